Context: an optimization exercise on an open-source flow, tuned for small area. The choices shown serve that exercise and are no tape-out recipe.
Only simulation tests tie the RTL to the original design; equivalence was not proved.
Order is by start time. A run may have started before the one above it ended, and the first run may already hold edits.
The series may have gaps, and a smaller design here may also do less where the tests do not look.
Power and IR drop assume default switching activity. No driver is modelled on the clock port, so clocking that relies on it looks cheaper here than on a real chip.

$ cat flow/run.sh
#!/bin/bash
# synth_recipe.tcl (not shown) runs the flow's synth.tcl, then flattens the netlist and writes it again
# the make line also repeats each setting of config.mk as NAME=value (left out here)
make -C /OpenROAD-flow-scripts/flow DESIGN_CONFIG=/design/flow/config.mk WORK_HOME=/design/flow/orfs CLKGATE_MAP_FILE= SYNTH_SCRIPT=/design/flow/synth_recipe.tcl finish
$ cat flow/config.mk
export PLATFORM = sky130hd
export DESIGN_NAME = event_monitor_top
export DESIGN_NICKNAME = event_monitor_top
export VERILOG_FILES = /design/flow/design.v
export SDC_FILE = /design/flow/constraint.sdc
export NUM_CORES = 4
export LEC_CHECK = 0
export CAP_MARGIN = 20
export CORE_MARGIN = 2
export CORE_UTILIZATION = 40
export SLEW_MARGIN = 20
$ cat flow/constraint.sdc
create_clock -name core_clock -period 10.0 [get_ports {clk}]
set_input_delay 2.0000 -clock core_clock [delete_from_list [all_inputs] [get_ports {clk}]]
set_output_delay 2.0000 -clock core_clock [all_outputs]
set_load 0.01 [all_outputs]
$ cat flow/design.v
module sync_fifo #(
  parameter int W = 72,
  parameter int DEPTH = 16
) (
  input  logic clk,
  input  logic rst_n,
  input  logic        push,
  input  logic [W-1:0] push_data,
  input  logic        pop,
  output logic [W-1:0] pop_data,
  output logic [W-1:0] peek_data,    
  output logic empty,
  output logic full,
  output logic [$clog2(DEPTH+1)-1:0] count,
  output logic overflow,
  output logic underflow
);
  localparam int AW = (DEPTH <= 2) ? 1 : $clog2(DEPTH);
  logic [W-1:0] mem [0:DEPTH-1];
  logic [AW-1:0] wptr;
  logic [AW-1:0] rptr;
  function automatic [AW-1:0] inc_ptr(input [AW-1:0] ptr);
    if (ptr == DEPTH-1) inc_ptr = '0;
    else inc_ptr = ptr + 1'b1;
  endfunction
  always_comb begin
    empty = (count == 0);
    full  = (count == DEPTH);
  end
  assign peek_data = empty ? '0 : mem[rptr];
  always_ff @(posedge clk or negedge rst_n) begin
    if (!rst_n) begin
      wptr      <= '0;
      rptr      <= '0;
      count     <= '0;
      pop_data  <= '0;
      overflow  <= 1'b0;
      underflow <= 1'b0;
    end else begin
      logic do_pop;
      logic do_push;
      overflow  <= 1'b0;
      underflow <= 1'b0;
      do_pop  = pop && !empty;
      do_push = push && (!full || do_pop);
      if (pop && empty) underflow <= 1'b1;
      if (push && full && !do_pop) overflow <= 1'b1;
      if (do_pop) begin
        pop_data <= mem[rptr];
        rptr <= inc_ptr(rptr);
      end
      if (do_push) begin
        mem[wptr] <= push_data;
        wptr <= inc_ptr(wptr);
      end
      unique case ({do_push, do_pop})
        2'b10: count <= count + 1'b1;
        2'b01: count <= count - 1'b1;
        default: count <= count;
      endcase
    end
  end
endmodule
module event_monitor_core #(
  parameter int PROBE_W = 32,
  parameter int ID_W = 8,
  parameter int TS_W = 32,
  parameter int FIFO_DEPTH = 16
)(
  input logic clk,
  input logic rst_n,
  input logic en,
  input logic arm,
  input logic clear_sticky, 
  input logic ts_load,
  input logic [TS_W-1:0] ts_load_value,
  output logic [TS_W-1:0] ts_value,
  input logic [1:0] trig_mode,
  input logic [PROBE_W-1:0] trig_value,
  input logic [PROBE_W-1:0] trig_mask,
  input logic [ID_W-1:0] probe_id,
  input logic [PROBE_W-1:0] probe_data,
  input logic evt_pop,
  output logic [TS_W + ID_W + PROBE_W - 1:0] evt_data,
  output logic evt_valid,
  output logic triggered_sticky,
  output logic fifo_overflow_sticky,
  output logic fifo_empty,
  output logic fifo_full,
  output logic [$clog2(FIFO_DEPTH + 1)-1:0] fifo_count
);
  localparam int EVT_W = TS_W + ID_W + PROBE_W;
  logic [TS_W-1:0] ts;
  logic [PROBE_W-1:0] masked_probe;
  logic [PROBE_W-1:0] masked_value;
  logic [PROBE_W-1:0] masked_probe_d;
  logic trig_hit_now;
  logic push_pending;
  logic [EVT_W-1:0] pending_event;
  logic [EVT_W-1:0] fifo_pop_data;
  logic [EVT_W-1:0] fifo_peek_data;
  logic [EVT_W-1:0] last_popped;
  logic last_popped_valid;
  logic fifo_overflow;
  logic fifo_underflow;
  assign masked_probe = probe_data & trig_mask;
  assign masked_value = trig_value & trig_mask;
  always_comb begin
    trig_hit_now = 1'b0;
    unique case (trig_mode)
      2'd0: trig_hit_now = (masked_probe == masked_value);
      2'd1: trig_hit_now = ((masked_probe_d == '0) && (masked_probe != '0));
      default: trig_hit_now = 1'b0;
    endcase
  end
  always_ff @(posedge clk or negedge rst_n) begin
    if (!rst_n) begin
      ts <= '0;
      masked_probe_d <= '0;
    end else begin
      if (ts_load) ts <= ts_load_value;
      else if (en) ts <= ts + 1'b1;
      masked_probe_d <= masked_probe;
    end
  end
  always_ff @(posedge clk or negedge rst_n) begin
    if (!rst_n) begin
      push_pending <= 1'b0;
      pending_event <= '0;
      triggered_sticky <= 1'b0;
      fifo_overflow_sticky <= 1'b0;
    end else begin
      push_pending <= 1'b0;
      if (en && arm && trig_hit_now) begin
        triggered_sticky <= 1'b1;
        pending_event <= {ts, probe_id, probe_data};
        push_pending <= 1'b1;
      end
      if (fifo_overflow) fifo_overflow_sticky <= 1'b1;
      if (clear_sticky) begin
         triggered_sticky <= 1'b0;
         fifo_overflow_sticky <= 1'b0;
      end
    end
  end
  sync_fifo #(.W(EVT_W), .DEPTH(FIFO_DEPTH)) u_fifo (
    .clk(clk),
    .rst_n(rst_n),
    .push(push_pending),
    .push_data(pending_event),
    .pop(evt_pop && !fifo_empty),
    .pop_data(fifo_pop_data),
    .peek_data(fifo_peek_data),
    .empty(fifo_empty),
    .full(fifo_full),
    .count(fifo_count),
    .overflow(fifo_overflow),
    .underflow(fifo_underflow)
  );
  always_ff @(posedge clk or negedge rst_n) begin
    if (!rst_n) begin
      last_popped <= '0;
      last_popped_valid <= 1'b0;
    end else begin
      last_popped_valid <= 1'b0;
      if (evt_pop && !fifo_empty) begin
        last_popped <= fifo_peek_data;
        last_popped_valid <= 1'b1;
      end
    end
  end
  assign evt_data = last_popped_valid ? last_popped : fifo_peek_data;
  assign evt_valid = !fifo_empty;
  assign ts_value = ts;
endmodule
module reg_block_simple #(
  parameter int PROBE_W = 32,
  parameter int ID_W = 8,
  parameter int TS_W = 32,
  parameter int FIFO_DEPTH = 16
) (
  input logic clk,
  input logic rst_n,
  input logic bus_wr,
  input logic bus_rd,
  input logic [7:0] bus_addr,
  input logic [31:0] bus_wdata,
  output logic [31:0] bus_rdata,
  output logic en,
  output logic arm,
  output logic [1:0] trig_mode,
  output logic [PROBE_W-1:0] trig_value,
  output logic [PROBE_W-1:0] trig_mask,
  output logic clear_sticky,
  output logic ts_load,
  output logic [TS_W-1:0] ts_load_value,
  input logic [TS_W-1:0] ts_value,
  output logic evt_pop,
  input logic [TS_W+ID_W+PROBE_W-1:0] evt_data,
  input logic evt_valid,
  input logic fifo_empty,
  input logic fifo_full,
  input logic [$clog2(FIFO_DEPTH + 1)-1:0] fifo_count, 
  input logic triggered_sticky,
  input logic fifo_overflow_sticky
);
  localparam logic [7:0] ADDR_CONTROL    = 8'h00;
  localparam logic [7:0] ADDR_TRIG_VALUE = 8'h04;
  localparam logic [7:0] ADDR_TRIG_MASK  = 8'h08;
  localparam logic [7:0] ADDR_STATUS     = 8'h0C;
  localparam logic [7:0] ADDR_EVENT_BASE = 8'h10;
  localparam logic [7:0] ADDR_TIMESTAMP  = 8'h1C;
  logic [31:0] control_reg;
  always_ff @(posedge clk or negedge rst_n) begin
    if (!rst_n) begin
      control_reg <= 32'h0;
      trig_value <= '0;
      trig_mask <= '0;
    end else begin
      if (bus_wr) begin
        unique case (bus_addr)
          ADDR_CONTROL:    control_reg <= bus_wdata;
          ADDR_TRIG_VALUE: trig_value <= bus_wdata[PROBE_W-1:0];
          ADDR_TRIG_MASK:  trig_mask <= bus_wdata[PROBE_W-1:0];
          default: begin end
        endcase
      end
    end
  end
  always_comb begin
    en = control_reg[0];
    arm = control_reg[1];
    trig_mode = {1'b0, control_reg[2]};
    clear_sticky = bus_wr && (bus_addr == ADDR_CONTROL) && bus_wdata[3];
    ts_load = bus_wr && (bus_addr == ADDR_TIMESTAMP);
    ts_load_value = bus_wdata[TS_W-1:0];
    evt_pop = bus_rd && evt_valid && (bus_addr == (ADDR_EVENT_BASE + 8'h08));
    bus_rdata = 32'h0;
    unique case (bus_addr)
      ADDR_CONTROL:    bus_rdata = control_reg;
      ADDR_TRIG_VALUE: bus_rdata = trig_value;
      ADDR_TRIG_MASK:  bus_rdata = trig_mask;
      ADDR_STATUS: begin
        bus_rdata[0] = fifo_empty;
        bus_rdata[1] = fifo_full;
        bus_rdata[15:8] = fifo_count; 
        bus_rdata[16] = triggered_sticky;
        bus_rdata[17] = fifo_overflow_sticky;
      end
      ADDR_EVENT_BASE: begin
        if (evt_valid) bus_rdata = evt_data[PROBE_W-1:0];
      end
      (ADDR_EVENT_BASE + 8'h04): begin
        if (evt_valid) begin
          bus_rdata[7:0] = evt_data[PROBE_W +: ID_W];
          bus_rdata[31:8] = evt_data[PROBE_W + ID_W +: 24];
        end
      end
      (ADDR_EVENT_BASE + 8'h08): begin
        if (evt_valid) bus_rdata[7:0] = evt_data[PROBE_W + ID_W + 24 +: 8];
      end
      ADDR_TIMESTAMP:  bus_rdata = ts_value;
      default: begin end
    endcase
  end
endmodule
module event_monitor_top #(
  parameter int PROBE_W = 32,
  parameter int ID_W = 8,
  parameter int TS_W = 32,
  parameter int FIFO_DEPTH = 16
)(
  input logic clk,
  input logic rst_n,
  input logic [ID_W-1:0] probe_id,
  input logic [PROBE_W-1:0] probe_data,
  input logic bus_wr,
  input logic bus_rd,
  input logic [7:0] bus_addr,
  input logic [31:0] bus_wdata,
  output logic [31:0] bus_rdata
);
  logic en;
  logic arm;
  logic [1:0] trig_mode;
  logic [PROBE_W-1:0] trig_value;
  logic [PROBE_W-1:0] trig_mask;
  logic clear_sticky;
  logic ts_load;
  logic [TS_W-1:0] ts_load_value;
  logic [TS_W-1:0] ts_value;
  logic evt_pop;
  logic [TS_W + ID_W + PROBE_W - 1:0] evt_data;
  logic evt_valid;
  logic fifo_empty;
  logic fifo_full;
  logic [$clog2(FIFO_DEPTH + 1)-1:0] fifo_count;
  logic triggered_sticky;
  logic fifo_overflow_sticky;
  event_monitor_core #(
    .PROBE_W(PROBE_W),
    .ID_W(ID_W),
    .TS_W(TS_W),
    .FIFO_DEPTH(FIFO_DEPTH)
  ) u_core (
    .clk(clk),
    .rst_n(rst_n),
    .en(en),
    .arm(arm),
    .clear_sticky(clear_sticky),
    .ts_load(ts_load),
    .ts_load_value(ts_load_value),
    .ts_value(ts_value),
    .trig_mode(trig_mode),
    .trig_value(trig_value),
    .trig_mask(trig_mask),
    .probe_id(probe_id),
    .probe_data(probe_data),
    .evt_pop(evt_pop),
    .evt_data(evt_data),
    .evt_valid(evt_valid),
    .triggered_sticky(triggered_sticky),
    .fifo_overflow_sticky(fifo_overflow_sticky),
    .fifo_empty(fifo_empty),
    .fifo_full(fifo_full),
    .fifo_count(fifo_count)
  );
  reg_block_simple #(
    .PROBE_W(PROBE_W),
    .ID_W(ID_W),
    .TS_W(TS_W),
    .FIFO_DEPTH(FIFO_DEPTH)
  ) u_regs (
    .clk(clk),
    .rst_n(rst_n),
    .bus_wr(bus_wr),
    .bus_rd(bus_rd),
    .bus_addr(bus_addr),
    .bus_wdata(bus_wdata),
    .bus_rdata(bus_rdata),
    .en(en),
    .arm(arm),
    .trig_mode(trig_mode),
    .trig_value(trig_value),
    .trig_mask(trig_mask),
    .clear_sticky(clear_sticky),
    .ts_load(ts_load),
    .ts_load_value(ts_load_value),
    .ts_value(ts_value),
    .evt_pop(evt_pop),
    .evt_data(evt_data),
    .evt_valid(evt_valid),
    .fifo_empty(fifo_empty),
    .fifo_full(fifo_full),
    .fifo_count(fifo_count),
    .triggered_sticky(triggered_sticky),
    .fifo_overflow_sticky(fifo_overflow_sticky)
  );
endmodule
==> impl_metrics.py, run 1 <==
metrics = {
    "run_status": {
        "status": "complete, no violations",
    },
    "die": {
        "fp.dieH_um": 397,
        "core_area_mm2": 0.154,
        "die_w_um": 397,
        "ios": 116,
        "rows": 144,
        "dieArea_mm2": 0.157,
        "start_util_pct": 40.2,
    },
    "place": {
        "dpl.hpwl_um": 128000,
        "gp_congestion": 0.937,
        "port_buffers": 115,
    },
    "clock_network": {
        "cts.reportedPaths.clkPinSlew_ns": 0.06,
        "cts-hold-fix-buffers": 0,
        "cts-root-buf": "clkbuf_16",
        "cts_tree": "done",
        "h-tree-depth": 4,
        "cts-buffers-inserted": 154,
        "post_cts_buffers": 0,
        "cts_buffer_depth": 3,
        "cts.sinks": 1474,
        "clkLatencyLatePin_ns": 0.80,
        "cts_resized": 0,
    },
    "detailed_routing": {
        "wl_met1_um": 86800,
        "wl_per_cell_um": 32.7,
        "route.met3.wl_um": 20100,
        "dr.pass1.iters": 7,
        "drtIter0Drc": 6226,
        "num_vias": 42700,
        "antenna_left": 0,
        "wl_um": 214000,
        "viasPerCell": 6.50,
        "wl_met2_um": 99100,
        "top_layer_used": "met5",
        "drc": 0,
    },
    "setup_path": {
        "crit_chain": "clkdlybuf4s50_1 > nor4b_1 > nand3_1 > or3_1 > nor2_2 > a21oi_1 > o21ai_0 > clkdlybuf4s50_1",
        "crit_top_cell": "clkdlybuf4s50_1",
        "path_class": "input port to output port",
        "crit_path_start_kind": "input port",
        "cpPeakStageDelay_ns": 0.84,
        "crit_path_end_kind": "output port",
        "crit_fanout": 17,
        "cpMaxStageDelayCell": "nor2_2",
        "critPathArrivalTime_ns": 6.60,
        "critical_path_required_ns": 8.00,
    },
    "grt": {
        "antenna_found_initial": 5,
        "grt_max_degree": 145,
        "gr-total-overflow": 0,
        "grt.total_usage_pct": 26.7,
        "grt_pass1_vias": 40400,
        "grt_pass1_wl_um": 304000,
    },
    "yosys": {
        "synth_warnings": 4,
        "async_flop_share_pct": 21.8,
        "synth_seq_cells": 1474,
        "ys_types": 80,
        "synth_flop_cell": "edfxtp_1",
        "syn_area_per_cell_um2": 14.1,
        "syn_nets": 4479,
        "syn_inst": 4381,
        "synth_edf_count": 1152,
        "synth_seq_area_share_pct": 69.2,
        "syn_area_mm2": 0.0616,
    },
    "final_layout": {
        "layout_commonest_cell": "edfxtp_1",
        "largest_reg_flops": 1152,
        "drive_gt1_share_pct": 11.5,
        "final_cell_mix": "edfxtp_1, dfrtp_1, nand2_1",
        "regArea_mm2": 0.0427,
        "n_fill_cell": 13700,
        "reg_top3": "u_core.u_fifo.mem x1152, u_core.last_popped x72, u_core.pending_event x72",
        "area_growth_pct": 13.6,
        "top_register": "u_core.u_fifo.mem",
        "nNetsFinal": 4492,
        "multi_input_area_mm2": 0.0177,
    },
    "pwr": {
        "power_density_mw_per_mm2": 198,
        "ir_worst_vdd_mv": 0.169,
        "p_total_mw": 13.8,
        "p_leak_nw": 21.1,
    },
    "min_path": {
        "worst_hold_path_type": "flop to flop",
    },
    "timing": {
        "rsz0062_at_grt": "false",
        "setup_tns_ns": 0,
        "fin_crit_ns": 8.60,
        "relSlewSlack_pct": 18.5,
        "slew_violations": 0,
        "max_freq_ghz": 0.116,
        "fin_crit_sh_pct": 86.0,
        "clock_skew_ns": 0.0256,
        "worst_slew_pin_slew_ns": 1.22,
        "hold_viol": 0,
        "finalSetupViolations": 0,
    },
    "flow_run": {
        "cap_violations": 0,
    },
}
-- critical path: cells and delay by family --
kind,cells,cell delay (ns)
buf+inv,2,1.40
simple gates,4,2.75
compound gates,2,0.42
-- cells by family (layout without fill, tap and decap cells) --
kind of cell             count (synthesis)  in the layout  synth area share (%)
AO/OA/AOI/OAI                         1270           1270                  15.3
XOR/XNOR                                69             69                 0.980
adder cells (fa/ha/maj)                 14             14                 0.296
buffers and inverters                  383            522                  2.48
flip-flops                            1474           1474                  69.2
multiplexers                           231            231                  4.33
other                                    0              2                     0
AND/OR/NAND/NOR                        940            940                  7.44
-- area by class of cell --
class                   count  share of cell area (%)
repair buffers            217                    3.03
multi-input cells        2524                    25.3
diodes                      2                 0.00715
clock inverters            73                   0.990
well taps                2044                    3.65
inverters                  23                   0.130
clock buffers             209                    5.96
flip-flops and latches   1474                    60.9
-- routing by layer --
layer,vias to the layer above,track usage [%]
li1,17600,-
met1,22300,37.5
met2,2428,41.5
met3,353,4.68
met4,4,10.3
met5,-,0
-- cell usage after synthesis (all sizes together) (103+ instances only) --
library cell / instances / area (um2)
a21oi: 165 / 826
nand3: 171 / 856
mux2: 126 / 1420
a22oi: 177 / 1330
nand2: 309 / 1160
buf: 147 / 644
edfxtp: 1152 / 34600
and2: 132 / 826
clkbuf: 213 / 800
nor2: 159 / 597
o21ai: 156 / 781
a211oi: 103 / 786
dfrtp: 322 / 8060
-- power by group --
part	switching (mW)	internal, mW	leakage (nW)	total, mW
sequential	0.165	6.62	12.5	6.79
clock	2.45	3.15	2.37	5.60
combinational	1.01	0.448	6.25	1.46
total	3.62	10.2	21.1	13.8
-- final timing paths --
path | startpoint | slack (ns) | cells past startpoint | end
max in group asynchronous | rst_n | 7.44 | 2 | u_core.u_fifo.rptr[3]
min in group asynchronous | rst_n | 1.15 | 1 | u_regs.trig_mask[3]
min | u_core.last_popped[16] | 0.48 | 2 | u_core.last_popped[16]
max | bus_addr[3] | 1.40 | 8 | bus_rdata[22]
min reg2reg | u_core.last_popped[16] | 0.48 | 2 | u_core.last_popped[16]
max reg2reg | u_core.u_fifo.count[1] | 5.13 | 8 | u_core.u_fifo.mem[0][26]
-- through the flow --
step	utilization [%]	worst slack, ns	cell area, um2	hold slack (ns)	instances
6_report	45.6	1.40	70000	0.484	6566
5_1_grt	45.6	1.26	70000	0.507	6564
4_1_cts	45.6	1.60	70000	0.483	6564
3_5_place_dp	42.4	1.59	65100	0.470	6282
3_3_place_gp	42.4	1.36	65100	0.452	6282
2_1_floorplan	-	0.857	61600	0.428	4381
==> inputs of run 2 (changes only) <==
==> flow/design.v (replaced) <==
module event_monitor_top (
  input  logic        clk,
  input  logic        rst_n,
  input  logic [7:0]  probe_id,
  input  logic [31:0] probe_data,
  input  logic        bus_wr,
  input  logic        bus_rd,
  input  logic [7:0]  bus_addr,
  input  logic [31:0] bus_wdata,
  output logic [31:0] bus_rdata
);
  logic a_ctrl, a_tval, a_tmask, a_stat, a_ed, a_eid, a_ehi, a_ts;
  assign a_ctrl  = (bus_addr == 8'h00);
  assign a_tval  = (bus_addr == 8'h04);
  assign a_tmask = (bus_addr == 8'h08);
  assign a_stat  = (bus_addr == 8'h0C);
  assign a_ed    = (bus_addr == 8'h10);
  assign a_eid   = (bus_addr == 8'h14);
  assign a_ehi   = (bus_addr == 8'h18);
  assign a_ts    = (bus_addr == 8'h1C);
  logic [31:0] control, trig_value, trig_mask, ts;
  logic        clear_sticky;
  assign clear_sticky = bus_wr & a_ctrl & bus_wdata[3];
  always_ff @(posedge clk or negedge rst_n) begin
    if (!rst_n) begin
      control    <= '0;
      trig_value <= '0;
      trig_mask  <= '0;
    end else begin
      if (bus_wr & a_ctrl)  control    <= bus_wdata;
      if (bus_wr & a_tval)  trig_value <= bus_wdata;
      if (bus_wr & a_tmask) trig_mask  <= bus_wdata;
    end
  end
  logic en, arm, mode;
  assign en   = control[0];
  assign arm  = control[1];
  assign mode = control[2];
  always_ff @(posedge clk or negedge rst_n) begin
    if (!rst_n)               ts <= '0;
    else if (bus_wr & a_ts)   ts <= bus_wdata;
    else if (en)              ts <= ts + 32'd1;
  end
  logic [31:0] masked;
  logic        m_zero, prev_zero, hit, capture;
  assign masked = probe_data & trig_mask;
  assign m_zero = (masked == 32'd0);
  assign hit = mode ? (prev_zero & ~m_zero)
                    : (((probe_data ^ trig_value) & trig_mask) == 32'd0);
  assign capture = en & arm & hit;
  always_ff @(posedge clk or negedge rst_n) begin
    if (!rst_n) prev_zero <= 1'b1;
    else        prev_zero <= m_zero;
  end
  logic        push_pending;
  logic [71:0] pending;
  always_ff @(posedge clk) pending <= {ts, probe_id, probe_data};
  logic [71:0] mem [0:15];
  logic [3:0]  wptr, rptr;
  logic [4:0]  count;
  logic        empty, full, pop, push, ovf_d;
  logic        trig_sticky, ovf_sticky;
  assign empty = (count == 5'd0);
  assign full  = count[4];
  assign pop   = bus_rd & a_ehi & ~empty;
  assign push  = push_pending & (~full | pop);
  always_ff @(posedge clk or negedge rst_n) begin
    if (!rst_n) begin
      push_pending <= 1'b0;
      wptr  <= '0;
      rptr  <= '0;
      count <= '0;
      ovf_d <= 1'b0;
      trig_sticky <= 1'b0;
      ovf_sticky  <= 1'b0;
    end else begin
      push_pending <= capture;
      ovf_d <= push_pending & full & ~pop;
      if (push) wptr <= wptr + 4'd1;
      if (pop)  rptr <= rptr + 4'd1;
      if (push & ~pop) count <= count + 5'd1;
      else if (pop & ~push) count <= count - 5'd1;
      if (clear_sticky) begin
        trig_sticky <= 1'b0;
        ovf_sticky  <= 1'b0;
      end else begin
        if (capture) trig_sticky <= 1'b1;
        if (ovf_d)   ovf_sticky  <= 1'b1;
      end
    end
  end
  always_ff @(posedge clk) begin
    if (push) mem[wptr] <= pending;
  end
  logic [71:0] shown;
  always_ff @(posedge clk) shown <= empty ? pending : mem[rptr];
  always_comb begin
    bus_rdata = 32'd0;
    if (a_ctrl)  bus_rdata = bus_rdata | control;
    if (a_tval)  bus_rdata = bus_rdata | trig_value;
    if (a_tmask) bus_rdata = bus_rdata | trig_mask;
    if (a_stat)  bus_rdata = bus_rdata | {14'd0, ovf_sticky, trig_sticky, 3'd0, count, 6'd0, full, empty};
    if (a_ed & ~empty)  bus_rdata = bus_rdata | shown[31:0];
    if (a_eid & ~empty) bus_rdata = bus_rdata | shown[63:32];
    if (a_ehi & ~empty) bus_rdata = bus_rdata | {24'd0, shown[71:64]};
    if (a_ts)    bus_rdata = bus_rdata | ts;
  end
endmodule
==> run 2 against run 1 <==
Effect of this change:
- still clean on timing, DRC and antenna
- clock power shrank 3%
- hold slack worse by 0.031 ns
- non-clock buffer count decreased by 51
- die area down 11%
==> impl_metrics.py, run 2 <==
metrics = {
    "timing": {
        "hold_viol": 0,
        "relSlewSlack_pct": 17.2,
        "rsz0062_at_grt": "false",
        "slew_violations": 0,
        "fin_crit_sh_pct": 78.6,
        "finalSetupViolations": 0,
        "worst_slew_pin_slew_ns": 1.24,
        "clock_skew_ns": 0.0340,
        "max_freq_ghz": 0.127,
        "setup_tns_ns": 0,
        "fin_crit_ns": 7.86,
    },
    "clock_network": {
        "cts_resized": 0,
        "clkLatencyLatePin_ns": 0.79,
        "cts-root-buf": "clkbuf_16",
        "cts.reportedPaths.clkPinSlew_ns": 0.06,
        "post_cts_buffers": 0,
        "cts-buffers-inserted": 144,
        "cts_buffer_depth": 3,
        "h-tree-depth": 4,
        "cts_tree": "done",
        "cts-hold-fix-buffers": 0,
        "cts.sinks": 1442,
    },
    "setup_path": {
        "r2r_slack_ns": 6.21,
        "path_class": "input port to output port",
        "cp-startpoint": "bus_addr[7]",
        "cpMaxStageDelayCell": "nor2_2",
        "cpPeakStageDelay_ns": 0.87,
        "critical_path_required_ns": 8.00,
        "crit_chain": "clkdlybuf4s50_1 > or3_1 > buf_4 > or4b_1 > nor2_2 > a222oi_1 > o211ai_1 > clkdlybuf4s50_1",
        "r2r_start": "count[0]",
        "rr_worst_depth": 13,
        "crit_path_end_kind": "output port",
        "critPathArrivalTime_ns": 5.86,
        "crit_path_start_kind": "input port",
        "crit_fanout": 20,
        "worst_r2r_endpoint": "count[4]",
        "crit_top_cell": "clkdlybuf4s50_1",
    },
    "pwr": {
        "p_leak_nw": 20.0,
        "power_density_mw_per_mm2": 208,
        "intPower_mw": 10.2,
        "combinationalPowerShare_pct": 4.3,
        "power_switching_mw": 2.94,
        "ir_worst_vdd_mv": 0.132,
        "seqPwrFrac_pct": 54.1,
        "p_sw_share_pct": 22.4,
        "clockPowerShare_pct": 41.6,
    },
    "final_layout": {
        "fin_util_pct": 46.5,
        "n_fill_cell": 11200,
        "drive_gt1_share_pct": 27.9,
        "nNetsFinal": 2846,
        "largest_reg_flops": 1152,
        "reg_top3": "mem x1152, pending x72, shown x72",
        "top_register": "mem",
        "final_cell_mix": "edfxtp_1, mux4_2, clkbuf_16",
        "final_cell_area_mm2": 0.0631,
        "layout_commonest_cell": "edfxtp_1",
        "area_growth_pct": 15.1,
    },
    "grt": {
        "met1_usage_pct": 30.3,
        "grt_max_degree": 168,
        "grt.met2_usage_pct": 32.0,
        "grt.total_usage_pct": 21.2,
        "gr-total-overflow": 0,
        "use_met3_pct": 5.96,
        "grt_pass1_wl_um": 210000,
        "antenna_found_initial": 27,
        "grt_pass1_vias": 27900,
        "grt.busiest_layer": "met2",
    },
    "yosys": {
        "async_flop_share_pct": 10.1,
        "syn_nets": 2663,
        "syn_area_mm2": 0.0548,
        "synth.area.top_cells": "edfxtp_1, mux4_2, dfrtp_1",
        "synth_flop_cell": "edfxtp_1",
        "synth_seq_cells": 1442,
        "syn_inst": 2568,
        "ys_types": 54,
        "synth_seq_area_share_pct": 75.0,
        "synth_warnings": 1,
        "netlist_top_cells_count": "edfxtp_1, mux4_2, dfrtp_1",
        "synth_edf_count": 1152,
        "yosysTopAreaCell": "edfxtp_1",
        "yosysTopAreaCellShare_pct": 63.1,
        "syn_area_per_cell_um2": 21.3,
        "yosysMostFrequentCell": "edfxtp_1",
    },
    "min_path": {
        "whs_path_depth": 1,
        "hold_path.startpoint": "ovf_d",
        "worst_hold_path_type": "flop to flop",
        "hold_end": "ovf_sticky",
    },
    "detailed_routing": {
        "num_vias": 27400,
        "antenna_left": 0,
        "wl_per_cell_um": 31.8,
        "dr.pass1.iters": 9,
        "drc": 0,
        "viasPerCell": 5.89,
        "wl_um": 148000,
        "drtIter0Drc": 3525,
    },
    "place": {
        "gp_congestion": 0.924,
        "place_area_mm2": 0.0582,
        "dpl.hpwl_um": 85600,
        "port_buffers": 115,
    },
    "die": {
        "die_w_um": 374,
        "start_util_pct": 40.4,
        "fp.dieH_um": 374,
        "core_area_mm2": 0.136,
        "dieArea_mm2": 0.140,
        "ios": 116,
        "rows": 135,
    },
    "run_status": {
        "status": "complete, no violations",
    },
    "flow_run": {
        "cap_violations": 0,
    },
}
==> run 2: routing by layer <==
metal / routed length [um] / part of all wire, %
met1: 61900 / 42
met2: 67900 / 46
met3: 15100 / 10
met5: 158 / 0.11
met4: 3310 / 2.2
==> run 2: logic make-up after synthesis <==
family	count (synthesis)	share of synthesized area, %
xor+xnor	74	1.18
compound gates	164	2.25
simple gates	205	1.91
fa+ha+maj	11	0.265
buf+inv	140	1.04
mux	532	18.3
flops	1442	75.0
==> run 2: through the flow <==
stage	setup slack, ns	hold WS, ns	cells	power, mW
floorplan	-0.899	0.381	2568	7.40
global placement	1.98	0.438	4382	7.75
detailed placement	1.92	0.436	4383	7.77
CTS	1.93	0.453	4652	13.2
global route	2.10	0.483	4656	13.5
finish	2.14	0.453	4658	13.1
==> run 2: power groups by stage <==
stage	logic [mW]	registers, mW	clock network (mW)
after floorplan	0.384	7.01	0
final	0.560	7.10	5.46
after global placement	0.554	7.20	0
after detailed placement	0.560	7.21	0
after global routing	0.599	7.12	5.76
after CTS	0.564	7.09	5.55
==> run 2: worst max-delay path by stage <==
stage	to	slack, ns
after floorplan	mem[0][0]	-0.90
after global placement	bus_rdata[30]	1.98
after detailed placement	bus_rdata[30]	1.92
after CTS	bus_rdata[30]	1.93
after global routing	bus_rdata[0]	2.10
final	bus_rdata[0]	2.14
==> run 2: final cells by class <==
class                      instances  area, um2  share of cell area (%)
antenna                            3       7.51                  0.0119
tap                             1781       2230                    3.53
clock inverter                    65        796                    1.26
timing repair buffer             166       1610                    2.55
sequential                      1442      41100                    65.2
clock buffer                     204       4030                    6.39
inverter                          11       41.3                  0.0654
multi-input combinational        986      13300                    21.0
==> run 2: worst max-delay path: cells and delay by family <==
kind                   cells  cell delay, ns
AND/OR/NAND/NOR            3            1.95
buffers and inverters      3            1.27
AO/OA/AOI/OAI              2            0.59
==> inputs of run 3 (changes only) <==
--- a/flow/config.mk
+++ b/flow/config.mk
@@ -8,4 +8,6 @@
 export CAP_MARGIN = 20
 export CORE_MARGIN = 2
-export CORE_UTILIZATION = 40
+export CORE_UTILIZATION = 60
+export CTS_BUF_LIST = sky130_fd_sc_hd__clkbuf_8
+export CTS_CLUSTER_SIZE = 20
 export SLEW_MARGIN = 20
==> run 3 against run 2 <==
Effect of this change:
- first-iteration DRC count grew 6.0%
- clock skew down 0.0033 ns
- routed wire length grew 0.52%
- sequential power hardly changed
- non-clock buffer count stayed put
- design area fell by 1.7%
- synthesized cell count unchanged
- critical path depth stayed put
- worst setup slack lost 0.54 ns
- register-to-register slack worse by 0.26 ns
- largest power group unchanged
- core utilization grew 22 points
==> impl_metrics.py, run 3 <==
metrics = {
    "run_status": {
        "status": "complete, no violations",
    },
    "timing": {
        "worst_slew_pin_slew_ns": 1.23,
        "finalSetupViolations": 0,
        "layout_setup_ws_ns": 1.60,
        "fin_crit_sh_pct": 84.0,
        "max_freq_ghz": 0.119,
        "slew_violations": 0,
        "rsz0062_at_grt": "false",
        "fin_crit_ns": 8.40,
        "hold_viol": 0,
        "clock_skew_ns": 0.0307,
        "relSlewSlack_pct": 17.7,
        "whs_ns": 0.469,
    },
    "min_path": {
        "whs_path_depth": 1,
        "worst_hold_path_type": "flop to flop",
    },
    "grt": {
        "antenna_found_initial": 17,
        "grt_max_degree": 139,
        "gr-total-overflow": 0,
        "grt_pass1_wl_um": 212000,
        "grt_pass1_vias": 29000,
        "grt.total_usage_pct": 32.6,
    },
    "setup_path": {
        "worst_r2r_endpoint": "count[4]",
        "crit_top_cell": "clkdlybuf4s50_1",
        "critical_path_required_ns": 8.00,
        "r2r_slack_ns": 5.95,
        "crit_fanout": 20,
        "crit_chain": "clkdlybuf4s50_1 > or3_1 > or4b_1 > nor3_4 > buf_4 > a222oi_1 > o211ai_1 > clkdlybuf4s50_1",
        "crit_end": "bus_rdata[30]",
        "critPathArrivalTime_ns": 6.40,
        "crit_path_end_kind": "output port",
        "cpPeakStageDelay_ns": 0.86,
        "r2r_start": "count[0]",
        "cp-startpoint": "bus_addr[7]",
        "cpMaxStageDelayCell": "or4b_1",
        "rr_worst_depth": 13,
        "path_class": "input port to output port",
        "crit_path_start_kind": "input port",
    },
    "final_layout": {
        "final_cell_mix": "edfxtp_1, mux4_2, clkbuf_8",
        "finalNonFillerCells": 4206,
        "drive_gt1_share_pct": 29.5,
        "largest_reg_flops": 1152,
        "top_register": "mem",
        "area_growth_pct": 13.2,
        "nNetsFinal": 2920,
        "reg_top3": "mem x1152, pending x72, shown x72",
        "fin_util_pct": 68.7,
        "layout_commonest_cell": "edfxtp_1",
    },
    "clock_network": {
        "h-tree-depth": 4,
        "cts_tree": "done",
        "post_cts_buffers": 0,
        "cts-buffers-inserted": 218,
        "cts.reportedPaths.clkPinSlew_ns": 0.07,
        "cts_buffer_depth": 3,
        "cts_resized": 0,
        "cts-hold-fix-buffers": 0,
        "clkLatencyLatePin_ns": 0.90,
        "cts-root-buf": "clkbuf_8",
        "cts.sinks": 1442,
    },
    "pwr": {
        "clockPowerShare_pct": 38.4,
        "p_sw_share_pct": 23.5,
        "power_density_mw_per_mm2": 201,
        "combinationalPowerShare_pct": 4.6,
        "p_leak_nw": 20.4,
        "power_switching_mw": 2.93,
        "ir_worst_vdd_mv": 0.160,
        "seqPwrFrac_pct": 57.0,
        "intPower_mw": 9.56,
    },
    "die": {
        "rows": 110,
        "ios": 116,
        "die_w_um": 306,
        "start_util_pct": 60.7,
        "dieArea_mm2": 0.0938,
        "fp.dieH_um": 306,
        "core_area_mm2": 0.0903,
    },
    "flow_run": {
        "cap_violations": 0,
    },
    "yosys": {
        "synth_warnings": 1,
        "async_flop_share_pct": 10.1,
        "syn_area_mm2": 0.0548,
        "synth_seq_cells": 1442,
        "synth.area.top_cells": "edfxtp_1, mux4_2, dfrtp_1",
        "yosysTopAreaCellShare_pct": 63.1,
        "ys_types": 54,
        "syn_nets": 2663,
        "netlist_top_cells_count": "edfxtp_1, mux4_2, dfrtp_1",
        "synth_seq_area_share_pct": 75.0,
        "yosysMostFrequentCell": "edfxtp_1",
        "synth_edf_count": 1152,
        "synth_flop_cell": "edfxtp_1",
        "syn_inst": 2568,
        "yosysTopAreaCell": "edfxtp_1",
        "syn_area_per_cell_um2": 21.3,
    },
    "place": {
        "place_inst": 3780,
        "pre_cts_slack_ns": 1.69,
        "gp_congestion": 0.966,
        "dpl.hpwl_um": 85500,
        "port_buffers": 115,
    },
    "detailed_routing": {
        "wl_per_cell_um": 35.4,
        "dr.pass1.iters": 11,
        "drc": 0,
        "antenna_left": 0,
        "num_vias": 28500,
        "drtIter0Drc": 3736,
        "viasPerCell": 6.77,
        "wl_um": 149000,
    },
}
-- run 3: cell types whose count changed in the layout (fill, tap and decap cells not counted), sizes merged --
cell,change
diode,+4
inv,+104
clkinvlp,-1
bufinv,-8
clkinv,-11
clkbuf,+65
-- run 3: through the flow --
step | setup TNS (ns) | total power, mW | area, um2
after floorplan | -258.93 | 7.40 | 54800
after global placement | 0 | 7.78 | 57500
after detailed placement | 0 | 7.80 | 57500
after CTS | 0 | 12.5 | 62000
after global routing | 0 | 12.9 | 62000
final | 0 | 12.5 | 62000
-- run 3: power groups by stage --
stage | Clock [mW] | Sequential [mW] | Combinational, mW
floorplan | 0 | 7.01 | 0.384
global placement | 0 | 7.21 | 0.571
detailed placement | 0 | 7.22 | 0.575
CTS | 4.86 | 7.10 | 0.579
global route | 5.12 | 7.13 | 0.612
finish | 4.79 | 7.12 | 0.577
-- run 3: layout make-up --
cell class / count / area, um2
well taps: 1176 / 1470
clock inverters: 149 / 753
multi-input cells: 986 / 13300
inverters: 11 / 41.3
flip-flops and latches: 1442 / 41100
clock buffers: 269 / 3700
diodes: 7 / 17.5
repair buffers: 166 / 1650
fillers: 5654 / 28200
-- run 3: how the worst min path moves through the flow --
| stage | start | to | slack [ns] |
|---|---|---|---|
| after floorplan | ts[20] | pending[60] | 0.38 |
| after global placement | ovf_d | ovf_sticky | 0.44 |
| after detailed placement | ovf_d | ovf_sticky | 0.45 |
| after CTS | ovf_d | ovf_sticky | 0.47 |
| after global routing | ovf_d | ovf_sticky | 0.49 |
| final | ovf_d | ovf_sticky | 0.47 |
-- run 3: logic make-up after synthesis --
kind of cell               Yosys count  synth area share (%)
DFF                               1442                  75.0
and+or+nand+nor                    205                  1.91
muxes                              532                  18.3
xor gates and xnor gates            74                  1.18
AOI/OAI and AO/OA                  164                  2.25
buffers and inverters              140                  1.04
adders and majority gates           11                 0.265
-- run 3: worst max-delay path: cells and delay by family --
family | cells | cell delay, ns
buffers and inverters | 3 | 1.43
and+or+nand+nor | 3 | 2.51
AOI/OAI and AO/OA | 2 | 0.42
-- run 3: metal layers --
layer  routed length (um)  track usage (%)  share of wire [%]
met1                59500             48.2                 40
met2                68100             48.6                 46
met5                  159            0.620               0.11
met4                 5220             11.4                3.5
met3                16100             7.75                 11
==> inputs of run 4 (changes only) <==
--- a/flow/design.v
+++ b/flow/design.v
@@ -1,2 +1,34 @@
+module fifo_cell_upd (
+  input  logic q,
+  input  logic we,
+  input  logic we_n,
+  input  logic d,
+  output logic y
+);
+  assign y = ~((q | we) & (d | we_n));
+endmodule
+module fifo_sel3 (
+  input  logic [2:0] q,
+  input  logic [2:0] s,
+  output logic       y_n
+);
+  assign y_n = ~|(q & s);
+endmodule
+module fifo_sel1 (
+  input  logic q,
+  input  logic s,
+  output logic y_n
+);
+  assign y_n = ~(q & s);
+endmodule
+module reg_upd (
+  input  logic q,
+  input  logic we,
+  input  logic we_n,
+  input  logic d,
+  output logic y
+);
+  assign y = (q | we) & (d | we_n);
+endmodule
 module event_monitor_top (
   input  logic        clk,
@@ -19,22 +51,37 @@
   assign a_ehi   = (bus_addr == 8'h18);
   assign a_ts    = (bus_addr == 8'h1C);
-  logic [31:0] control, trig_value, trig_mask, ts;
-  logic        clear_sticky;
-  assign clear_sticky = bus_wr & a_ctrl & bus_wdata[3];
+  logic [31:0] control_q, trig_value_q, trig_mask_q;
+  logic [31:0] control_d, trig_value_d, trig_mask_d;
+  logic        c_wr, v_wr, m_wr;
+  logic [2:0]  rwe, rwe_n;
+  assign rwe   = {bus_wr & a_tmask, bus_wr & a_tval, bus_wr & a_ctrl};
+  assign rwe_n = ~rwe;
+  for (genvar b = 0; b < 32; b++) begin : g_reg
+    reg_upd u_c (.q(control_q[b]),    .we(rwe[0]), .we_n(rwe_n[0]), .d(bus_wdata[b]), .y(control_d[b]));
+    reg_upd u_v (.q(trig_value_q[b]), .we(rwe[1]), .we_n(rwe_n[1]), .d(bus_wdata[b]), .y(trig_value_d[b]));
+    reg_upd u_m (.q(trig_mask_q[b]),  .we(rwe[2]), .we_n(rwe_n[2]), .d(bus_wdata[b]), .y(trig_mask_d[b]));
+  end
+  always_ff @(posedge clk) begin
+    control_q    <= control_d;
+    trig_value_q <= trig_value_d;
+    trig_mask_q  <= trig_mask_d;
+  end
   always_ff @(posedge clk or negedge rst_n) begin
     if (!rst_n) begin
-      control    <= '0;
-      trig_value <= '0;
-      trig_mask  <= '0;
+      c_wr <= 1'b0;
+      v_wr <= 1'b0;
+      m_wr <= 1'b0;
     end else begin
-      if (bus_wr & a_ctrl)  control    <= bus_wdata;
-      if (bus_wr & a_tval)  trig_value <= bus_wdata;
-      if (bus_wr & a_tmask) trig_mask  <= bus_wdata;
+      c_wr <= c_wr | rwe[0];
+      v_wr <= v_wr | rwe[1];
+      m_wr <= m_wr | rwe[2];
     end
   end
-  logic en, arm, mode;
-  assign en   = control[0];
-  assign arm  = control[1];
-  assign mode = control[2];
+  logic en, arm, mode, clear_sticky;
+  assign en   = c_wr & control_q[0];
+  assign arm  = c_wr & control_q[1];
+  assign mode = c_wr & control_q[2];
+  assign clear_sticky = bus_wr & a_ctrl & bus_wdata[3];
+  logic [31:0] ts;
   always_ff @(posedge clk or negedge rst_n) begin
     if (!rst_n)               ts <= '0;
@@ -42,10 +89,9 @@
     else if (en)              ts <= ts + 32'd1;
   end
-  logic [31:0] masked;
-  logic        m_zero, prev_zero, hit, capture;
-  assign masked = probe_data & trig_mask;
-  assign m_zero = (masked == 32'd0);
-  assign hit = mode ? (prev_zero & ~m_zero)
-                    : (((probe_data ^ trig_value) & trig_mask) == 32'd0);
+  logic m_zero, prev_zero, hit, capture, lvl_hit;
+  assign m_zero  = ~m_wr | ((probe_data & trig_mask_q) == 32'd0);
+  assign lvl_hit = ~m_wr | (v_wr ? (((probe_data ^ trig_value_q) & trig_mask_q) == 32'd0)
+                                 : ((probe_data & trig_mask_q) == 32'd0));
+  assign hit = mode ? (prev_zero & ~m_zero) : lvl_hit;
   assign capture = en & arm & hit;
   always_ff @(posedge clk or negedge rst_n) begin
@@ -56,8 +102,7 @@
   logic [71:0] pending;
   always_ff @(posedge clk) pending <= {ts, probe_id, probe_data};
-  logic [71:0] mem [0:15];
   logic [3:0]  wptr, rptr;
   logic [4:0]  count;
-  logic        empty, full, pop, push, ovf_d;
+  logic        empty, full, pop, push, ovf_d, lpv;
   logic        trig_sticky, ovf_sticky;
   assign empty = (count == 5'd0);
@@ -72,4 +117,5 @@
       count <= '0;
       ovf_d <= 1'b0;
+      lpv   <= 1'b0;
       trig_sticky <= 1'b0;
       ovf_sticky  <= 1'b0;
@@ -77,4 +123,5 @@
       push_pending <= capture;
       ovf_d <= push_pending & full & ~pop;
+      lpv   <= pop;
       if (push) wptr <= wptr + 4'd1;
       if (pop)  rptr <= rptr + 4'd1;
@@ -90,14 +137,43 @@
     end
   end
+  logic [15:0] we, we_n, rs, ph;
+  logic [71:0] mem   [0:15];
+  logic [71:0] mem_d [0:15];
+  always_comb
+    for (int e = 0; e < 16; e++) begin
+      we[e] = push & (wptr == e[3:0]);
+      rs[e] = (rptr == e[3:0]);
+    end
+  assign we_n = ~we;
+  for (genvar e = 0; e < 16; e++) begin : g_ent
+    for (genvar b = 0; b < 72; b++) begin : g_bit
+      fifo_cell_upd u_upd (.q(mem[e][b]), .we(we[e]), .we_n(we_n[e]), .d(pending[b]), .y(mem_d[e][b]));
+    end
+  end
   always_ff @(posedge clk) begin
-    if (push) mem[wptr] <= pending;
+    for (int e = 0; e < 16; e++) mem[e] <= mem_d[e];
+    ph <= we | ~ph;
   end
-  logic [71:0] shown;
-  always_ff @(posedge clk) shown <= empty ? pending : mem[rptr];
+  logic [71:0] grp_n [0:5];
+  for (genvar b = 0; b < 72; b++) begin : g_rd
+    for (genvar g = 0; g < 5; g++) begin : g_grp
+      fifo_sel3 u_sel (.q({mem[3*g+2][b], mem[3*g+1][b], mem[3*g][b]}),
+                       .s(rs[3*g+2:3*g]), .y_n(grp_n[g][b]));
+    end
+    fifo_sel1 u_sel15 (.q(mem[15][b]), .s(rs[15]), .y_n(grp_n[5][b]));
+  end
+  logic [71:0] head;
+  logic        head_ph;
+  assign head_ph = |(ph & rs);
+  assign head = ~(grp_n[0] & grp_n[1] & grp_n[2] & grp_n[3] & grp_n[4] & grp_n[5])
+                ^ {72{head_ph}};
+  logic [71:0] last_head, shown;
+  always_ff @(posedge clk) last_head <= head;
+  assign shown = lpv ? last_head : head;
   always_comb begin
     bus_rdata = 32'd0;
-    if (a_ctrl)  bus_rdata = bus_rdata | control;
-    if (a_tval)  bus_rdata = bus_rdata | trig_value;
-    if (a_tmask) bus_rdata = bus_rdata | trig_mask;
+    if (a_ctrl & c_wr)  bus_rdata = bus_rdata | control_q;
+    if (a_tval & v_wr)  bus_rdata = bus_rdata | trig_value_q;
+    if (a_tmask & m_wr) bus_rdata = bus_rdata | trig_mask_q;
     if (a_stat)  bus_rdata = bus_rdata | {14'd0, ovf_sticky, trig_sticky, 3'd0, count, 6'd0, full, empty};
     if (a_ed & ~empty)  bus_rdata = bus_rdata | shown[31:0];
--- a/flow/config.mk
+++ b/flow/config.mk
@@ -8,6 +8,8 @@
 export CAP_MARGIN = 20
 export CORE_MARGIN = 2
-export CORE_UTILIZATION = 60
-export CTS_BUF_LIST = sky130_fd_sc_hd__clkbuf_8
-export CTS_CLUSTER_SIZE = 20
+export CORE_UTILIZATION = 65
+export CTS_CLUSTER_DIAMETER = 100
+export CTS_CLUSTER_SIZE = 25
 export SLEW_MARGIN = 20
+export SYNTH_HIERARCHICAL = 1
+export SYNTH_MINIMUM_KEEP_SIZE = 0
==> run 4 against run 3 <==
Effect of this change:
- die area down 19%
- worst setup slack better by 0.67 ns
- register-to-register slack worse by 0.34 ns
- critical path depth up 1
- largest power group unchanged
- highest routed layer unchanged
- count of clock-buffer cells in the layout down 185
- sequential share of layout area down 10 points
- via count up 53%
==> impl_metrics.py, run 4 <==
metrics = {
    "run_status": {
        "status": "complete, no violations",
    },
    "detailed_routing": {
        "top_layer_used": "met5",
        "num_vias": 43500,
        "wl_um": 187000,
        "wl_per_cell_um": 35.1,
        "antenna_left": 0,
        "wl_met1_um": 67500,
        "drc": 0,
        "dr.pass1.iters": 26,
        "viasPerCell": 8.17,
        "route.met3.wl_um": 31300,
        "wl_met2_um": 74900,
        "drtIter0Drc": 8634,
    },
    "min_path": {
        "worst_hold_path_type": "flop to flop",
        "whs_path_depth": 1,
    },
    "timing": {
        "hold_viol": 0,
        "layout_setup_ws_ns": 2.27,
        "setup_tns_ns": 0,
        "slew_violations": 0,
        "fin_crit_sh_pct": 77.3,
        "rsz0062_at_grt": "false",
        "fin_crit_ns": 7.73,
        "relSlewSlack_pct": 10.7,
        "worst_slew_pin_slew_ns": 1.34,
        "max_freq_ghz": 0.129,
        "clock_skew_ns": 0.0319,
        "finalSetupViolations": 0,
    },
    "setup_path": {
        "crit_chain": "buf_2 > buf_4 > nor2b_1 > and2_1 > a2bb2oi_1 > o21ai_0 > a22oi_1 > o21ai_0 > clkdlybuf4s50_1",
        "r2r_slack_ns": 5.61,
        "cpMaxStageDelayCell": "and2_1",
        "critical_path_required_ns": 8.00,
        "cp_num_buf_inv": 3,
        "worst-path-stages": 9,
        "cpPeakStageDelay_ns": 0.88,
        "crit_fanout": 59,
        "rr_worst_depth": 5,
        "crit_path_end_kind": "output port",
        "critPathTopFamily": "simple AND/OR/NAND/NOR gates",
        "crit_top_cell": "o21ai_0",
        "path_class": "input port to output port",
        "critPathArrivalTime_ns": 5.73,
        "crit_path_start_kind": "input port",
    },
    "clock_network": {
        "clkLatencyLatePin_ns": 0.66,
        "cts.sinks": 1462,
        "cts-buffers-inserted": 68,
        "post_cts_buffers": 0,
        "cts_tree": "done",
        "cts-hold-fix-buffers": 0,
        "cts.reportedPaths.clkPinSlew_ns": 0.09,
        "cts-root-buf": "clkbuf_16",
        "cts_resized": 0,
        "h-tree-depth": 3,
        "cts_buffer_depth": 3,
    },
    "die": {
        "ios": 116,
        "core_area_mm2": 0.0731,
        "dieArea_mm2": 0.0762,
        "start_util_pct": 65.8,
        "rows": 99,
        "fp.dieH_um": 276,
        "die_w_um": 276,
    },
    "place": {
        "pre_cts_slack_ns": 2.41,
        "dpl.hpwl_um": 105000,
        "place_area_mm2": 0.0510,
        "port_buffers": 115,
        "gp_congestion": 1.02,
    },
    "yosys": {
        "yosysMostFrequentCell": "dfxtp_1",
        "synth_edf_count": 0,
        "ys_types": 60,
        "yosysTopAreaCell": "dfxtp_1",
        "async_flop_share_pct": 3.69,
        "netlist_top_cells_count": "dfxtp_1, o22ai_1, a222oi_1",
        "synth_seq_area_share_pct": 61.4,
        "synth_seq_cells": 1462,
        "syn_area_per_cell_um2": 11.6,
        "synth.area.top_cells": "dfxtp_1, o22ai_1, a222oi_1",
        "synth_warnings": 11,
        "synth_flop_cell": "dfxtp_1",
        "yosysTopAreaCellShare_pct": 58.6,
        "syn_nets": 4239,
        "syn_inst": 4141,
        "syn_area_mm2": 0.0481,
    },
    "pwr": {
        "p_leak_nw": 18.7,
        "power_density_mw_per_mm2": 183,
        "ir_worst_vdd_mv": 0.164,
        "p_total_mw": 9.70,
    },
    "grt": {
        "grt_pass1_wl_um": 269000,
        "grt_max_degree": 73,
        "grt.total_usage_pct": 47.0,
        "antenna_found_initial": 18,
        "grt_pass1_vias": 40300,
        "gr-total-overflow": 0,
    },
    "flow_run": {
        "cap_violations": 0,
    },
    "final_layout": {
        "final_cell_area_mm2": 0.0529,
        "top_register": "mem",
        "nNetsFinal": 4435,
        "reg_top3": "mem x1152, last_head x72, pending x72",
        "area_growth_pct": 9.88,
        "layout_commonest_cell": "dfxtp_1",
        "largest_reg_flops": 1152,
        "final_cell_mix": "dfxtp_1, o22ai_1, a222oi_1",
        "drive_gt1_share_pct": 5.19,
    },
}
run 4: cell count changes after synthesis, sizes merged, moves of 43 or more:
cell / change
nand2: +164
dfxtp: +1264
nand3: +61
a222oi: +357
mux2: -165
mux4: -358
and4: +54
o22ai: +1159
xnor2: +56
edfxtp: -1152
dfrtp: -92
o22a: +96
clkbuf: -43
o21ai: +78
run 4: metal layers:
metal	up-vias	global-route usage, %
li1	17800	-
met1	20900	63.9
met2	3957	65.3
met3	848	15.5
met4	10	27.4
met5	-	0
run 4: worst reg2reg max path, stage by stage (launching register included):
cell and delay (ns):
dfrtp_1 0.51, nor2b_1 0.71, nand3_4 0.86, inv_4 1.11, buf_4 0.79, o22ai_1 0.25
run 4: cells by family after synthesis:
group,share of synthesized area [%]
simple gates,5.55
buf+inv,0.915
xor+xnor,3.03
fa+ha+maj,0.380
flops,61.4
compound gates,27.8
mux,0.879
run 4: path summary, 6_finish.rpt:
check,startpoint,to
setup / recovery,bus_addr[2],bus_rdata[2]
hold / removal,ph[13],ph[13]
setup reg to reg,wptr[3],mem[9][57]
hold reg to reg,ph[13],ph[13]
max in group asynchronous,rst_n,ts[31]
min in group asynchronous,rst_n,rptr[1]
run 4: power breakdown:
| group | internal [mW] | leakage (nW) | switching (mW) |
|---|---|---|---|
| combinational | 0.177 | 4.56 | 0.170 |
| clock | 1.30 | 0.902 | 1.81 |
| sequential | 5.93 | 13.3 | 0.306 |
| total | 7.41 | 18.7 | 2.29 |
run 4: Yosys stat by module, one instance, submodules excluded:
module	flip-flops and latches	copies in the design	area, um2	cells inside
event_monitor_top	1462	1	36200	2461
fifo_cell_upd	0	1152	6.26	1
fifo_sel1	0	72	3.75	1
fifo_sel3	0	360	10.0	1
reg_upd	0	96	8.76	1
run 4: cell type report:
cell class | count | area (um2)
Antenna cell | 11 | 27.5
Clock buffer | 84 | 1830
Clock inverter | 2 | 25.0
Fill cell | 5415 | 20200
Inverter | 33 | 166
Multi-Input combinational cell | 2584 | 18400
Sequential cell | 1462 | 29500
Tap cell | 959 | 1200
Timing Repair Buffer | 188 | 1700
run 4: through the flow:
stage	hold WS (ns)	util, %	instances
floorplan	0.346	-	4141
global placement	0.364	69.8	5226
detailed placement	0.369	69.8	5226
CTS	0.390	72.3	5312
global route	0.399	72.3	5321
finish	0.390	72.3	5323
==> inputs of run 5 (changes only) <==
--- a/flow/design.v
+++ b/flow/design.v
@@ -1,2 +1,10 @@
+module fifo_cell3 (
+  input  logic a, sa,
+  input  logic b, sb,
+  input  logic c, sc,
+  output logic y
+);
+  assign y = ~((a & sa) | (b & sb) | (c & sc));
+endmodule
 module fifo_cell_upd (
   input  logic q,
@@ -7,18 +15,4 @@
 );
   assign y = ~((q | we) & (d | we_n));
-endmodule
-module fifo_sel3 (
-  input  logic [2:0] q,
-  input  logic [2:0] s,
-  output logic       y_n
-);
-  assign y_n = ~|(q & s);
-endmodule
-module fifo_sel1 (
-  input  logic q,
-  input  logic s,
-  output logic y_n
-);
-  assign y_n = ~(q & s);
 endmodule
 module reg_upd (
@@ -102,5 +96,4 @@
   logic [71:0] pending;
   always_ff @(posedge clk) pending <= {ts, probe_id, probe_data};
-  logic [3:0]  wptr, rptr;
   logic [4:0]  count;
   logic        empty, full, pop, push, ovf_d, lpv;
@@ -113,6 +106,4 @@
     if (!rst_n) begin
       push_pending <= 1'b0;
-      wptr  <= '0;
-      rptr  <= '0;
       count <= '0;
       ovf_d <= 1'b0;
@@ -124,6 +115,4 @@
       ovf_d <= push_pending & full & ~pop;
       lpv   <= pop;
-      if (push) wptr <= wptr + 4'd1;
-      if (pop)  rptr <= rptr + 4'd1;
       if (push & ~pop) count <= count + 5'd1;
       else if (pop & ~push) count <= count - 5'd1;
@@ -137,35 +126,31 @@
     end
   end
-  logic [15:0] we, we_n, rs, ph;
+  logic [4:0]  wpos;
+  logic [15:0] we, sh, hd, ph;
   logic [71:0] mem   [0:15];
   logic [71:0] mem_d [0:15];
+  assign wpos = pop ? count - 5'd1 : count;
   always_comb
     for (int e = 0; e < 16; e++) begin
-      we[e] = push & (wptr == e[3:0]);
-      rs[e] = (rptr == e[3:0]);
+      we[e] = push & (wpos == e[4:0]);
+      sh[e] = pop & ~we[e];
+      hd[e] = ~pop & ~we[e];
     end
-  assign we_n = ~we;
-  for (genvar e = 0; e < 16; e++) begin : g_ent
+  for (genvar e = 0; e < 15; e++) begin : g_ent
     for (genvar b = 0; b < 72; b++) begin : g_bit
-      fifo_cell_upd u_upd (.q(mem[e][b]), .we(we[e]), .we_n(we_n[e]), .d(pending[b]), .y(mem_d[e][b]));
+      fifo_cell3 u_upd (.a(mem[e+1][b]), .sa(sh[e]), .b(pending[b]), .sb(we[e]),
+                        .c(mem[e][b]), .sc(hd[e]), .y(mem_d[e][b]));
     end
+  end
+  for (genvar b = 0; b < 72; b++) begin : g_last
+    fifo_cell_upd u_upd (.q(mem[15][b]), .we(we[15]), .we_n(~we[15]), .d(pending[b]), .y(mem_d[15][b]));
   end
   always_ff @(posedge clk) begin
     for (int e = 0; e < 16; e++) mem[e] <= mem_d[e];
-    ph <= we | ~ph;
-  end
-  logic [71:0] grp_n [0:5];
-  for (genvar b = 0; b < 72; b++) begin : g_rd
-    for (genvar g = 0; g < 5; g++) begin : g_grp
-      fifo_sel3 u_sel (.q({mem[3*g+2][b], mem[3*g+1][b], mem[3*g][b]}),
-                       .s(rs[3*g+2:3*g]), .y_n(grp_n[g][b]));
-    end
-    fifo_sel1 u_sel15 (.q(mem[15][b]), .s(rs[15]), .y_n(grp_n[5][b]));
+    for (int e = 0; e < 15; e++) ph[e] <= we[e] | (sh[e] ? ~ph[e+1] : ~ph[e]);
+    ph[15] <= we[15] | ~ph[15];
   end
   logic [71:0] head;
-  logic        head_ph;
-  assign head_ph = |(ph & rs);
-  assign head = ~(grp_n[0] & grp_n[1] & grp_n[2] & grp_n[3] & grp_n[4] & grp_n[5])
-                ^ {72{head_ph}};
+  assign head = mem[0] ^ {72{ph[0]}};
   logic [71:0] last_head, shown;
   always_ff @(posedge clk) last_head <= head;
==> flow/flow/run.sh (new file) <==
#!/bin/bash
# Layout flow: the standard flow (standard.sh, unchanged synthesis), with
# two changes to how the layout is built:
#  - clock tree synthesis without dummy loads, clustering 25 sinks per leaf
#    buffer within 100 um;
#  - every input and output port still gets a buffer, but the smallest one
#    (buf_1) instead of the flow's default choice.
# All make/tool output goes to flow_standard.log in this folder; ORFS also
# keeps each step's own log under orfs/logs/.
set -euo pipefail
export CTS_ARGS="-sink_clustering_enable -repair_clock_nets -sink_clustering_size 25 -sink_clustering_max_diameter 100 -dont_use_dummy_load"
export BUFFER_PORTS_ARGS="-buffer_cell sky130_fd_sc_hd__buf_1"
bash standard.sh > flow_standard.log 2>&1
==> flow/standard.sh (new file) <==
#!/bin/bash
# synth_recipe.tcl (not shown) runs the flow's synth.tcl, then flattens the netlist and writes it again
# the make line also repeats each setting of config.mk as NAME=value (left out here)
make -C /OpenROAD-flow-scripts/flow DESIGN_CONFIG=/design/flow/config.mk WORK_HOME=/design/flow/orfs CLKGATE_MAP_FILE= SYNTH_SCRIPT=/design/flow/synth_recipe.tcl "${@:-finish}"
--- a/flow/config.mk
+++ b/flow/config.mk
@@ -8,5 +8,5 @@
 export CAP_MARGIN = 20
 export CORE_MARGIN = 2
-export CORE_UTILIZATION = 65
+export CORE_UTILIZATION = 55
 export CTS_CLUSTER_DIAMETER = 100
 export CTS_CLUSTER_SIZE = 25
removed: flow/run.sh
==> run 5 against run 4 <==
Effect of this change:
- count of clock-buffer cells in the layout decreased by 16
- clock skew increased by 0.026 ns
- first-iteration DRC count increased by 16%
==> impl_metrics.py, run 5 <==
metrics = {
    "place": {
        "port_buffers": 115,
        "pre_cts_slack_ns": 2.85,
        "gp_congestion": 0.957,
        "place_area_mm2": 0.0493,
        "dpl.hpwl_um": 105000,
    },
    "final_layout": {
        "largest_reg_flops": 1152,
        "multi_input_area_mm2": 0.0175,
        "reg_top3": "mem x1152, last_head x72, pending x72",
        "nNetsFinal": 3789,
        "final_cell_mix": "dfxtp_1, a222oi_1, nand2_1",
        "drive_gt1_share_pct": 6.08,
        "layout_commonest_cell": "dfxtp_1",
        "area_growth_pct": 9.28,
        "n_fill_cell": 6717,
        "top_register": "mem",
        "regArea_mm2": 0.0293,
        "final_cell_area_mm2": 0.0511,
    },
    "die": {
        "start_util_pct": 55.7,
        "core_area_mm2": 0.0840,
        "ios": 116,
        "die_w_um": 296,
        "dieArea_mm2": 0.0874,
        "rows": 106,
        "fp.dieH_um": 296,
    },
    "timing": {
        "worst_slew_pin_slew_ns": 1.27,
        "slew_violations": 0,
        "layout_setup_ws_ns": 2.73,
        "rsz0062_at_grt": "false",
        "max_freq_ghz": 0.138,
        "finalSetupViolations": 0,
        "fin_crit_sh_pct": 72.7,
        "clock_skew_ns": 0.0580,
        "relSlewSlack_pct": 14.6,
        "hold_viol": 0,
        "setup_tns_ns": 0,
        "fin_crit_ns": 7.27,
    },
    "yosys": {
        "synth_mux_area_share_pct": 0.797,
        "synth_flop_cell": "dfxtp_1",
        "synth_seq_area_share_pct": 62.7,
        "yosysTopAreaCellShare_pct": 60.3,
        "synth_top_family_by_area": "compound AO/OA/AOI/OAI gates",
        "synth-simple-area-share_pct": 3.04,
        "ys_types": 64,
        "yosysTopAreaCell": "dfxtp_1",
        "synthAdderAreaFrac_pct": 0.107,
        "synth_compound_area_share_pct": 30.0,
        "netlist_top_cells_count": "dfxtp_1, a222oi_1, nand2_1",
        "synth.area.top_cells": "dfxtp_1, a222oi_1, dfrtp_1",
        "yosysMostFrequentCell": "dfxtp_1",
        "synth_xor_area_share_pct": 2.62,
        "syn_inst": 3501,
        "async_flop_share_pct": 3.16,
        "synth_seq_cells": 1454,
        "syn_nets": 3589,
        "synth_warnings": 10,
        "syn_area_per_cell_um2": 13.4,
        "syn_area_mm2": 0.0468,
        "synth_edf_count": 0,
    },
    "clock_network": {
        "cts_resized": 0,
        "cts_buffer_depth": 3,
        "h-tree-depth": 3,
        "cts.sinks": 1454,
        "cts.reportedPaths.clkPinSlew_ns": 0.09,
        "cts-buffers-inserted": 68,
        "post_cts_buffers": 0,
        "cts_tree": "done",
        "cts-root-buf": "clkbuf_16",
        "clkLatencyLatePin_ns": 0.64,
        "cts-hold-fix-buffers": 0,
    },
    "pwr": {
        "p_sw_share_pct": 24.6,
        "intPower_mw": 7.61,
        "p_leak_nw": 18.4,
        "seqPwrFrac_pct": 65.4,
        "p_total_mw": 10.1,
        "power_density_mw_per_mm2": 197,
        "combinationalPowerShare_pct": 4.8,
        "clockPowerShare_pct": 29.8,
        "power_switching_mw": 2.48,
        "ir_worst_vdd_mv": 0.174,
    },
    "detailed_routing": {
        "drc": 0,
        "wl_per_cell_um": 35.2,
        "wl_um": 170000,
        "num_vias": 39200,
        "drtIter0Drc": 10100,
        "dr.pass1.iters": 15,
        "viasPerCell": 8.10,
        "antenna_left": 0,
    },
    "grt": {
        "gr-total-overflow": 0,
        "antenna_found_initial": 22,
        "met1_usage_pct": 53.3,
        "grt_max_degree": 75,
        "grt_pass1_vias": 37400,
        "use_met3_pct": 9.23,
        "grt.met2_usage_pct": 55.9,
        "grt.total_usage_pct": 37.6,
        "grt_pass1_wl_um": 249000,
        "grt.busiest_layer": "met2",
    },
    "setup_path": {
        "cpMaxStageDelayCell": "nor4b_4",
        "crit_path_end_kind": "output port",
        "path_class": "input port to output port",
        "crit_fanout": 13,
        "crit_chain": "buf_1 > or4_4 > nor4b_4 > nand2_1 > o22ai_1 > a211oi_1 > nand2_1 > buf_1",
        "critPathArrivalTime_ns": 5.27,
        "critical_path_required_ns": 8.00,
        "crit_path_start_kind": "input port",
        "cpPeakStageDelay_ns": 0.87,
    },
    "run_status": {
        "status": "complete, no violations",
    },
    "min_path": {
        "worst_hold_path_type": "flop to flop",
    },
    "flow_run": {
        "cap_violations": 0,
    },
}
[run 5: changes by cell type after synthesis, moves of 14 or more]
cell / delta
and4_1: -54
o22ai_1: -1085
nand4_1: -25
a21o_1: +14
nor2_1: +16
xnor2_1: -36
a222oi_1: +699
xor2_1: +44
nand3_1: -63
o21ai_0: -28
buf_2: +17
nand2_1: -99
[run 5: per-module statistics from Yosys (local to each module, per instance)]
module / area (um2) / cells inside
event_monitor_top: 34700 / 2253
fifo_cell3: 10.0 / 1
reg_upd: 8.76 / 1
fifo_cell_upd: 6.26 / 1
[run 5: per-stage QoR]
stage / util [%] / hold WS (ns) / std cells
6_report: 60.9 / 0.417 / 4842
5_1_grt: 60.9 / 0.438 / 4841
4_1_cts: 60.8 / 0.415 / 4830
3_5_place_dp: 58.7 / 0.386 / 4762
3_3_place_gp: 58.7 / 0.380 / 4761
2_1_floorplan: - / 0.367 / 3501
[run 5: critical path: cells and delay by family]
family          cells  cell delay (ns)
buf+inv             2             0.29
compound gates      2             0.65
simple gates        4             2.32
[run 5: power groups by stage]
| stage | Sequential (mW) | Combinational (mW) | Clock (mW) |
|---|---|---|---|
| after floorplan | 6.51 | 0.360 | 0 |
| after global placement | 6.69 | 0.458 | 0 |
| after detailed placement | 6.71 | 0.476 | 0 |
| after CTS | 6.57 | 0.478 | 3.03 |
| after global routing | 6.64 | 0.528 | 3.21 |
| final | 6.60 | 0.486 | 3.00 |
[run 5: worst paths after layout]
check | startpoint | endpoint | slack (ns) | cells after the start
worst max register to register | count[0] | mem[7][6] | 3.91 | 12
worst min register to register | ph[15] | ph[15] | 0.42 | 1
worst min-delay path | ph[15] | ph[15] | 0.42 | 1
worst max-delay path | bus_addr[0] | bus_rdata[0] | 2.73 | 8
max in group asynchronous | rst_n | lpv | 8.01 | 2
min in group asynchronous | rst_n | count[0] | 1.49 | 2
[run 5: final cells by class]
class                   count  area share [%]
clock buffers              68            3.33
multi-input cells        1968            34.2
flip-flops and latches   1454            57.4
repair buffers            188            2.06
well taps                1134            2.78
inverters                  21           0.157
diodes                      9          0.0441
[run 5: per-layer routing]
| metal | share of wire [%] | routed length (um) |
|---|---|---|
| met4 | 3.4 | 5720 |
| met1 | 40 | 68500 |
| met5 | 0.047 | 80 |
| met2 | 43 | 73600 |
| met3 | 13 | 22400 |
[run 5: logic make-up (layout without fill, tap and decap cells)]
| group | after synthesis | in the layout |
|---|---|---|
| mux | 31 | 31 |
| other cells | 0 | 9 |
| flops | 1454 | 1454 |
| buf+inv | 79 | 277 |
| simple gates | 300 | 300 |
| xor+xnor | 140 | 140 |
| compound gates | 1493 | 1493 |
| fa+ha+maj | 4 | 4 |
==> inputs of run 6 (changes only) <==
--- a/flow/config.mk
+++ b/flow/config.mk
@@ -8,5 +8,5 @@
 export CAP_MARGIN = 20
 export CORE_MARGIN = 2
-export CORE_UTILIZATION = 55
+export CORE_UTILIZATION = 45
 export CTS_CLUSTER_DIAMETER = 100
 export CTS_CLUSTER_SIZE = 25
==> run 6 against run 5 <==
Effect of this change:
- synthesized cell count stayed put
- worst setup slack worse by 0.16 ns
- core utilization is 11 points lower
- area after synthesis stayed put
- cell count is 5.3% higher
- clock skew is 0.0079 ns higher
- critical endpoint is now bus_rdata[1]
- highest routed layer unchanged
- clock power hardly changed
==> impl_metrics.py, run 6 <==
metrics = {
    "run_status": {
        "status": "complete, no violations",
    },
    "place": {
        "dpl.hpwl_um": 104000,
        "gp_congestion": 1.05,
        "port_buffers": 115,
    },
    "timing": {
        "slew_violations": 0,
        "fin_crit_sh_pct": 74.3,
        "clock_skew_ns": 0.0659,
        "fin_crit_ns": 7.43,
        "max_freq_ghz": 0.135,
        "rsz0062_at_grt": "false",
        "worst_slew_pin_slew_ns": 1.25,
        "hold_viol": 0,
        "setup_tns_ns": 0,
        "relSlewSlack_pct": 16.9,
        "finalSetupViolations": 0,
    },
    "yosys": {
        "synth_edf_count": 0,
        "yosysTopAreaCell": "dfxtp_1",
        "yosysTopAreaCellShare_pct": 60.3,
        "async_flop_share_pct": 3.16,
        "synth.area.top_cells": "dfxtp_1, a222oi_1, dfrtp_1",
        "synth_seq_cells": 1454,
        "synth_mux_area_share_pct": 0.797,
        "synth_warnings": 10,
        "ys_types": 64,
        "syn_area_per_cell_um2": 13.4,
        "yosysMostFrequentCell": "dfxtp_1",
        "syn_area_mm2": 0.0468,
        "syn_nets": 3589,
        "syn_inst": 3501,
        "synth_compound_area_share_pct": 30.0,
        "netlist_top_cells_count": "dfxtp_1, a222oi_1, nand2_1",
        "synthAdderAreaFrac_pct": 0.107,
        "synth-simple-area-share_pct": 3.04,
        "synth_top_family_by_area": "compound AO/OA/AOI/OAI gates",
        "synth_flop_cell": "dfxtp_1",
        "synth_seq_area_share_pct": 62.7,
        "synth_xor_area_share_pct": 2.62,
    },
    "setup_path": {
        "crit_top_cell": "buf_1",
        "crit_path_end_kind": "output port",
        "critical_path_required_ns": 8.00,
        "worst-path-stages": 8,
        "r2r_start": "count[0]",
        "worst_r2r_endpoint": "mem[7][31]",
        "r2r_slack_ns": 4.34,
        "crit_chain": "buf_1 > inv_1 > nor2_1 > and3_1 > buf_4 > a222oi_1 > o2111ai_1 > buf_1",
        "rr_worst_depth": 11,
        "path_class": "input port to output port",
        "critPathTopFamily": "buffers and inverters",
        "crit_path_start_kind": "input port",
        "cpMaxStageDelayCell": "buf_1",
        "cpPeakStageDelay_ns": 0.79,
        "crit_fanout": 31,
        "cp_num_buf_inv": 4,
        "critPathArrivalTime_ns": 5.43,
    },
    "detailed_routing": {
        "antenna_left": 0,
        "drtIter0Drc": 9107,
        "drc": 0,
        "dr.pass1.iters": 14,
        "wl_um": 167000,
        "viasPerCell": 7.60,
        "wl_per_cell_um": 32.8,
        "num_vias": 38700,
    },
    "grt": {
        "grt.busiest_layer": "met2",
        "grt_max_degree": 74,
        "grt.total_usage_pct": 30.1,
        "gr-total-overflow": 0,
        "grt_pass1_wl_um": 246000,
        "use_met3_pct": 6.04,
        "grt_pass1_vias": 36300,
        "antenna_found_initial": 17,
        "met1_usage_pct": 43.1,
        "grt.met2_usage_pct": 45.3,
    },
    "die": {
        "start_util_pct": 45.3,
        "rows": 118,
        "core_area_mm2": 0.103,
        "die_w_um": 326,
        "fp.dieH_um": 326,
        "ios": 116,
        "dieArea_mm2": 0.107,
    },
    "clock_network": {
        "clkLatencyLatePin_ns": 0.68,
        "cts_resized": 0,
        "cts-buffers-inserted": 68,
        "cts_buffer_depth": 3,
        "cts.reportedPaths.clkPinSlew_ns": 0.07,
        "cts-root-buf": "clkbuf_16",
        "h-tree-depth": 3,
        "cts.sinks": 1454,
        "cts_tree": "done",
        "post_cts_buffers": 0,
        "cts-hold-fix-buffers": 0,
    },
    "final_layout": {
        "fin_util_pct": 49.8,
        "area_growth_pct": 10.1,
        "top_register": "mem",
        "nNetsFinal": 3803,
        "final_cell_mix": "dfxtp_1, a222oi_1, nand2_1",
        "drive_gt1_share_pct": 6.33,
        "n_fill_cell": 9316,
        "largest_reg_flops": 1152,
        "reg_top3": "mem x1152, last_head x72, pending x72",
        "layout_commonest_cell": "dfxtp_1",
    },
    "min_path": {
        "worst_hold_path_type": "flop to flop",
        "hold_end": "ph[15]",
        "hold_path.startpoint": "ph[15]",
        "whs_path_depth": 1,
    },
    "flow_run": {
        "cap_violations": 0,
    },
    "pwr": {
        "ir_worst_vdd_mv": 0.141,
        "p_leak_nw": 18.5,
        "power_density_mw_per_mm2": 195,
    },
}
run 6: report_power, final:
part	internal [mW]	switching, mW	total [mW]
Clock	1.23	1.79	3.02
Sequential	6.13	0.417	6.55
Combinational	0.252	0.244	0.495
run 6: final cells by class:
class                   count  area [um2]  area share [%]
repair buffers            202        1170            2.27
flip-flops and latches   1454       29300            57.0
clock buffers              68        1700            3.30
inverters                  21        81.3           0.158
multi-input cells        1968       17500            33.9
diodes                      4        10.0          0.0194
well taps                1380        1730            3.35
run 6: stage by stage:
stage	total power [mW]	hold WS, ns	area [um2]	std cells	setup slack, ns
after CTS	10.1	0.411	51400	5087	2.82
after detailed placement	7.15	0.392	49700	5019	2.83
final	10.1	0.407	51500	5097	2.57
after global placement	7.14	0.385	49700	5019	2.91
after global routing	10.4	0.439	51500	5096	2.55
after floorplan	6.87	0.367	46800	3501	1.35
run 6: kinds of logic after synthesis:
logic type                 Yosys count
and+or+nand+nor                    300
DFF                               1454
muxes                               31
AOI/OAI and AO/OA                 1493
xor gates and xnor gates           140
adders and majority gates            4
buffers and inverters               79
run 6: how the worst max path moves through the flow:
stage / from / endpoint / slack (ns)
finish: bus_addr[2] / bus_rdata[1] / 2.57
floorplan: bus_addr[2] / mem[7][0] / 1.35
detailed placement: bus_addr[2] / bus_rdata[1] / 2.83
CTS: bus_addr[2] / bus_rdata[1] / 2.82
global placement: bus_addr[2] / bus_rdata[1] / 2.91
global route: bus_addr[2] / bus_rdata[1] / 2.55
run 6: per-layer routing:
| layer | wire length [um] | up-vias |
|---|---|---|
| met3 | 17900 | 302 |
| met2 | 72200 | 2147 |
| met4 | 5790 | 14 |
| met5 | 83 | - |
| li1 | - | 16300 |
| met1 | 71300 | 19900 |
run 6: worst register-to-register path: stages, from the launching register on:
cell	delay, ns
dfrtp_1	0.56
inv_1	0.24
ha_1	0.39
nor4b_4	0.49
nand4b_1	0.67
nor4_1	0.10
o211ai_1	0.84
a21oi_4	0.02
buf_4	0.34
nor2_4	0.92
buf_4	0.71
a222oi_1	0.26
run 6: Yosys stat by module, one instance, submodules excluded:
module	area, um2	times used	cells
reg_upd	8.76	96	1
event_monitor_top	34700	1	2253
fifo_cell3	10.0	1080	1
fifo_cell_upd	6.26	72	1
==> inputs of run 7 (changes only) <==
--- a/flow/design.v
+++ b/flow/design.v
@@ -133,5 +133,5 @@
   always_comb
     for (int e = 0; e < 16; e++) begin
-      we[e] = push & (wpos == e[4:0]);
+      we[e] = (e[4:0] >= wpos);
       sh[e] = pop & ~we[e];
       hd[e] = ~pop & ~we[e];
==> flow/flow/run.sh (replaced) <==
#!/bin/bash
# Layout flow: the standard flow (standard.sh, unchanged synthesis), with
# two changes to how the layout is built:
#  - clock tree synthesis without dummy loads, clustering 28 sinks per leaf
#    buffer within 100 um;
#  - every input and output port still gets a buffer, but the smallest one
#    (buf_1) instead of the flow's default choice.
# All make/tool output goes to flow_standard.log in this folder; ORFS also
# keeps each step's own log under orfs/logs/.
set -euo pipefail
export CTS_ARGS="-sink_clustering_enable -repair_clock_nets -sink_clustering_size 28 -sink_clustering_max_diameter 100 -dont_use_dummy_load"
export BUFFER_PORTS_ARGS="-buffer_cell sky130_fd_sc_hd__buf_1"
bash standard.sh > flow_standard.log 2>&1
--- a/flow/config.mk
+++ b/flow/config.mk
@@ -8,7 +8,7 @@
 export CAP_MARGIN = 20
 export CORE_MARGIN = 2
-export CORE_UTILIZATION = 45
+export CORE_UTILIZATION = 60
 export CTS_CLUSTER_DIAMETER = 100
-export CTS_CLUSTER_SIZE = 25
+export CTS_CLUSTER_SIZE = 28
 export SLEW_MARGIN = 20
 export SYNTH_HIERARCHICAL = 1
==> run 7 against run 6 <==
Effect of this change:
- hold slack improved by 0.016 ns
- combinational power rose by 130%
- via count rose by 3.4%
- synthesized cell count fell by 0.14%
- register-to-register slack got worse by 0.48 ns
- largest power group unchanged
- cell count fell by 6.8%
- die area fell by 25%
- sequential share of layout area rose by 0.88 points
- flip-flop and latch count did not move
- sequential power rose by 13%
- critical path depth rose by 2
- design area fell by 1.5%
==> impl_metrics.py, run 7 <==
metrics = {
    "run_status": {
        "status": "complete, no violations",
    },
    "die": {
        "die_w_um": 283,
        "core_area_mm2": 0.0772,
        "rows": 102,
        "dieArea_mm2": 0.0800,
        "fp.dieH_um": 283,
        "start_util_pct": 60.4,
        "ios": 116,
    },
    "detailed_routing": {
        "drtIter0Drc": 10400,
        "num_vias": 40000,
        "dr.pass1.iters": 22,
        "wl_um": 176000,
        "wl_per_cell_um": 37.0,
        "viasPerCell": 8.43,
        "antenna_left": 0,
        "drc": 0,
    },
    "pwr": {
        "combinationalPowerShare_pct": 10.0,
        "seqPwrFrac_pct": 65.6,
        "p_total_mw": 11.2,
        "ir_worst_vdd_mv": 0.184,
        "p_leak_nw": 22.5,
        "power_switching_mw": 3.09,
        "intPower_mw": 8.15,
        "p_sw_share_pct": 27.5,
        "clockPowerShare_pct": 24.4,
        "power_density_mw_per_mm2": 222,
    },
    "setup_path": {
        "crit_fanout": 17,
        "crit_chain": "buf_1 > nor4_2 > buf_4 > and3_1 > buf_4 > nand2_1 > o21ai_0 > a221oi_1 > o211ai_1 > buf_1",
        "path_class": "input port to output port",
        "critPathArrivalTime_ns": 5.18,
        "critical_path_required_ns": 8.00,
        "cpMaxStageDelayCell": "and3_1",
        "r2r_slack_ns": 3.86,
        "crit_path_start_kind": "input port",
        "cpPeakStageDelay_ns": 0.76,
        "crit_path_end_kind": "output port",
    },
    "timing": {
        "relSlewSlack_pct": 22.3,
        "setup_tns_ns": 0,
        "hold_viol": 0,
        "worst_slew_pin_slew_ns": 1.17,
        "fin_crit_ns": 7.18,
        "clock_skew_ns": 0.0495,
        "fin_crit_sh_pct": 71.8,
        "max_freq_ghz": 0.139,
        "slew_violations": 0,
        "rsz0062_at_grt": "false",
        "finalSetupViolations": 0,
    },
    "yosys": {
        "synth_seq_area_share_pct": 62.9,
        "syn_nets": 3584,
        "yosysTopAreaCell": "dfxtp_1",
        "synth_edf_count": 0,
        "synth_seq_cells": 1454,
        "yosysMostFrequentCell": "dfxtp_1",
        "netlist_top_cells_count": "dfxtp_1, a222oi_1, xor2_1",
        "async_flop_share_pct": 3.16,
        "yosysTopAreaCellShare_pct": 60.4,
        "syn_area_mm2": 0.0466,
        "synth_flop_cell": "dfxtp_1",
        "ys_types": 64,
        "syn_area_per_cell_um2": 13.3,
        "synth_warnings": 10,
        "synth.area.top_cells": "dfxtp_1, a222oi_1, dfrtp_1",
        "syn_inst": 3496,
    },
    "grt": {
        "grt_pass1_wl_um": 253000,
        "gr-total-overflow": 0,
        "grt.total_usage_pct": 42.2,
        "grt_pass1_vias": 37600,
        "grt_max_degree": 78,
        "antenna_found_initial": 24,
    },
    "final_layout": {
        "drive_gt1_share_pct": 5.69,
        "nNetsFinal": 3779,
        "final_cell_mix": "dfxtp_1, a222oi_1, xor2_1",
        "top_register": "mem",
        "layout_commonest_cell": "dfxtp_1",
        "reg_top3": "mem x1152, last_head x72, pending x72",
        "largest_reg_flops": 1152,
        "area_growth_pct": 8.75,
    },
    "clock_network": {
        "cts-buffers-inserted": 57,
        "clkLatencyLatePin_ns": 0.69,
        "h-tree-depth": 2,
        "cts_buffer_depth": 3,
        "cts.reportedPaths.clkPinSlew_ns": 0.11,
        "cts-hold-fix-buffers": 0,
        "cts_tree": "done",
        "cts-root-buf": "clkbuf_16",
        "cts_resized": 0,
        "cts.sinks": 1454,
        "post_cts_buffers": 0,
    },
    "place": {
        "gp_congestion": 0.954,
        "port_buffers": 115,
        "dpl.hpwl_um": 108000,
    },
    "min_path": {
        "worst_hold_path_type": "flop to flop",
    },
    "flow_run": {
        "cap_violations": 0,
    },
}
## run 7: cell count changes in the layout (fill, tap and decap cells not counted), moves of 12 or more
cell and change:
o21ai_0 -38, mux2i_1 +36, a221o_1 -12, o22ai_1 +16, nand2_1 -44, diode_2 +16, nor2_1 +49, nor2_4 -12
a21oi_1 +48, a22oi_1 -15
## run 7: power by group through the flow
stage	Combinational [mW]	Clock, mW	Sequential, mW
floorplan	0.762	0	7.17
global placement	1.02	0	7.43
detailed placement	1.08	0	7.46
CTS	1.08	2.75	7.33
global route	1.20	2.95	7.44
finish	1.12	2.74	7.37
## run 7: path summary, 6_finish.rpt
kind / start / end / depth (start not counted)
worst max-delay path: bus_addr[5] / bus_rdata[6] / 10
worst max register to register: count[0] / mem[7][42] / 10
max in group asynchronous: rst_n / ts[6] / 2
min in group asynchronous: rst_n / lpv / 2
worst min-delay path: ph[15] / ph[15] / 1
worst min register to register: ph[15] / ph[15] / 1
## run 7: metrics by stage
| stage | utilization [%] | hold WS, ns | instance area, um2 | setup WS [ns] | std cells |
|---|---|---|---|---|---|
| floorplan | - | 0.358 | 46600 | 0.492 | 3496 |
| global placement | 63.6 | 0.369 | 49100 | 2.76 | 4666 |
| detailed placement | 63.7 | 0.392 | 49200 | 2.79 | 4669 |
| CTS | 65.5 | 0.417 | 50600 | 3.13 | 4726 |
| global route | 65.7 | 0.432 | 50700 | 2.85 | 4740 |
| finish | 65.7 | 0.424 | 50700 | 2.82 | 4749 |
## run 7: critical path, delay by kind of cell
family                 cells  cell delay (ns)
buffers and inverters      4             1.17
AOI/OAI and AO/OA          3             0.47
and+or+nand+nor            3             1.52
## run 7: area by class of cell
class / instances / area [um2]
sequential: 1454 / 29300
fill: 5846 / 26500
multi-input combinational: 1969 / 17400
clock buffer: 57 / 1430
tap: 1040 / 1300
timing repair buffer: 195 / 1130
inverter: 14 / 58.8
antenna: 20 / 50.0
## run 7: cell families after synthesis
logic type | synth area share, %
AO/OA/AOI/OAI | 29.2
flip-flops | 62.9
AND/OR/NAND/NOR | 2.99
XOR/XNOR | 2.74
buffers and inverters | 0.655
multiplexers | 1.40
adder cells (fa/ha/maj) | 0.107
## run 7: Yosys stat by module (local to each module, per instance)
module             flip-flops and latches  cell area, um2  times used  cells
event_monitor_top                    1454           34500           1   2248
fifo_cell3                              0            10.0        1080      1
fifo_cell_upd                           0            6.26          72      1
reg_upd                                 0            8.76          96      1
## run 7: metal layers
| layer | share of wire (%) | global-route usage [%] |
|---|---|---|
| met2 | 44 | 64.5 |
| met3 | 13 | 10.5 |
| met5 | 0.035 | 0 |
| met1 | 36 | 54.6 |
| met4 | 6.0 | 24.4 |
==> inputs of run 8 (changes only) <==
--- a/flow/config.mk
+++ b/flow/config.mk
@@ -11,4 +11,5 @@
 export CTS_CLUSTER_DIAMETER = 100
 export CTS_CLUSTER_SIZE = 28
+export PLACE_DENSITY = 0.75
 export SLEW_MARGIN = 20
 export SYNTH_HIERARCHICAL = 1
==> run 8 against run 7 <==
Effect of this change:
- sequential share of layout area rose by 0.17 points
- critical path type unchanged
- sequential power barely moved
- global-route usage fell by 4.6 points
- highest routed layer unchanged
- fmax rose by 9.5%
- first-iteration DRC count fell by 8.8%
- via count fell by 2.5%
==> impl_metrics.py, run 8 <==
metrics = {
    "grt": {
        "gr-total-overflow": 0,
        "grt_max_degree": 81,
        "grt_pass1_wl_um": 232000,
        "grt.total_usage_pct": 37.6,
        "antenna_found_initial": 23,
        "grt_pass1_vias": 36900,
    },
    "clock_network": {
        "cts.reportedPaths.clkPinSlew_ns": 0.11,
        "cts_tree": "done",
        "cts-hold-fix-buffers": 0,
        "cts.sinks": 1454,
        "clkLatencyLatePin_ns": 0.69,
        "cts_buffer_depth": 3,
        "h-tree-depth": 2,
        "cts-buffers-inserted": 57,
        "post_cts_buffers": 0,
        "cts_resized": 0,
        "cts-root-buf": "clkbuf_16",
    },
    "final_layout": {
        "final_cell_area_mm2": 0.0506,
        "largest_reg_flops": 1152,
        "reg_top3": "mem x1152, last_head x72, pending x72",
        "area_growth_pct": 8.42,
        "nNetsFinal": 3769,
        "fin_util_pct": 65.5,
        "regArea_mm2": 0.0293,
        "multi_input_area_mm2": 0.0174,
        "layout_commonest_cell": "dfxtp_1",
        "final_cell_mix": "dfxtp_1, a222oi_1, xor2_1",
        "drive_gt1_share_pct": 5.46,
        "top_register": "mem",
        "n_fill_cell": 5783,
    },
    "detailed_routing": {
        "wl_um": 157000,
        "viasPerCell": 8.25,
        "num_vias": 39000,
        "drc": 0,
        "antenna_left": 0,
        "wl_per_cell_um": 33.2,
        "drtIter0Drc": 9500,
        "dr.pass1.iters": 23,
    },
    "setup_path": {
        "crit_fanout": 22,
        "crit_path_end_kind": "output port",
        "critical_path_required_ns": 8.00,
        "r2r_slack_ns": 4.11,
        "critPathArrivalTime_ns": 4.56,
        "path_class": "input port to output port",
        "r2r_start": "count[0]",
        "crit_end": "bus_rdata[23]",
        "worst_r2r_endpoint": "mem[0][17]",
        "rr_worst_depth": 14,
        "crit_path_start_kind": "input port",
        "cp-startpoint": "bus_addr[5]",
    },
    "yosys": {
        "synth_edf_count": 0,
        "yosysMostFrequentCell": "dfxtp_1",
        "syn_nets": 3584,
        "async_flop_share_pct": 3.16,
        "yosysTopAreaCellShare_pct": 60.4,
        "synth.area.top_cells": "dfxtp_1, a222oi_1, dfrtp_1",
        "syn_area_per_cell_um2": 13.3,
        "syn_area_mm2": 0.0466,
        "synth_seq_area_share_pct": 62.9,
        "synth_flop_cell": "dfxtp_1",
        "synth_seq_cells": 1454,
        "ys_types": 64,
        "synth_warnings": 10,
        "syn_inst": 3496,
        "netlist_top_cells_count": "dfxtp_1, a222oi_1, xor2_1",
        "yosysTopAreaCell": "dfxtp_1",
    },
    "die": {
        "rows": 102,
        "core_area_mm2": 0.0772,
        "die_w_um": 283,
        "ios": 116,
        "fp.dieH_um": 283,
        "start_util_pct": 60.4,
        "dieArea_mm2": 0.0800,
    },
    "timing": {
        "hold_viol": 0,
        "relSlewSlack_pct": 23.1,
        "fin_crit_ns": 6.56,
        "worst_slew_pin_slew_ns": 1.15,
        "finalSetupViolations": 0,
        "slew_violations": 0,
        "rsz0062_at_grt": "false",
        "clock_skew_ns": 0.0620,
        "setup_tns_ns": 0,
        "max_freq_ghz": 0.152,
        "fin_crit_sh_pct": 65.6,
        "whs_ns": 0.402,
    },
    "place": {
        "gp_congestion": 0.963,
        "dpl.hpwl_um": 101000,
        "port_buffers": 115,
        "place_area_mm2": 0.0491,
    },
    "min_path": {
        "hold_path.startpoint": "ph[15]",
        "worst_hold_path_type": "flop to flop",
    },
    "run_status": {
        "status": "complete, no violations",
    },
    "pwr": {
        "power_density_mw_per_mm2": 221,
        "ir_worst_vdd_mv": 0.175,
        "p_leak_nw": 22.4,
    },
    "flow_run": {
        "cap_violations": 0,
    },
}
==> run 8: report_power, final <==
part	total [mW]	leakage, nW	internal, mW	switching, mW
Combinational	1.06	9.55	0.484	0.575
Clock	2.72	0.703	1.02	1.70
Sequential	7.40	12.2	6.64	0.759
==> run 8: cells by family after synthesis <==
family                     after synthesis  share of synthesized area (%)
AOI/OAI and AO/OA                     1467                           29.2
DFF                                   1454                           62.9
and+or+nand+nor                        289                           2.99
xor gates and xnor gates               144                           2.74
buffers and inverters                   73                          0.655
muxes                                   65                           1.40
adders and majority gates                4                          0.107
==> run 8: worst min path at each step <==
stage,end,slack (ns),cells past startpoint
CTS,ph[15],0.40,1
floorplan,ph[15],0.36,1
finish,ph[15],0.40,1
global route,ph[15],0.43,1
detailed placement,ph[15],0.37,1
global placement,ph[15],0.37,1
==> run 8: per-module statistics from Yosys (local to each module, per instance) <==
module / copies in the design / flip-flops and latches / cells / cell area (um2)
event_monitor_top: 1 / 1454 / 2248 / 34500
fifo_cell3: 1080 / 0 / 1 / 10.0
reg_upd: 96 / 0 / 1 / 8.76
fifo_cell_upd: 72 / 0 / 1 / 6.26
==> run 8: per-layer routing <==
layer	wire (um)	share of wire, %	track usage (%)	up-vias
met4	9370	6.0	21.3	12
met3	17100	11	7.91	475
met1	57100	36	47.3	19600
met2	73500	47	60.5	2667
li1	-	-	-	16200
met5	83	0.053	0	-
==> run 8: area by class of cell <==
| cell class | count | share of cell area, % |
|---|---|---|
| Sequential cell | 1454 | 58.0 |
| Multi-Input combinational cell | 1969 | 34.4 |
| Clock buffer | 57 | 2.82 |
| Tap cell | 1040 | 2.57 |
| Timing Repair Buffer | 185 | 1.96 |
| Inverter | 14 | 0.124 |
| Antenna cell | 16 | 0.0792 |
==> run 8: worst max-delay path: stages <==
cell	delay, ns
buf_1	0.13
or4b_4	0.63
nor2_1	0.23
nand2_1	0.37
buf_4	0.40
o22ai_1	0.24
a221oi_1	0.10
nand2_1	0.17
buf_1	0.28
==> run 8: per-stage QoR <==
stage	setup WS (ns)	total power, mW	instances
final	3.44	11.2	4735
after global routing	3.38	11.5	4731
after CTS	3.49	11.1	4718
after detailed placement	3.38	8.52	4661
after global placement	3.44	8.43	4660
after floorplan	0.492	7.93	3496

-- afterwards: timing with drivers on the ports --
The flow's constraints put no driver on any port. The routed layouts listed below were extracted and timed again, unchanged, in two steps.
Step 1 sets driving cells, clkbuf_16 on the clock port and buf_2 on the other inputs (assumed; they add their load-dependent delay and slew).
Step 2 also shifts input and output timing later by t, the mid clock arrival at the registers, as if the neighbouring blocks saw the same clock.
a / b / c = ideal / step 1 / step 2; a / b = the first two.
| run | t, ns | setup WS [ns] | clock arrival spread, ns | worst register clock-pin slew, ns | worst slew at a driven data input, ns |
|---|---|---|---|---|---|
| run 1 | 0.867 | 1.403 / 1.371 / 1.371 | 0.027 / 0.027 | 0.07 / 0.07 | 0.05 |
| run 2 | 0.845 | 2.143 / 2.120 / 2.120 | 0.039 / 0.039 | 0.07 / 0.07 | 0.24 |
| run 3 | 0.946 | 1.604 / 1.572 / 1.572 | 0.035 / 0.034 | 0.07 / 0.07 | 0.24 |
| run 4 | 0.714 | 2.272 / 2.249 / 2.249 | 0.032 / 0.032 | 0.11 / 0.11 | 0.13 |
| run 5 | 0.693 | 2.728 / 2.698 / 2.698 | 0.080 / 0.080 | 0.10 / 0.10 | 0.17 |
| run 6 | 0.725 | 2.568 / 2.537 / 2.537 | 0.066 / 0.066 | 0.11 / 0.11 | 0.17 |
| run 7 | 0.732 | 2.817 / 2.792 / 2.776 | 0.059 / 0.059 | 0.12 / 0.12 | 0.21 |
| run 8 | 0.722 | 3.438 / 3.411 / 3.191 | 0.068 / 0.068 | 0.11 / 0.11 | 0.21 |
After both steps setup and hold are still met in every run listed. The setup slack of run 8, which loses most, moves by -0.027 ns with the drivers and by -0.247 ns with both steps.
